Background: an optimization exercise with open tools, aiming at small area. Do not read the settings as production practice. At most, simulation tests tie the RTL to the original design; equivalence was not proved. Order is by start time. A run may have started before the one above it ended, and the first run may already hold edits. The series may have gaps, and a smaller design here may also do less where the tests do not look. Function not checked in run 1: the RTL went through the layout flow alone.

[design/flow/design.v]
module fir_45
   #(parameter W = 20)
   (input clk,
    input reset_b,
    input  [W-1:0] data_input,
    output [W-1:0] data_output);
    wire signed [W:0] rom_coef [0:22];
    assign rom_coef [0  ] = 21'b111111110100110100000;
    assign rom_coef [1  ] = 21'b000000000100110100101;
    assign rom_coef [2  ] = 21'b000000000111101101101;
    assign rom_coef [3  ] = 21'b000000001011100101001;
    assign rom_coef [4  ] = 21'b000000001111000001011;
    assign rom_coef [5  ] = 21'b000000010000100001111;
    assign rom_coef [6  ] = 21'b000000001110110010011;
    assign rom_coef [7  ] = 21'b000000001000111101100;
    assign rom_coef [8  ] = 21'b111111111111000010110;
    assign rom_coef [9  ] = 21'b111111110010000010101;
    assign rom_coef [10 ] = 21'b111111100100000001101;
    assign rom_coef [11 ] = 21'b111111010111111011010;
    assign rom_coef [12 ] = 21'b111111010001001001101;
    assign rom_coef [13 ] = 21'b111111010010111111011;
    assign rom_coef [14 ] = 21'b111111100000000000011;
    assign rom_coef [15 ] = 21'b111111111001011001110;
    assign rom_coef [16 ] = 21'b000000011110101001001;
    assign rom_coef [17 ] = 21'b000001001101010000111;
    assign rom_coef [18 ] = 21'b000010000001000101111;
    assign rom_coef [19 ] = 21'b000010110100101100100;
    assign rom_coef [20 ] = 21'b000011100010001101010;
    assign rom_coef [21 ] = 21'b000100000100000111010;
    assign rom_coef [22 ] = 21'b000100010110001111101;
    reg signed [W-1:0] rg [0:45];
    always @ (posedge clk, negedge reset_b) begin : line_delay
    integer i;
        if(~reset_b) begin
            for(i=0; i < 46; i=i+1)
                rg[i] <= {(W){1'b0}};
        end else begin
            rg[0] <= data_input;
            for(i=0; i < 45; i=i+1)
                rg[i+1] <= rg[i];
        end
    end
    reg signed [W:0] add_0 [0:22];
    always @ (posedge clk, negedge reset_b) begin : adder_0
    integer i;
        if(~reset_b) begin
            for (i=0; i<23; i=i+1)
                add_0[i] <= {(W+1){1'b0}};
        end else begin
            add_0[0 ] <= rg[0 ] + rg[45];
            add_0[1 ] <= rg[1 ] + rg[44];
            add_0[2 ] <= rg[2 ] + rg[43];
            add_0[3 ] <= rg[3 ] + rg[42];
            add_0[4 ] <= rg[4 ] + rg[41];
            add_0[5 ] <= rg[5 ] + rg[40];
            add_0[6 ] <= rg[6 ] + rg[39];
            add_0[7 ] <= rg[7 ] + rg[38];
            add_0[8 ] <= rg[8 ] + rg[37];
            add_0[9 ] <= rg[9 ] + rg[36];
            add_0[10] <= rg[10] + rg[35];
            add_0[11] <= rg[11] + rg[34];
            add_0[12] <= rg[12] + rg[33];
            add_0[13] <= rg[13] + rg[32];
            add_0[14] <= rg[14] + rg[31];
            add_0[15] <= rg[15] + rg[30];
            add_0[16] <= rg[16] + rg[29];
            add_0[17] <= rg[17] + rg[28];
            add_0[18] <= rg[18] + rg[27];
            add_0[19] <= rg[19] + rg[26];
            add_0[20] <= rg[20] + rg[25];
            add_0[21] <= rg[21] + rg[24];
            add_0[22] <= rg[22] + rg[23];
        end
    end
    reg signed [W*2:0] mult [0:22];
    always @ (posedge clk, negedge reset_b) begin : multipliers
    integer i;
        if(~reset_b) begin
            for (i=0; i<23; i=i+1)
                mult[i] <= {(W*2+1){1'b0}};
        end else begin
            mult[0 ] <= add_0[0 ] * rom_coef[0 ];
            mult[1 ] <= add_0[1 ] * rom_coef[1 ];
            mult[2 ] <= add_0[2 ] * rom_coef[2 ];
            mult[3 ] <= add_0[3 ] * rom_coef[3 ];
            mult[4 ] <= add_0[4 ] * rom_coef[4 ];
            mult[5 ] <= add_0[5 ] * rom_coef[5 ];
            mult[6 ] <= add_0[6 ] * rom_coef[6 ];
            mult[7 ] <= add_0[7 ] * rom_coef[7 ];
            mult[8 ] <= add_0[8 ] * rom_coef[8 ];
            mult[9 ] <= add_0[9 ] * rom_coef[9 ];
            mult[10] <= add_0[10] * rom_coef[10];
            mult[11] <= add_0[11] * rom_coef[11];
            mult[12] <= add_0[12] * rom_coef[12];
            mult[13] <= add_0[13] * rom_coef[13];
            mult[14] <= add_0[14] * rom_coef[14];
            mult[15] <= add_0[15] * rom_coef[15];
            mult[16] <= add_0[16] * rom_coef[16];
            mult[17] <= add_0[17] * rom_coef[17];
            mult[18] <= add_0[18] * rom_coef[18];
            mult[19] <= add_0[19] * rom_coef[19];
            mult[20] <= add_0[20] * rom_coef[20];
            mult[21] <= add_0[21] * rom_coef[21];
            mult[22] <= add_0[22] * rom_coef[22];
        end
    end
    reg signed [W*2:0] add_1 [0:11];
    reg signed [W*2:0] add_2 [0:5];
    reg signed [W*2:0] add_3 [0:2];
    always @ (posedge clk, negedge reset_b) begin : adder_1
    integer i;
        if(~reset_b) begin
            for (i=0; i<12; i=i+1)
                add_1[i] <= {(W*2+1){1'b0}};
        end else begin
            add_1[0 ] <= mult[0 ];
            add_1[1 ] <= mult[1 ] + mult[22];
            add_1[2 ] <= mult[2 ] + mult[21];
            add_1[3 ] <= mult[3 ] + mult[20];
            add_1[4 ] <= mult[4 ] + mult[19];
            add_1[5 ] <= mult[5 ] + mult[18];
            add_1[6 ] <= mult[6 ] + mult[17];
            add_1[7 ] <= mult[7 ] + mult[16];
            add_1[8 ] <= mult[8 ] + mult[15];
            add_1[9 ] <= mult[9 ] + mult[14];
            add_1[10] <= mult[10] + mult[13];
            add_1[11] <= mult[11] + mult[12];
        end
    end
    always @ (posedge clk, negedge reset_b)
        if(~reset_b) begin
            add_2[0] <= {(W*2+1){1'b0}};
            add_2[1] <= {(W*2+1){1'b0}};
            add_2[2] <= {(W*2+1){1'b0}};
            add_2[3] <= {(W*2+1){1'b0}};
            add_2[4] <= {(W*2+1){1'b0}};
            add_2[5] <= {(W*2+1){1'b0}};
        end else begin
            add_2[0 ] <= add_1[0 ] + add_1[11];
            add_2[1 ] <= add_1[1 ] + add_1[10];
            add_2[2 ] <= add_1[2 ] + add_1[9 ];
            add_2[3 ] <= add_1[3 ] + add_1[8 ];
            add_2[4 ] <= add_1[4 ] + add_1[7 ];
            add_2[5 ] <= add_1[5 ] + add_1[6 ];
        end
    always @ (posedge clk, negedge reset_b)
        if(~reset_b) begin
            add_3[0] <= {(W*2+1){1'b0}};
            add_3[1] <= {(W*2+1){1'b0}};
            add_3[2] <= {(W*2+1){1'b0}};
        end else begin
            add_3[0] <= add_2[0 ] + add_2[5 ];
            add_3[1] <= add_2[1 ] + add_2[4 ];
            add_3[2] <= add_2[2 ] + add_2[3 ];
        end
    reg signed [W*2:0] add_4;
    always @ (posedge clk, negedge reset_b)
        if(~reset_b) begin
            add_4 <= {(W*2+1){1'b0}};
        end else begin
            add_4 <= add_3[0] + add_3[1] + add_3[2];
        end
    reg signed [W-1:0] add_5;
    always @ (posedge clk, negedge reset_b)
        if(~reset_b) begin
            add_5 <= {(W){1'b0}};
        end else  begin
            add_5 <= add_4[W*2:W+1]+$signed(add_4[W]);
        end
    assign data_output = add_5;
endmodule
[design/flow/run.sh]
#!/bin/bash
# synth_recipe.tcl (not shown) runs the flow's synth.tcl, then flattens the netlist and writes it again
# the make line also repeats each setting of config.mk as NAME=value (left out here)
make -C /OpenROAD-flow-scripts/flow DESIGN_CONFIG=/design/flow/config.mk WORK_HOME=/design/flow/orfs CLKGATE_MAP_FILE= SYNTH_SCRIPT=/design/flow/synth_recipe.tcl finish
[design/flow/constraint.sdc]
create_clock -name core_clock -period 12.0 [get_ports {clk}]
set_input_delay 2.4000 -clock core_clock [delete_from_list [all_inputs] [get_ports {clk}]]
set_output_delay 2.4000 -clock core_clock [all_outputs]
set_load 0.01 [all_outputs]
[design/flow/config.mk]
export PLATFORM = sky130hd
export DESIGN_NAME = fir_45
export DESIGN_NICKNAME = fir_45
export VERILOG_FILES = /design/flow/design.v
export SDC_FILE = /design/flow/constraint.sdc
export NUM_CORES = 4
export LEC_CHECK = 0
export CAP_MARGIN = 20
export CORE_MARGIN = 2
export CORE_UTILIZATION = 40
export SLEW_MARGIN = 20
==> results.py, run 1 <==
metrics = {
    "setup_path": {
        "critPathTopFamily": "adder cells",
        "r2r_slack_ns": 5.32,
        "reg2reg_to": "mult[22][39]",
        "crit_chain": "fa_1 > fa_1 > inv_1 > fa_1 > inv_1 > ha_1 > ha_1 > inv_1 > fa_1 > inv_1 > ha_1 > nor2b_1 > o21a_1 > o21ai_0 > a21oi_1 > o21ai_0 > a211oi_1 > a311oi_1 > a21oi_1 > and2_1 > o31a_1 > nor4b_1 > a311oi_1",
        "max_stage_delay_ns": 0.55,
        "cp-start-kind": "flop",
        "worstSetupPathType": "flop to flop",
        "worstReg2RegStart": "add_0[22][0]",
        "worst_setup_path_end_kind": "flop",
        "arrival_ns": 7.49,
        "cp_max_fo": 8,
        "critical_path.slowest_cell": "fa_1",
        "rr_worst_depth": 23,
        "worst_ep_required_time_ns": 12.81,
        "critPathBufInv": 4,
    },
    "timing": {
        "fin_crit_ns": 6.68,
        "finalSetupViolCount": 0,
        "max_slew.worst_pin.slew_ns": 1.33,
        "timing.fmax_mhz": 150,
        "period_share_pct": 55.6,
        "slew_headroom_pct": 10.8,
        "clock_skew_ns": 0.148,
        "maxSlewViolCount": 0,
        "fin_setup_tns_ns": 0,
        "rsz0062_at_grt": "no",
        "hold_violations": 0,
    },
    "clock_network": {
        "cts_sinks": 3102,
        "cts_buffer_depth": 4,
        "cts_setup_buffers": 0,
        "htree_levels": 5,
        "clock_latency_ns": 1.05,
        "hold_buffers": 0,
        "cts-root-buf": "clkbuf_16",
        "clk_pin_slew_worst_paths_ns": 0.07,
        "cts_made_buffers": 355,
        "cts-resized-gates": 0,
        "cts_tree": "built",
    },
    "logic_synthesis": {
        "yosys_warnings": 7,
        "synth-compound-area-share_pct": 11.3,
        "synth_xor_area_share_pct": 6.20,
        "synth_top_cells_by_count": "4816 x inv_1, 4512 x ha_1, 3102 x dfrtp_1",
        "syn_area_per_cell_um2": 10.6,
        "synth_fa_ha_area_share_pct": 39.4,
        "syn-num-nets": 31700,
        "yosysTopAreaCell": "dfrtp_1",
        "synthMuxAreaShare_pct": 0.238,
        "synth_top_family_by_area": "adder cells",
        "synth_seq_area_share_pct": 29.6,
        "synth-edff-count": 0,
        "synth_cell_types": 87,
        "postSynthCellCount": 24800,
        "syn_area_mm2": 0.262,
        "synth.most_common_cell": "inv_1",
        "async_reset_ff_share_pct": 100,
        "synth_area_leaders": "dfrtp_1 30%, ha_1 22%, fa_1 18%",
        "synth-simple-area-share_pct": 6.24,
        "synth-seq-cells": 3102,
        "synth_top_area_share_pct": 29.6,
        "synth_flop_cell": "dfrtp_1",
    },
    "global_route": {
        "grt_pass1_wl_mm": 1140,
        "grt_use_total_pct": 22.9,
        "antenna_found_initial": 127,
        "grt_max_degree": 188,
        "grt_pass1_vias": 179000,
        "grt_overflow": 0,
        "grt_busiest_layer": "met2",
        "use_met3_pct": 3.10,
        "grtUsageMet2_pct": 36.2,
        "grt_util_met1_pct": 31.9,
    },
    "layout": {
        "final_nets": 32100,
        "synthToLayoutAreaGrowth_pct": 9.43,
        "drive_above_1_share_pct": 3.41,
    },
    "placement": {
        "port_buffers": 41,
        "place_congestion": 0.978,
        "dpl.hpwl_mm": 645,
    },
    "drt": {
        "wl_per_cell_um": 22.2,
        "first_iter_violations": 11500,
        "wl_mm": 760,
        "firstDrtPassIters": 8,
        "drt-vias-per-instance": 5.10,
        "antenna_left": 0,
        "vias": 175000,
        "drc_errors": 0,
    },
    "die": {
        "ioPinCount": 42,
        "core_mm2": 0.654,
        "start_util_pct": 40.1,
        "die_h_um": 814,
        "dieArea_mm2": 0.662,
        "die_w_um": 814,
        "rows": 297,
    },
    "job": {
        "max_cap_violations": 0,
    },
    "min_path": {
        "hold_path_end": "rg[28][5]",
        "whs_path_depth": 0,
        "min_from": "rg[27][5]",
        "min_path_type": "flop to flop",
    },
    "status": {
        "status": "complete, no violations",
    },
}
==> final cells by class <==
| cell class | instances | area [um2] |
|---|---|---|
| fillers | 61600 | 367000 |
| diodes | 126 | 315 |
| clock buffers | 442 | 9700 |
| repair buffers | 142 | 1360 |
| inverters | 4819 | 18100 |
| well taps | 8671 | 10800 |
| multi-input cells | 16800 | 166000 |
| clock inverters | 206 | 2720 |
| flip-flops and latches | 3102 | 77600 |
==> per-stage QoR <==
stage / cells / util, % / instance area [um2] / hold WS [ns] / worst slack (ns)
final: 34300 / 43.9 / 287000 / 0.314 / 5.32
after global routing: 34200 / 43.9 / 287000 / 0.318 / 4.86
after CTS: 34200 / 43.8 / 287000 / 0.304 / 5.31
after detailed placement: 33500 / 41.9 / 274000 / 0.335 / 5.31
after global placement: 33500 / 41.9 / 274000 / 0.332 / 5.30
after floorplan: 24800 / - / 262000 / 0.331 / 5.96
==> how the worst max path moves through the flow <==
stage                   end  depth (start not counted)           from
6_report       mult[22][39]                         23   add_0[22][0]
5_1_grt        mult[22][39]                         23   add_0[22][7]
4_1_cts        mult[13][30]                         25   add_0[13][8]
3_5_place_dp   mult[13][33]                         21   add_0[13][7]
3_3_place_gp   mult[22][39]                         23   add_0[22][7]
2_1_floorplan  mult[22][39]                         22  add_0[22][20]
==> layout by cell type, fill, tap and decap left out, types with 44 or more instances in the layout <==
cell / count
a211o_1: 63
a31oi_1: 120
o211ai_1: 60
o21a_1: 269
and3_1: 135
o21ai_0: 805
nand2b_1: 263
a21oi_1: 1452
ha_1: 4512
and2_1: 83
dfrtp_1: 3100
or2_2: 59
diode_2: 126
fa_1: 2343
mux2i_1: 50
or3_1: 98
clkinv_2: 57
a211oi_1: 119
nor2b_1: 267
clkbuf_16: 357
nand2_1: 728
a221oi_1: 44
a21o_1: 872
nand4_1: 144
xnor2_1: 1338
o31ai_1: 74
o21bai_1: 198
nor3_1: 249
a21boi_0: 115
buf_4: 88
nand3_1: 291
inv_1: 4815
clkbuf_8: 45
nor2_1: 967
xor2_1: 499
==> layer usage <==
metal / vias to the layer above / part of all wire, %
li1: 82800 / -
met1: 87300 / 46
met2: 3780 / 45
met3: 965 / 4.8
met4: 32 / 4.7
met5: - / 0.027
==> cells by family (layout without fill, tap and decap cells) <==
family / after synthesis / after routing
flip-flops: 3102 / 3102
buffers and inverters: 4922 / 5609
AO/OA/AOI/OAI: 4626 / 4626
multiplexers: 61 / 61
AND/OR/NAND/NOR: 3377 / 3377
other: 0 / 126
adder cells (fa/ha/maj): 6855 / 6855
XOR/XNOR: 1856 / 1856
==> sequential cells by signal, summed over array words and instances (netlist names) <==
name and cells:
add_2 246, add_1 470, add_4 21, mult 819, add_5 20, add_3 123
add_0 483, rg 920
Power of run 1 is not shown: default switching activity piles up to over one toggle a cycle in this logic, so the estimate is an artifact.
## Run 2: large edit since run 1, in outline
design/flow/design.v: 171 -> 7079 lines; modules unchanged: 0
  fir_45: edited, 171 -> 7071 lines, shown in part
  fir45_fa: new, 4 lines
  fir45_ha: new, 4 lines
==> module fir_45, changes in run 2, first 41 of 7226 lines <==
@@ -4,168 +4,7068 @@
     input reset_b,
     input  [W-1:0] data_input,
     output [W-1:0] data_output);
-    wire signed [W:0] rom_coef [0:22];
-    assign rom_coef [0  ] = 21'b111111110100110100000;
-    assign rom_coef [1  ] = 21'b000000000100110100101;
-    assign rom_coef [2  ] = 21'b000000000111101101101;
-    assign rom_coef [3  ] = 21'b000000001011100101001;
-    assign rom_coef [4  ] = 21'b000000001111000001011;
-    assign rom_coef [5  ] = 21'b000000010000100001111;
-    assign rom_coef [6  ] = 21'b000000001110110010011;
-    assign rom_coef [7  ] = 21'b000000001000111101100;
-    assign rom_coef [8  ] = 21'b111111111111000010110;
-    assign rom_coef [9  ] = 21'b111111110010000010101;
-    assign rom_coef [10 ] = 21'b111111100100000001101;
-    assign rom_coef [11 ] = 21'b111111010111111011010;
-    assign rom_coef [12 ] = 21'b111111010001001001101;
-    assign rom_coef [13 ] = 21'b111111010010111111011;
-    assign rom_coef [14 ] = 21'b111111100000000000011;
-    assign rom_coef [15 ] = 21'b111111111001011001110;
-    assign rom_coef [16 ] = 21'b000000011110101001001;
-    assign rom_coef [17 ] = 21'b000001001101010000111;
-    assign rom_coef [18 ] = 21'b000010000001000101111;
-    assign rom_coef [19 ] = 21'b000010110100101100100;
-    assign rom_coef [20 ] = 21'b000011100010001101010;
-    assign rom_coef [21 ] = 21'b000100000100000111010;
-    assign rom_coef [22 ] = 21'b000100010110001111101;
-    reg signed [W-1:0] rg [0:45];
-    always @ (posedge clk, negedge reset_b) begin : line_delay
-    integer i;
-        if(~reset_b) begin
-            for(i=0; i < 46; i=i+1)
-                rg[i] <= {(W){1'b0}};
+    reg [19:0] d0;
+    reg [19:0] d1;
+    reg [19:0] d2;
+    reg [19:0] d3;
+    reg [19:0] d4;
+    reg [19:0] d5;
+    reg [19:0] d6;
==> module fir45_fa as of run 2 <==
module fir45_fa (input a, input b, input c, output s, output co);
    assign s = a ^ b ^ c;
    assign co = (a & b) | (a & c) | (b & c);
endmodule
==> module fir45_ha as of run 2 <==
module fir45_ha (input a, input b, output s, output co);
    assign s = a ^ b;
    assign co = a & b;
endmodule
--- a/design/flow/config.mk
+++ b/design/flow/config.mk
@@ -9,3 +9,4 @@
 export CORE_MARGIN = 2
 export CORE_UTILIZATION = 40
 export SLEW_MARGIN = 20
+export SYNTH_HIERARCHICAL = 1
==> results.py, run 2 <==
metrics = {
    "timing": {
        "max_slew.worst_pin.slew_ns": 1.06,
        "slew_headroom_pct": 29.5,
        "maxSlewViolCount": 0,
        "period_share_pct": 80.4,
        "hold_violations": 0,
        "fin_crit_ns": 9.65,
        "finalSetupViolCount": 0,
        "timing.fmax_mhz": 104,
        "fin_setup_tns_ns": 0,
        "setup_ws_ns": 2.35,
        "clock_skew_ns": 0.0574,
        "rsz0062_at_grt": "no",
    },
    "setup_path": {
        "max_stage_delay_ns": 1.00,
        "critPathTopFamily": "adder cells",
        "worstSetupPathType": "flop to flop",
        "cp_max_fo": 6,
        "worst_setup_path_end_kind": "flop",
        "critPathBufInv": 0,
        "crit_top_cell": "fa_1",
        "arrival_ns": 10.37,
        "crit_chain": "fa_1 > fa_1 > fa_1 > fa_1 > fa_1 > fa_1 > fa_1 > fa_1 > fa_1 > fa_1 > fa_1 > fa_1 > fa_1 > fa_1 > fa_1 > fa_1 > fa_1 > fa_1 > fa_1",
        "worst_ep_required_time_ns": 12.73,
        "critical_path.slowest_cell": "fa_1",
        "cp-start-kind": "flop",
    },
    "clock_network": {
        "cts_sinks": 1124,
        "cts_buffer_depth": 3,
        "clock_latency_ns": 0.83,
        "hold_buffers": 0,
        "clk_pin_slew_worst_paths_ns": 0.06,
        "htree_levels": 4,
        "cts_made_buffers": 130,
        "cts-resized-gates": 0,
        "cts_setup_buffers": 0,
        "cts-root-buf": "clkbuf_16",
        "cts_tree": "built",
    },
    "logic_synthesis": {
        "synth_flop_cell": "dfrtp_1",
        "synth-seq-cells": 1124,
        "synth_top_area_share_pct": 66.5,
        "synth_cell_types": 6,
        "syn_area_per_cell_um2": 19.4,
        "synth_top_cells_by_count": "3063 x fa_1, 1090 x dfrtp_1, 486 x inv_1",
        "async_reset_ff_share_pct": 100,
        "yosysTopAreaCell": "fa_1",
        "syn-num-nets": 7887,
        "synth_seq_area_share_pct": 30.6,
        "synth_area_leaders": "fa_1 67%, dfrtp_1 30%, inv_1 2.0%",
        "yosys_warnings": 7,
        "synth-edff-count": 0,
        "syn_area_mm2": 0.0921,
        "postSynthCellCount": 4739,
        "synth.most_common_cell": "fa_1",
    },
    "drt": {
        "drc_errors": 0,
        "drt-vias-per-instance": 5.24,
        "first_iter_violations": 4185,
        "wl_mm": 286,
        "firstDrtPassIters": 5,
        "antenna_left": 0,
        "vias": 42400,
        "wl_per_cell_um": 35.3,
    },
    "global_route": {
        "grt_max_degree": 173,
        "antenna_found_initial": 1,
        "grt_use_total_pct": 25.8,
        "grt_overflow": 0,
        "grt_pass1_wl_mm": 412,
        "grt_pass1_vias": 53100,
    },
    "layout": {
        "synthToLayoutAreaGrowth_pct": 9.87,
        "drive_above_1_share_pct": 5.89,
        "final_cell_mix": "3063 x fa_1, 1090 x dfrtp_1, 486 x inv_1",
        "fin_util_pct": 44.1,
        "design_area_mm2": 0.101,
        "layout_commonest_cell": "fa_1",
        "final_nets": 8110,
        "multi_input_area_mm2": 0.0621,
        "seq_area_mm2": 0.0282,
        "fillers": 19800,
    },
    "die": {
        "start_util_pct": 40.2,
        "core_mm2": 0.229,
        "dieArea_mm2": 0.234,
        "rows": 176,
        "die_w_um": 484,
        "die_h_um": 484,
        "ioPinCount": 42,
    },
    "placement": {
        "place_congestion": 0.988,
        "port_buffers": 41,
        "dpl.hpwl_mm": 257,
        "place_area_mm2": 0.0967,
        "pre_cts_ws_ns": 2.32,
    },
    "min_path": {
        "min_path_type": "flop to flop",
    },
    "job": {
        "max_cap_violations": 0,
    },
    "status": {
        "status": "complete, no violations",
    },
}
==> run 2: changes by cell type in the layout (fill, tap and decap cells not counted), moves of 967 or more <==
cell     before   now
inv_1      4815   486
xnor2_1    1338     0
nor2_1      967     0
ha_1       4512    63
a21oi_1    1452     0
dfrtp_1    3100  1090
==> run 2: modules after synthesis (local to each module, per instance) <==
module / cells inside / copies in the design / area, um2 / flops+latches
fir_45: 1634 / 1 / 30300 / 1124
fir45_fa: 1 / 3063 / 20.0 / 0
fir45_ha: 1 / 42 / 12.5 / 0
==> run 2: worst register-to-register path, cell delays in order (launching register included) <==
cell and delay, ns:
dfrtp_1 0.40, fa_1 1.00, fa_1 0.57, fa_1 0.41, fa_1 0.46, fa_1 0.47
fa_1 0.50, fa_1 0.50, fa_1 0.48, fa_1 0.44, fa_1 0.47, fa_1 0.43
fa_1 0.41, fa_1 0.47, fa_1 0.47, fa_1 0.40, fa_1 0.39, fa_1 0.40
fa_1 0.41, fa_1 0.50
==> run 2: stage by stage <==
| stage | cells | hold slack, ns |
|---|---|---|
| 2_1_floorplan | 4739 | 0.331 |
| 6_report | 8084 | 0.337 |
| 3_3_place_gp | 7855 | 0.333 |
| 5_1_grt | 8084 | 0.348 |
| 3_5_place_dp | 7855 | 0.335 |
| 4_1_cts | 8082 | 0.337 |
==> run 2: layer usage <==
layer / wire [um] / up-vias / share of wire, % / track usage, %
met2: 136000 / 1986 / 48 / 39.6
met3: 25500 / 383 / 8.9 / 7.26
met1: 116000 / 25600 / 41 / 36.7
met4: 8320 / 0 / 2.9 / 6.61
li1: - / 14400 / - / -
met5: 0 / - / 0 / 0
==> run 2: kinds of logic after synthesis <==
family | after synthesis | synth area share, %
buffers and inverters | 486 | 1.98
adders and majority gates | 3126 | 67.4
and+or+nand+nor | 3 | 0.0448
DFF | 1124 | 30.6
==> run 2: final timing paths <==
check / startpoint / to / slack, ns / depth (start not counted)
max: d25[10] / p8608 / 2.35 / 19
min: d0[6] / d1[6] / 0.34 / 0
max reg2reg: d25[10] / p8608 / 2.35 / 19
min reg2reg: d0[6] / d1[6] / 0.34 / 0
max in group asynchronous: reset_b / d40[2] / 7.98 / 4
min in group asynchronous: reset_b / d1[18] / 1.46 / 1
==> run 2: cell type report <==
cell class | instances | area share [%]
Clock buffer | 175 | 3.68
Inverter | 486 | 1.80
Tap cell | 3026 | 3.74
Sequential cell | 1124 | 27.8
Antenna cell | 1 | 0.00247
Multi-Input combinational cell | 3129 | 61.4
Clock inverter | 52 | 0.709
Timing Repair Buffer | 91 | 0.849
Power of run 2 is left out for the same reason.
==> inputs of run 3 (changes only) <==
--- a/design/flow/config.mk
+++ b/design/flow/config.mk
@@ -7,6 +7,6 @@
 export LEC_CHECK = 0
 export CAP_MARGIN = 20
 export CORE_MARGIN = 2
-export CORE_UTILIZATION = 40
+export CORE_UTILIZATION = 65
 export SLEW_MARGIN = 20
 export SYNTH_HIERARCHICAL = 1
==> results.py, run 3 <==
metrics = {
    "layout": {
        "final_cell_mix": "3063 x fa_1, 1090 x dfrtp_1, 486 x inv_1",
        "fin_cells": 6908,
        "synthToLayoutAreaGrowth_pct": 7.45,
        "multi_input_area_mm2": 0.0621,
        "final_nets": 8058,
        "design_area_mm2": 0.0990,
        "seq_area_mm2": 0.0282,
        "fillers": 8781,
        "drive_above_1_share_pct": 4.78,
        "layout_commonest_cell": "fa_1",
    },
    "die": {
        "ioPinCount": 42,
        "dieArea_mm2": 0.145,
        "rows": 138,
        "core_mm2": 0.141,
        "die_h_um": 381,
        "start_util_pct": 65.3,
        "die_w_um": 381,
    },
    "clock_network": {
        "cts_sinks": 1124,
        "clk_pin_slew_worst_paths_ns": 0.07,
        "cts_made_buffers": 109,
        "cts-root-buf": "clkbuf_16",
        "cts_buffer_depth": 3,
        "htree_levels": 3,
        "cts_tree": "built",
        "cts_setup_buffers": 0,
        "cts-resized-gates": 0,
        "clock_latency_ns": 0.78,
        "hold_buffers": 0,
    },
    "timing": {
        "finalSetupViolCount": 0,
        "fin_setup_tns_ns": 0,
        "fin_crit_ns": 10.17,
        "slew_headroom_pct": 32.8,
        "rsz0062_at_grt": "no",
        "clock_skew_ns": 0.0853,
        "max_slew.worst_pin.slew_ns": 1.01,
        "setup_ws_ns": 1.83,
        "period_share_pct": 84.8,
        "maxSlewViolCount": 0,
        "hold_violations": 0,
        "timing.fmax_mhz": 98.3,
    },
    "logic_synthesis": {
        "syn_area_per_cell_um2": 19.4,
        "synth_area_leaders": "fa_1 67%, dfrtp_1 30%, inv_1 2.0%",
        "synth_seq_area_share_pct": 30.6,
        "synth_top_area_share_pct": 66.5,
        "syn-num-nets": 7887,
        "synth.most_common_cell": "fa_1",
        "synth_top_cells_by_count": "3063 x fa_1, 1090 x dfrtp_1, 486 x inv_1",
        "synth-compound-area-share_pct": 0,
        "synth_flop_cell": "dfrtp_1",
        "async_reset_ff_share_pct": 100,
        "synth-edff-count": 0,
        "synth_fa_ha_area_share_pct": 67.4,
        "synth_cell_types": 6,
        "synth-seq-cells": 1124,
        "yosys_warnings": 7,
        "postSynthCellCount": 4739,
        "yosysTopAreaCell": "fa_1",
        "syn_area_mm2": 0.0921,
        "synth-simple-area-share_pct": 0.0448,
        "synth_top_family_by_area": "adder cells",
        "synthMuxAreaShare_pct": 0,
        "synth_xor_area_share_pct": 0,
    },
    "setup_path": {
        "cp-start-kind": "flop",
        "cp_max_fo": 8,
        "worst_setup_path_end_kind": "flop",
        "worst_ep_required_time_ns": 12.70,
        "worstSetupPathType": "flop to flop",
        "arrival_ns": 10.87,
    },
    "global_route": {
        "use_met3_pct": 23.5,
        "grt_max_degree": 173,
        "grt_pass1_vias": 54100,
        "antenna_found_initial": 11,
        "grt_busiest_layer": "met1",
        "grt_pass1_wl_mm": 440,
        "grt_overflow": 0,
        "grtUsageMet2_pct": 62.3,
        "grt_use_total_pct": 46.6,
        "grt_util_met1_pct": 66.1,
    },
    "placement": {
        "port_buffers": 41,
        "post-place-cells": 6689,
        "place_area_mm2": 0.0951,
        "place_congestion": 1.12,
        "pre_cts_ws_ns": 2.01,
        "dpl.hpwl_mm": 272,
    },
    "drt": {
        "wl_per_cell_um": 45.0,
        "antenna_left": 0,
        "first_iter_violations": 5602,
        "drc_errors": 0,
        "vias": 44900,
        "wl_mm": 311,
        "firstDrtPassIters": 5,
        "drt-vias-per-instance": 6.50,
    },
    "min_path": {
        "min_path_type": "flop to flop",
    },
    "status": {
        "status": "complete, no violations",
    },
    "job": {
        "max_cap_violations": 0,
    },
}
## run 3: cell types whose count changed in the layout (fill, tap and decap cells not counted), sizes merged
cell,previous run,this run
buf,51,20
clkinv,21,27
clkbuf,175,149
bufinv,9,11
inv,500,495
diode,1,15
## run 3: critical path, cell delays in order (launching register included)
cell,delay [ns]
dfrtp_1,0.42
fa_1,0.48
fa_1,0.41
fa_1,0.45
fa_1,0.48
fa_1,0.50
fa_1,0.50
fa_1,0.46
fa_1,0.47
fa_1,1.04
fa_1,0.57
fa_1,0.58
fa_1,0.44
fa_1,0.40
fa_1,0.45
fa_1,0.49
fa_1,0.45
fa_1,0.49
inv_1,0.06
fa_1,0.43
fa_1,0.51
## run 3: cell type report
class                   count  share of cell area [%]
diodes                     15                  0.0379
repair buffers             60                   0.627
inverters                 486                    1.84
multi-input cells        3129                    62.8
clock inverters            55                   0.792
well taps                1890                    2.39
clock buffers             149                    3.09
flip-flops and latches   1124                    28.5
## run 3: worst paths after layout
kind | endpoint | slack (ns) | depth (start not counted) | start
setup / recovery | p8608 | 1.83 | 20 | d24[10]
hold / removal | d3[3] | 0.30 | 0 | d2[3]
setup reg to reg | p8608 | 1.83 | 20 | d24[10]
hold reg to reg | d3[3] | 0.30 | 0 | d2[3]
max in group asynchronous | d30[8] | 8.15 | 3 | reset_b
min in group asynchronous | q[11] | 1.61 | 1 | reset_b
## run 3: metal layers
| layer | vias up | routed length (um) |
|---|---|---|
| met4 | 10 | 17100 |
| li1 | 14300 | - |
| met3 | 707 | 49300 |
| met5 | - | 221 |
| met2 | 3831 | 132000 |
| met1 | 26000 | 112000 |
## run 3: logic make-up (layout without fill, tap and decap cells)
| group | after synthesis | in the layout |
|---|---|---|
| fa+ha+maj | 3126 | 3126 |
| buf+inv | 486 | 750 |
| flops | 1124 | 1124 |
| other cells | 0 | 15 |
| simple gates | 3 | 3 |
## run 3: modules after synthesis, one instance, submodules excluded
module,flip-flops and latches,cell area (um2),times used,cells
fir_45,1124,30300,1,1634
fir45_fa,0,20.0,3063,1
fir45_ha,0,12.5,42,1
## run 3: stage by stage
| stage | hold slack [ns] | utilization, % |
|---|---|---|
| final | 0.300 | 70.2 |
| after global routing | 0.310 | 70.2 |
| after CTS | 0.291 | 70.2 |
| after detailed placement | 0.335 | 67.4 |
| after global placement | 0.332 | 67.4 |
| after floorplan | 0.331 | - |
Power of run 3 is left out for the same reason.
--- run 4: outline of the changes from run 3 ---
design/flow/design.v: 7079 -> 5420 lines; modules unchanged: 2
  fir_45: edited, 7071 -> 5412 lines, shown in part
==> module fir_45 as of run 4, first 81 of 5412 lines <==
module fir_45
   #(parameter W = 20)
   (input clk,
    input reset_b,
    input  [W-1:0] data_input,
    output [W-1:0] data_output);
    reg [19:0] d0;
    reg [19:0] d1;
    reg [19:0] d2;
    reg [19:0] d3;
    reg [19:0] d4;
    reg [19:0] d5;
    reg [19:0] d6;
    reg [19:0] d7;
    reg [19:0] d8;
    reg [19:0] d9;
    reg [19:0] d10;
    reg [19:0] d11;
    reg [19:0] d12;
    reg [19:0] d13;
    reg [19:0] d14;
    reg [19:0] d15;
    reg [19:0] d16;
    reg [19:0] d17;
    reg [19:0] d18;
    reg [19:0] d19;
    reg [19:0] d20;
    reg [19:0] d21;
    reg [19:0] d22;
    reg [19:0] d23;
    reg [19:0] d24;
    reg [19:0] d25;
    reg [19:0] d26;
    reg [19:0] d27;
    reg [19:0] d28;
    reg [19:0] d29;
    reg [19:0] d30;
    reg [19:0] d31;
    reg [19:0] d32;
    reg [19:0] d33;
    reg [19:0] d34;
    reg [19:0] d35;
    reg [19:0] d36;
    reg [19:0] d37;
    reg [19:0] d38;
    reg [19:0] d39;
    reg [19:0] d40;
    reg [19:0] d41;
    reg [19:0] d42;
    reg [19:0] d43;
    reg [19:0] d44;
    reg [19:0] d45;
    reg [19:0] d46;
    reg [19:0] d47;
    reg [19:0] d48;
    reg [19:0] d49;
    reg [19:0] d50;
    always @(posedge clk, negedge reset_b) begin
        if (~reset_b) begin
            d0 <= 20'd0;
            d1 <= 20'd0;
            d2 <= 20'd0;
            d3 <= 20'd0;
            d4 <= 20'd0;
            d5 <= 20'd0;
            d6 <= 20'd0;
            d7 <= 20'd0;
            d8 <= 20'd0;
            d9 <= 20'd0;
            d10 <= 20'd0;
            d11 <= 20'd0;
            d12 <= 20'd0;
            d13 <= 20'd0;
            d14 <= 20'd0;
            d15 <= 20'd0;
            d16 <= 20'd0;
            d17 <= 20'd0;
            d18 <= 20'd0;
            d19 <= 20'd0;
            d20 <= 20'd0;
            d21 <= 20'd0;
==> results.py, run 4 <==
metrics = {
    "timing": {
        "period_share_pct": 90.9,
        "rsz0062_at_grt": "no",
        "clock_skew_ns": 0.0653,
        "fin_setup_tns_ns": 0,
        "timing.fmax_mhz": 91.7,
        "slew_headroom_pct": 33.4,
        "setup_ws_ns": 1.09,
        "hold_violations": 0,
        "finalSetupViolCount": 0,
        "maxSlewViolCount": 0,
        "max_slew.worst_pin.slew_ns": 0.999,
        "fin_crit_ns": 10.91,
        "fin_hold_ws_ns": 0.347,
    },
    "clock_network": {
        "cts_tree": "built",
        "cts_buffer_depth": 3,
        "clock_latency_ns": 0.75,
        "cts_made_buffers": 110,
        "cts_setup_buffers": 0,
        "cts-resized-gates": 0,
        "cts_sinks": 1178,
        "htree_levels": 3,
        "hold_buffers": 0,
        "cts-root-buf": "clkbuf_16",
        "clk_pin_slew_worst_paths_ns": 0.07,
    },
    "logic_synthesis": {
        "synth_seq_area_share_pct": 38.9,
        "synth_area_leaders": "fa_1 56%, dfrtp_1 37%, ha_1 2.3%",
        "async_reset_ff_share_pct": 100,
        "syn-num-nets": 6227,
        "synth_top_area_share_pct": 56.4,
        "synth_flop_cell": "dfrtp_1",
        "syn_area_per_cell_um2": 19.4,
        "synth-seq-cells": 1178,
        "syn_area_mm2": 0.0760,
        "synth_cell_types": 7,
        "synth.most_common_cell": "fa_1",
        "yosysTopAreaCell": "fa_1",
        "synth_top_cells_by_count": "2141 x fa_1, 1136 x dfrtp_1, 455 x inv_1",
        "yosys_warnings": 7,
        "postSynthCellCount": 3923,
        "synth-edff-count": 0,
    },
    "placement": {
        "pre_cts_ws_ns": 1.35,
        "place_congestion": 1.11,
        "port_buffers": 41,
        "place_area_mm2": 0.0784,
        "dpl.hpwl_mm": 221,
    },
    "layout": {
        "final_nets": 6392,
        "synthToLayoutAreaGrowth_pct": 8.31,
        "layout_commonest_cell": "fa_1",
        "design_area_mm2": 0.0823,
        "fillers": 6726,
        "final_cell_mix": "2141 x fa_1, 1136 x dfrtp_1, 455 x inv_1",
        "drive_above_1_share_pct": 5.81,
        "n_antenna_cell": 0,
    },
    "die": {
        "dieArea_mm2": 0.120,
        "die_h_um": 346,
        "start_util_pct": 65.5,
        "core_mm2": 0.116,
        "rows": 125,
        "die_w_um": 346,
        "ioPinCount": 42,
    },
    "global_route": {
        "grt_pass1_wl_mm": 358,
        "grt_pass1_vias": 44000,
        "antenna_found_initial": 6,
        "grt_max_degree": 207,
        "grt_overflow": 0,
        "grt_use_total_pct": 45.7,
    },
    "setup_path": {
        "cp-start-kind": "flop",
        "arrival_ns": 11.52,
        "crit_chain": "fa_1 > fa_1 > fa_1 > fa_1 > fa_1 > fa_1 > fa_1 > fa_1 > fa_1 > fa_1 > inv_1 > fa_1 > fa_1 > fa_1 > fa_1 > fa_1 > fa_1 > fa_1 > fa_1 > fa_1 > fa_1",
        "worstReg2RegStart": "d16[12]",
        "critical_path.slowest_cell": "fa_1",
        "crit_top_cell": "fa_1",
        "worst_ep_required_time_ns": 12.62,
        "worstSetupPathType": "flop to flop",
        "worst_setup_path_end_kind": "flop",
        "crit_start": "d16[12]",
        "max_stage_delay_ns": 0.92,
        "cp_max_fo": 2,
    },
    "drt": {
        "first_iter_violations": 4773,
        "wl_per_cell_um": 44.5,
        "firstDrtPassIters": 5,
        "vias": 37000,
        "wl_mm": 254,
        "antenna_left": 0,
        "drt-vias-per-instance": 6.49,
        "drc_errors": 0,
    },
    "min_path": {
        "min_from": "d2[9]",
        "min_path_type": "flop to flop",
    },
    "status": {
        "status": "complete, no violations",
    },
    "job": {
        "max_cap_violations": 0,
    },
}
-- run 4: cell types whose count changed after synthesis --
cell	delta
inv_1	-31
nor2b_4	+4
fa_1	-922
dfrtp_1	+46
nand2b_1	+1
dfstp_2	+8
ha_1	+78
-- run 4: worst paths after layout --
check | end | slack, ns | cells past startpoint
hold / removal | d3[9] | 0.35 | 0
min in group asynchronous | q[18] | 1.69 | 1
max in group asynchronous | d3[10] | 7.64 | 4
hold reg to reg | d3[9] | 0.35 | 0
setup reg to reg | p6883 | 1.09 | 21
setup / recovery | p6883 | 1.09 | 21
-- run 4: kinds of logic (layout without fill, tap and decap cells) --
group | Yosys count | in the layout | synth area share [%]
buf+inv | 455 | 712 | 2.25
simple gates | 8 | 8 | 0.135
fa+ha+maj | 2282 | 2282 | 58.7
flops | 1178 | 1178 | 38.9
-- run 4: per-stage QoR --
step                      instances  utilization [%]
after floorplan                3923                -
after global placement         5498             67.6
after detailed placement       5498             67.6
after CTS                      5702             70.9
after global routing           5704             70.9
final                          5704             70.9
-- run 4: worst max-delay path: cells and delay by family, from the launching register on --
family | cells | cell delay, ns
fa+ha+maj | 20 | 10.27
flops | 1 | 0.41
buf+inv | 1 | 0.06
-- run 4: routing by layer --
metal  wire length, um  track usage [%]  up-vias
li1                  -                -    12000
met1             94400             65.5    21400
met2            109000             63.0     2947
met3             33500             17.8      714
met4             16900             22.3        8
met5                76            0.280        -
-- run 4: cell type report --
cell class	instances	area, um2	area share (%)
Clock buffer	155	3140	3.82
Clock inverter	49	674	0.820
Inverter	455	1710	2.08
Multi-Input combinational cell	2290	44700	54.4
Sequential cell	1178	29500	35.9
Tap cell	1524	1910	2.32
Timing Repair Buffer	53	588	0.715
-- run 4: modules after synthesis (local to each module, per instance) --
module,copies in the design,flip-flops and latches,cells,cell area [um2]
fir_45,1,1178,1718,32300
fir45_fa,2141,0,1,20.0
fir45_ha,64,0,1,12.5
Power of run 4 is left out for the same reason.
==> run 5: too many edits to list; what changed since run 4 <==
design/flow/design.v: 5420 -> 5389 lines; modules unchanged: 2
  fir_45: edited, 5412 -> 5381 lines, shown in part
==> module fir_45 as of run 5, first 81 of 5381 lines <==
module fir_45
   #(parameter W = 20)
   (input clk,
    input reset_b,
    input  [W-1:0] data_input,
    output [W-1:0] data_output);
    reg [19:0] d0;
    reg [19:0] d1;
    reg [19:0] d2;
    reg [19:0] d3;
    reg [19:0] d4;
    reg [19:0] d5;
    reg [19:0] d6;
    reg [19:0] d7;
    reg [19:0] d8;
    reg [19:0] d9;
    reg [19:0] d10;
    reg [19:0] d11;
    reg [19:0] d12;
    reg [19:0] d13;
    reg [19:0] d14;
    reg [19:0] d15;
    reg [19:0] d16;
    reg [19:0] d17;
    reg [19:0] d18;
    reg [19:0] d19;
    reg [19:0] d20;
    reg [19:0] d21;
    reg [19:0] d22;
    reg [19:0] d23;
    reg [19:0] d24;
    reg [19:0] d25;
    reg [19:0] d26;
    reg [19:0] d27;
    reg [19:0] d28;
    reg [19:0] d29;
    reg [19:0] d30;
    reg [19:0] d31;
    reg [19:0] d32;
    reg [19:0] d33;
    reg [19:0] d34;
    reg [19:0] d35;
    reg [19:0] d36;
    reg [19:0] d37;
    reg [19:0] d38;
    reg [19:0] d39;
    reg [19:0] d40;
    reg [19:0] d41;
    reg [19:0] d42;
    reg [19:0] d43;
    reg [19:0] d44;
    reg [19:0] d45;
    reg [19:0] d46;
    reg [19:0] d47;
    reg [19:0] d48;
    reg [19:0] d49;
    reg [19:0] d50;
    always @(posedge clk, negedge reset_b) begin
        if (~reset_b) begin
            d0 <= 20'd0;
            d1 <= 20'd0;
            d2 <= 20'd0;
            d3 <= 20'd0;
            d4 <= 20'd0;
            d5 <= 20'd0;
            d6 <= 20'd0;
            d7 <= 20'd0;
            d8 <= 20'd0;
            d9 <= 20'd0;
            d10 <= 20'd0;
            d11 <= 20'd0;
            d12 <= 20'd0;
            d13 <= 20'd0;
            d14 <= 20'd0;
            d15 <= 20'd0;
            d16 <= 20'd0;
            d17 <= 20'd0;
            d18 <= 20'd0;
            d19 <= 20'd0;
            d20 <= 20'd0;
            d21 <= 20'd0;
--- a/design/flow/config.mk
+++ b/design/flow/config.mk
@@ -8,5 +8,7 @@
 export CAP_MARGIN = 20
 export CORE_MARGIN = 2
 export CORE_UTILIZATION = 65
+export CTS_CLUSTER_DIAMETER = 90
+export CTS_CLUSTER_SIZE = 25
 export SLEW_MARGIN = 20
 export SYNTH_HIERARCHICAL = 1
==> results.py, run 5 <==
metrics = {
    "status": {
        "status": "complete, no violations",
    },
    "clock_network": {
        "hold_buffers": 0,
        "cts_tree": "built",
        "cts_setup_buffers": 0,
        "clk_pin_slew_worst_paths_ns": 0.10,
        "cts_buffer_depth": 3,
        "cts_sinks": 1165,
        "htree_levels": 2,
        "cts-resized-gates": 0,
        "cts_made_buffers": 54,
        "clock_latency_ns": 0.72,
        "cts-root-buf": "clkbuf_16",
    },
    "layout": {
        "layout_commonest_cell": "fa_1",
        "fillers": 7159,
        "n_antenna_cell": 0,
        "final_nets": 6328,
        "seq_area_mm2": 0.0292,
        "synthToLayoutAreaGrowth_pct": 5.40,
        "final_cell_mix": "2141 x fa_1, 1119 x dfrtp_1, 460 x inv_1",
        "multi_input_area_mm2": 0.0447,
        "drive_above_1_share_pct": 2.98,
    },
    "logic_synthesis": {
        "synth-seq-cells": 1165,
        "postSynthCellCount": 3915,
        "synth_area_leaders": "fa_1 57%, dfrtp_1 37%, ha_1 2.3%",
        "synth_seq_area_share_pct": 38.6,
        "syn_area_mm2": 0.0756,
        "synth-edff-count": 0,
        "async_reset_ff_share_pct": 100,
        "synth_top_area_share_pct": 56.7,
        "synth_top_cells_by_count": "2141 x fa_1, 1119 x dfrtp_1, 460 x inv_1",
        "synth_cell_types": 7,
        "yosys_warnings": 7,
        "syn-num-nets": 6219,
        "syn_area_per_cell_um2": 19.3,
        "synth.most_common_cell": "fa_1",
        "yosysTopAreaCell": "fa_1",
        "synth_flop_cell": "dfrtp_1",
    },
    "global_route": {
        "grt_overflow": 0,
        "grt_pass1_wl_mm": 347,
        "grt_max_degree": 208,
        "grt_pass1_vias": 42300,
        "antenna_found_initial": 3,
        "grt_use_total_pct": 44.5,
    },
    "timing": {
        "slew_headroom_pct": 29.6,
        "clock_skew_ns": 0.0607,
        "hold_violations": 0,
        "finalSetupViolCount": 0,
        "fin_setup_tns_ns": 0,
        "timing.fmax_mhz": 91.6,
        "setup_ws_ns": 1.08,
        "max_slew.worst_pin.slew_ns": 1.06,
        "fin_crit_ns": 10.92,
        "maxSlewViolCount": 0,
        "rsz0062_at_grt": "no",
        "period_share_pct": 91.0,
    },
    "placement": {
        "place_congestion": 1.10,
        "pre_cts_ws_ns": 1.30,
        "dpl.hpwl_mm": 220,
        "port_buffers": 41,
    },
    "setup_path": {
        "worst_setup_path_end_kind": "flop",
        "worstSetupPathType": "flop to flop",
        "arrival_ns": 11.55,
        "worst_ep_required_time_ns": 12.62,
        "cp_max_fo": 3,
        "cp-start-kind": "flop",
    },
    "die": {
        "core_mm2": 0.116,
        "start_util_pct": 65.3,
        "dieArea_mm2": 0.119,
        "die_w_um": 345,
        "rows": 125,
        "ioPinCount": 42,
        "die_h_um": 345,
    },
    "min_path": {
        "min_path_type": "flop to flop",
    },
    "drt": {
        "drt-vias-per-instance": 6.39,
        "vias": 35700,
        "firstDrtPassIters": 5,
        "drc_errors": 0,
        "first_iter_violations": 4775,
        "wl_per_cell_um": 44.0,
        "wl_mm": 246,
        "antenna_left": 0,
    },
    "job": {
        "max_cap_violations": 0,
    },
}
run 5: cells by family (layout without fill, tap and decap cells):
group	Yosys count	after routing	share of synthesized area, %
simple gates	8	8	0.0662
flops	1165	1165	38.6
fa+ha+maj	2282	2282	59.0
buf+inv	460	603	2.28
run 5: area by class of cell:
| cell class | count | share of cell area [%] |
|---|---|---|
| clock buffer | 82 | 1.83 |
| clock inverter | 8 | 0.171 |
| inverter | 460 | 2.17 |
| multi-input combinational | 2290 | 56.1 |
| sequential | 1165 | 36.7 |
| tap | 1524 | 2.39 |
| timing repair buffer | 53 | 0.736 |
run 5: worst paths after layout:
path,depth (start not counted),slack [ns],endpoint,start
worst max-delay path,23,1.08,p6904,d7[12]
worst min-delay path,0,0.34,d1[14],d0[14]
worst max register to register,23,1.08,p6904,d7[12]
worst min register to register,0,0.34,d1[14],d0[14]
max in group asynchronous,4,7.86,d14[10],reset_b
min in group asynchronous,1,1.69,p6871,reset_b
run 5: through the flow:
step	cell area [um2]	hold slack, ns	utilization (%)	instances
2_1_floorplan	75600	0.331	-	3915
3_3_place_gp	78100	0.331	67.5	5491
3_5_place_dp	78100	0.335	67.5	5491
4_1_cts	79700	0.341	68.8	5581
5_1_grt	79700	0.345	68.9	5582
6_report	79700	0.344	68.9	5582
run 5: modules after synthesis, one instance, submodules excluded:
module    flops+latches  cell area, um2  cells inside
fir_45             1165           32000          1710
fir45_fa              0            20.0             1
fir45_ha              0            12.5             1
run 5: per-layer routing:
| layer | track usage [%] | vias to the layer above | wire length, um |
|---|---|---|---|
| met5 | 0 | - | 12 |
| met4 | 19.2 | 2 | 14100 |
| met3 | 16.3 | 524 | 31900 |
| met2 | 61.9 | 2580 | 107000 |
| met1 | 65.1 | 20800 | 92200 |
| li1 | - | 11800 | - |
run 5: worst max-delay path, cell delays in order (launching register included):
cell and delay (ns):
dfrtp_1 0.47, fa_1 0.49, fa_1 0.48, fa_1 0.42
fa_1 0.44, fa_1 0.46, fa_1 0.44, fa_1 0.41
inv_1 0.15, fa_1 0.57, fa_1 0.78, fa_1 0.53
fa_1 0.42, fa_1 0.48, fa_1 0.44, fa_1 0.55
fa_1 0.45, fa_1 0.41, fa_1 0.50, inv_1 0.06
fa_1 0.45, fa_1 0.44, fa_1 0.45, fa_1 0.55
Power of run 5 is left out for the same reason.
## Run 6: large edit since run 5, in outline
design/flow/design.v: 5389 -> 5332 lines; modules unchanged: 2
  fir_45: edited, 5381 -> 5324 lines, shown in part
==> module fir_45 as of run 6, first 81 of 5324 lines <==
module fir_45
   #(parameter W = 20)
   (input clk,
    input reset_b,
    input  [W-1:0] data_input,
    output [W-1:0] data_output);
    reg [19:0] d0;
    reg [19:0] d1;
    reg [19:0] d2;
    reg [19:0] d3;
    reg [19:0] d4;
    reg [19:0] d5;
    reg [19:0] d6;
    reg [19:0] d7;
    reg [19:0] d8;
    reg [19:0] d9;
    reg [19:0] d10;
    reg [19:0] d11;
    reg [19:0] d12;
    reg [19:0] d13;
    reg [19:0] d14;
    reg [19:0] d15;
    reg [19:0] d16;
    reg [19:0] d17;
    reg [19:0] d18;
    reg [19:0] d19;
    reg [19:0] d20;
    reg [19:0] d21;
    reg [19:0] d22;
    reg [19:0] d23;
    reg [19:0] d24;
    reg [19:0] d25;
    reg [19:0] d26;
    reg [19:0] d27;
    reg [19:0] d28;
    reg [19:0] d29;
    reg [19:0] d30;
    reg [19:0] d31;
    reg [19:0] d32;
    reg [19:0] d33;
    reg [19:0] d34;
    reg [19:0] d35;
    reg [19:0] d36;
    reg [19:0] d37;
    reg [19:0] d38;
    reg [19:0] d39;
    reg [19:0] d40;
    reg [19:0] d41;
    reg [19:0] d42;
    reg [19:0] d43;
    reg [19:0] d44;
    reg [19:0] d45;
    reg [19:0] d46;
    reg [19:0] d47;
    reg [19:0] d48;
    reg [19:0] d49;
    reg [19:0] d50;
    always @(posedge clk, negedge reset_b) begin
        if (~reset_b) begin
            d0 <= 20'd0;
            d1 <= 20'd0;
            d2 <= 20'd0;
            d3 <= 20'd0;
            d4 <= 20'd0;
            d5 <= 20'd0;
            d6 <= 20'd0;
            d7 <= 20'd0;
            d8 <= 20'd0;
            d9 <= 20'd0;
            d10 <= 20'd0;
            d11 <= 20'd0;
            d12 <= 20'd0;
            d13 <= 20'd0;
            d14 <= 20'd0;
            d15 <= 20'd0;
            d16 <= 20'd0;
            d17 <= 20'd0;
            d18 <= 20'd0;
            d19 <= 20'd0;
            d20 <= 20'd0;
            d21 <= 20'd0;
==> results.py, run 6 <==
metrics = {
    "status": {
        "status": "complete, no violations",
    },
    "placement": {
        "port_buffers": 41,
        "place_congestion": 1.10,
        "dpl.hpwl_mm": 214,
        "post-place-cells": 5429,
    },
    "timing": {
        "slew_headroom_pct": 31.9,
        "max_slew.worst_pin.slew_ns": 1.02,
        "finalSetupViolCount": 0,
        "rsz0062_at_grt": "no",
        "clock_skew_ns": 0.0284,
        "fin_setup_tns_ns": 0,
        "fin_hold_ws_ns": 0.351,
        "maxSlewViolCount": 0,
        "timing.fmax_mhz": 93.4,
        "period_share_pct": 89.2,
        "fin_crit_ns": 10.71,
        "hold_violations": 0,
    },
    "global_route": {
        "grt_overflow": 0,
        "grt_pass1_vias": 42100,
        "grt_pass1_wl_mm": 337,
        "grt_use_total_pct": 43.7,
        "antenna_found_initial": 1,
        "grt_max_degree": 209,
    },
    "drt": {
        "antenna_left": 0,
        "drc_errors": 0,
        "wl_mm": 239,
        "first_iter_violations": 4288,
        "firstDrtPassIters": 5,
        "wl_per_cell_um": 43.4,
        "drt-vias-per-instance": 6.42,
        "vias": 35400,
    },
    "die": {
        "core_mm2": 0.115,
        "start_util_pct": 65.6,
        "die_w_um": 344,
        "dieArea_mm2": 0.118,
        "die_h_um": 344,
        "rows": 124,
        "ioPinCount": 42,
    },
    "logic_synthesis": {
        "postSynthCellCount": 3866,
        "synth_seq_area_share_pct": 38.7,
        "synth.most_common_cell": "fa_1",
        "syn_area_per_cell_um2": 19.4,
        "syn_area_mm2": 0.0751,
        "synth-compound-area-share_pct": 0,
        "synthMuxAreaShare_pct": 0,
        "synth-edff-count": 0,
        "yosysTopAreaCell": "fa_1",
        "synth_top_family_by_area": "adder cells",
        "synth_area_leaders": "fa_1 57%, dfrtp_1 38%, ha_1 2.3%",
        "synth-simple-area-share_pct": 0.0333,
        "synth-seq-cells": 1161,
        "async_reset_ff_share_pct": 100,
        "synth_fa_ha_area_share_pct": 59.0,
        "syn-num-nets": 6155,
        "synth_top_cells_by_count": "2127 x fa_1, 1129 x dfrtp_1, 433 x inv_1",
        "synth_cell_types": 7,
        "synth_flop_cell": "dfrtp_1",
        "synth_top_area_share_pct": 56.7,
        "yosys_warnings": 7,
        "synth_xor_area_share_pct": 0.0117,
    },
    "layout": {
        "seq_area_mm2": 0.0291,
        "n_antenna_cell": 0,
        "final_cell_mix": "2127 x fa_1, 1129 x dfrtp_1, 433 x inv_1",
        "synthToLayoutAreaGrowth_pct": 5.52,
        "layout_commonest_cell": "fa_1",
        "final_nets": 6266,
        "drive_above_1_share_pct": 2.82,
        "fin_cells": 5515,
        "multi_input_area_mm2": 0.0444,
        "fillers": 7084,
    },
    "clock_network": {
        "hold_buffers": 0,
        "cts_sinks": 1161,
        "htree_levels": 2,
        "cts_buffer_depth": 3,
        "cts_tree": "built",
        "cts-root-buf": "clkbuf_16",
        "cts_setup_buffers": 0,
        "cts_made_buffers": 55,
        "cts-resized-gates": 0,
        "clock_latency_ns": 0.72,
        "clk_pin_slew_worst_paths_ns": 0.10,
    },
    "setup_path": {
        "worstReg2RegStart": "d7[0]",
        "cp_max_fo": 3,
        "crit_start": "d7[0]",
        "worstSetupPathType": "flop to flop",
        "r2r_slack_ns": 1.29,
        "arrival_ns": 11.34,
        "rr_worst_depth": 22,
        "cp-start-kind": "flop",
        "worst_ep_required_time_ns": 12.63,
        "reg2reg_to": "p5697",
        "worst_setup_path_end_kind": "flop",
    },
    "min_path": {
        "hold_path_end": "d4[16]",
        "whs_path_depth": 0,
        "min_path_type": "flop to flop",
        "min_from": "d3[16]",
    },
    "job": {
        "max_cap_violations": 0,
    },
}
[run 6: cell count changes after synthesis]
cell | previous run | this run
inv_1 | 460 | 433
dfstp_2 | 46 | 32
fa_1 | 2141 | 2127
dfrtp_1 | 1119 | 1129
nor2b_1 | 7 | 4
ha_1 | 141 | 140
or2_1 | 1 | 0
xnor2_1 | 0 | 1
[run 6: per-layer routing]
| layer | track usage [%] | part of all wire, % |
|---|---|---|
| met1 | 63.5 | 38 |
| met2 | 60.1 | 43 |
| met3 | 17.6 | 13 |
| met4 | 18.6 | 5.6 |
| met5 | 0 | 0 |
[run 6: area by class of cell]
class | instances | area share, %
inverters | 433 | 2.05
well taps | 1512 | 2.39
multi-input cells | 2272 | 56.0
repair buffers | 54 | 0.791
clock buffers | 73 | 1.85
flip-flops and latches | 1161 | 36.7
clock inverters | 10 | 0.201
[run 6: cell families after synthesis]
group         Yosys count
xor+xnor                1
simple gates            4
fa+ha+maj            2267
buf+inv               433
flops                1161
[run 6: Yosys stat by module (local to each module, per instance)]
| module | flops+latches | copies in the design |
|---|---|---|
| fir_45 | 1161 | 1 |
| fir45_fa | 0 | 2126 |
| fir45_ha | 0 | 74 |
[run 6: metrics by stage]
step / setup slack [ns] / utilization (%) / cell area (um2)
3_3_place_gp: 1.30 / 67.7 / 77500
3_5_place_dp: 1.40 / 67.7 / 77500
4_1_cts: 1.35 / 69.1 / 79100
6_report: 1.29 / 69.2 / 79200
2_1_floorplan: 2.56 / - / 75100
5_1_grt: 1.16 / 69.2 / 79200
[run 6: worst max-delay path, stage by stage (launching register included)]
cell and delay (ns):
dfrtp_1 0.42, ha_1 0.23, fa_1 0.41, fa_1 0.61
fa_1 0.48, fa_1 0.40, fa_1 0.68, fa_1 0.56
fa_1 0.47, fa_1 0.40, fa_1 0.41, fa_1 0.51
fa_1 0.60, fa_1 0.70, fa_1 0.49, fa_1 0.49
fa_1 0.40, fa_1 0.43, fa_1 0.55, inv_1 0.08
fa_1 0.40, fa_1 0.40, fa_1 0.50
[run 6: how the worst max path moves through the flow]
stage	end	slack, ns	cells after the start
global placement	p5697	1.30	22
finish	p5697	1.29	22
detailed placement	p5697	1.40	22
floorplan	p5697	2.56	22
CTS	p5697	1.35	22
global route	p5697	1.16	22
Power of run 6 is left out for the same reason.
==> inputs of run 7 (changes only) <==
--- a/design/flow/config.mk
+++ b/design/flow/config.mk
@@ -7,7 +7,7 @@
 export LEC_CHECK = 0
 export CAP_MARGIN = 20
 export CORE_MARGIN = 2
-export CORE_UTILIZATION = 65
+export CORE_UTILIZATION = 80
 export CTS_CLUSTER_DIAMETER = 90
 export CTS_CLUSTER_SIZE = 25
 export SLEW_MARGIN = 20
==> results.py, run 7 <==
metrics = {
    "status": {
        "status": "complete, no violations",
    },
    "setup_path": {
        "worstSetupPathType": "flop to flop",
        "rr_worst_depth": 22,
        "worst_ep_required_time_ns": 12.70,
        "critical_path.slowest_cell": "fa_1",
        "worstReg2RegStart": "d7[0]",
        "max_stage_delay_ns": 0.89,
        "crit_top_cell": "fa_1",
        "cp-start-kind": "flop",
        "critPathCapture": "p5697",
        "crit_chain": "ha_1 > fa_1 > fa_1 > fa_1 > fa_1 > fa_1 > fa_1 > fa_1 > fa_1 > fa_1 > fa_1 > fa_1 > fa_1 > fa_1 > fa_1 > fa_1 > fa_1 > fa_1 > fa_1 > inv_1 > fa_1 > fa_1",
        "worst_setup_path_end_kind": "flop",
        "arrival_ns": 11.49,
        "r2r_slack_ns": 1.21,
        "reg2reg_to": "p5697",
        "crit_start": "d7[0]",
        "cp_max_fo": 3,
    },
    "job": {
        "max_cap_violations": 0,
    },
    "logic_synthesis": {
        "synth_seq_area_share_pct": 38.7,
        "syn_area_per_cell_um2": 19.4,
        "postSynthCellCount": 3866,
        "async_reset_ff_share_pct": 100,
        "yosysTopAreaCell": "fa_1",
        "synth-seq-cells": 1161,
        "synth_top_area_share_pct": 56.7,
        "synth.most_common_cell": "fa_1",
        "syn-num-nets": 6155,
        "syn_area_mm2": 0.0751,
        "synth_top_cells_by_count": "2127 x fa_1, 1129 x dfrtp_1, 433 x inv_1",
        "synth_cell_types": 7,
        "synth_flop_cell": "dfrtp_1",
        "synth-edff-count": 0,
        "synth_area_leaders": "fa_1 57%, dfrtp_1 38%, ha_1 2.3%",
        "yosys_warnings": 7,
    },
    "drt": {
        "first_iter_violations": 5496,
        "vias": 37100,
        "firstDrtPassIters": 9,
        "wl_per_cell_um": 42.2,
        "drc_errors": 0,
        "wl_mm": 222,
        "drt-vias-per-instance": 7.04,
        "antenna_left": 0,
    },
    "clock_network": {
        "cts-resized-gates": 0,
        "cts_setup_buffers": 0,
        "cts-root-buf": "clkbuf_16",
        "cts_tree": "built",
        "cts_made_buffers": 56,
        "cts_sinks": 1161,
        "hold_buffers": 0,
        "clk_pin_slew_worst_paths_ns": 0.10,
        "htree_levels": 2,
        "cts_buffer_depth": 3,
        "clock_latency_ns": 0.75,
    },
    "timing": {
        "max_slew.worst_pin.slew_ns": 1.05,
        "clock_skew_ns": 0.0695,
        "period_share_pct": 89.9,
        "fin_setup_tns_ns": 0,
        "finalSetupViolCount": 0,
        "timing.fmax_mhz": 92.7,
        "fin_crit_ns": 10.79,
        "hold_violations": 0,
        "maxSlewViolCount": 0,
        "rsz0062_at_grt": "no",
        "slew_headroom_pct": 30.3,
    },
    "min_path": {
        "whs_path_depth": 0,
        "min_path_type": "flop to flop",
        "min_from": "d4[16]",
    },
    "placement": {
        "port_buffers": 41,
        "place_area_mm2": 0.0772,
        "place_congestion": 1.28,
        "dpl.hpwl_mm": 192,
    },
    "layout": {
        "final_nets": 6266,
        "design_area_mm2": 0.0790,
        "layout_commonest_cell": "fa_1",
        "drive_above_1_share_pct": 2.87,
        "final_cell_mix": "2127 x fa_1, 1129 x dfrtp_1, 433 x inv_1",
        "fillers": 4000,
        "synthToLayoutAreaGrowth_pct": 5.24,
    },
    "die": {
        "die_w_um": 310,
        "core_mm2": 0.0932,
        "start_util_pct": 80.6,
        "rows": 112,
        "ioPinCount": 42,
        "die_h_um": 310,
        "dieArea_mm2": 0.0963,
    },
    "global_route": {
        "grt_use_total_pct": 50.8,
        "grt_pass1_wl_mm": 319,
        "grt_pass1_vias": 43700,
        "grt_max_degree": 216,
        "grt_overflow": 0,
        "antenna_found_initial": 4,
    },
}
run 7: cell counts after synthesis:
Identical to the previous run, type by type.
run 7: logic make-up (layout without fill, tap and decap cells):
| group | after synthesis | in the layout | synth area share, % |
|---|---|---|---|
| simple gates | 4 | 4 | 0.0333 |
| buf+inv | 433 | 573 | 2.16 |
| xor+xnor | 1 | 1 | 0.0117 |
| other cells | 0 | 4 | 0 |
| fa+ha+maj | 2267 | 2267 | 59.0 |
| flops | 1161 | 1161 | 38.7 |
run 7: stage by stage:
| stage | util (%) | instances | setup slack, ns | hold WS (ns) |
|---|---|---|---|---|
| after floorplan | - | 3866 | 2.56 | 0.331 |
| after detailed placement | 82.8 | 5170 | 1.52 | 0.335 |
| after global routing | 84.8 | 5260 | 1.09 | 0.351 |
| after CTS | 84.7 | 5257 | 1.53 | 0.346 |
| after global placement | 82.8 | 5170 | 1.58 | 0.331 |
| final | 84.8 | 5264 | 1.21 | 0.345 |
run 7: cell type report:
type                       instances  area (um2)  share of cell area, %
tap                             1254        1570                   1.99
clock inverter                    13         264                  0.334
sequential                      1161       29100                   36.8
clock buffer                      74        1480                   1.87
multi-input combinational       2272       44400                   56.1
timing repair buffer              53         616                  0.779
antenna                            4        10.0                 0.0127
inverter                         433        1630                   2.06
run 7: worst min-delay path by stage:
| stage | slack (ns) | end |
|---|---|---|
| after floorplan | 0.33 | d15[12] |
| after global placement | 0.33 | d3[3] |
| after detailed placement | 0.33 | d15[12] |
| after CTS | 0.35 | d5[16] |
| after global routing | 0.35 | d9[12] |
| final | 0.35 | d5[16] |
run 7: metal layers:
metal | global-route usage [%] | up-vias | routed length [um]
li1 | - | 11600 | -
met1 | 69.0 | 20500 | 72000
met2 | 67.6 | 3918 | 93800
met3 | 26.5 | 1028 | 38000
met4 | 29.1 | 16 | 18100
met5 | 1.62 | - | 301
run 7: per-module statistics from Yosys (local to each module, per instance):
| module | flops+latches | cell area [um2] | cells inside | copies in the design |
|---|---|---|---|---|
| fir45_fa | 0 | 20.0 | 1 | 2126 |
| fir_45 | 1161 | 31600 | 1666 | 1 |
| fir45_ha | 0 | 12.5 | 1 | 74 |
run 7: critical path: cells and delay by family, from the launching register on:
family     cells  cell delay [ns]
fa+ha+maj     21            10.27
flops          1             0.43
buf+inv        1             0.06
Power of run 7 is left out for the same reason.
==> run 8: too many edits to list; what changed since run 7 <==
design/flow/design.v: 5332 -> 5347 lines; modules unchanged: 2
  fir_45: edited, 5324 -> 5339 lines, shown in part
==> module fir_45 as of run 8, first 81 of 5339 lines <==
module fir_45
   #(parameter W = 20)
   (input clk,
    input reset_b,
    input  [W-1:0] data_input,
    output [W-1:0] data_output);
    reg [19:0] d0;
    reg [19:0] d1;
    reg [19:0] d2;
    reg [19:0] d3;
    reg [19:0] d4;
    reg [19:0] d5;
    reg [19:0] d6;
    reg [19:0] d7;
    reg [19:0] d8;
    reg [19:0] d9;
    reg [19:0] d10;
    reg [19:0] d11;
    reg [19:0] d12;
    reg [19:0] d13;
    reg [19:0] d14;
    reg [19:0] d15;
    reg [19:0] d16;
    reg [19:0] d17;
    reg [19:0] d18;
    reg [19:0] d19;
    reg [19:0] d20;
    reg [19:0] d21;
    reg [19:0] d22;
    reg [19:0] d23;
    reg [19:0] d24;
    reg [19:0] d25;
    reg [19:0] d26;
    reg [19:0] d27;
    reg [19:0] d28;
    reg [19:0] d29;
    reg [19:0] d30;
    reg [19:0] d31;
    reg [19:0] d32;
    reg [19:0] d33;
    reg [19:0] d34;
    reg [19:0] d35;
    reg [19:0] d36;
    reg [19:0] d37;
    reg [19:0] d38;
    reg [19:0] d39;
    reg [19:0] d40;
    reg [19:0] d41;
    reg [19:0] d42;
    reg [19:0] d43;
    reg [19:0] d44;
    reg [19:0] d45;
    reg [19:0] d46;
    reg [19:0] d47;
    reg [19:0] d48;
    reg [19:0] d49;
    reg [19:0] d50;
    always @(posedge clk, negedge reset_b) begin
        if (~reset_b) begin
            d0 <= 20'd0;
            d1 <= 20'd0;
            d2 <= 20'd0;
            d3 <= 20'd0;
            d4 <= 20'd0;
            d5 <= 20'd0;
            d6 <= 20'd0;
            d7 <= 20'd0;
            d8 <= 20'd0;
            d9 <= 20'd0;
            d10 <= 20'd0;
            d11 <= 20'd0;
            d12 <= 20'd0;
            d13 <= 20'd0;
            d14 <= 20'd0;
            d15 <= 20'd0;
            d16 <= 20'd0;
            d17 <= 20'd0;
            d18 <= 20'd0;
            d19 <= 20'd0;
            d20 <= 20'd0;
            d21 <= 20'd0;
--- a/design/flow/config.mk
+++ b/design/flow/config.mk
@@ -7,7 +7,7 @@
 export LEC_CHECK = 0
 export CAP_MARGIN = 20
 export CORE_MARGIN = 2
-export CORE_UTILIZATION = 80
+export CORE_UTILIZATION = 65
 export CTS_CLUSTER_DIAMETER = 90
 export CTS_CLUSTER_SIZE = 25
 export SLEW_MARGIN = 20
==> results.py, run 8 <==
metrics = {
    "logic_synthesis": {
        "syn-num-nets": 6099,
        "synth_seq_area_share_pct": 38.9,
        "synth-seq-cells": 1165,
        "synth.most_common_cell": "fa_1",
        "synth_top_cells_by_count": "2126 x fa_1, 1126 x dfrtp_1, 370 x inv_1",
        "async_reset_ff_share_pct": 100,
        "synth_area_leaders": "fa_1 57%, dfrtp_1 38%, ha_1 2.4%",
        "postSynthCellCount": 3807,
        "syn_area_per_cell_um2": 19.7,
        "synth_top_area_share_pct": 56.8,
        "synth_cell_types": 6,
        "synth-edff-count": 0,
        "yosys_warnings": 7,
        "yosysTopAreaCell": "fa_1",
        "syn_area_mm2": 0.0750,
        "synth_flop_cell": "dfrtp_1",
    },
    "clock_network": {
        "cts-root-buf": "clkbuf_16",
        "clock_latency_ns": 0.74,
        "cts_buffer_depth": 3,
        "cts_made_buffers": 55,
        "clk_pin_slew_worst_paths_ns": 0.10,
        "cts-resized-gates": 0,
        "cts_tree": "built",
        "hold_buffers": 0,
        "htree_levels": 2,
        "cts_setup_buffers": 0,
        "cts_sinks": 1165,
    },
    "layout": {
        "n_antenna_cell": 0,
        "final_nets": 6207,
        "final_cell_mix": "2126 x fa_1, 1126 x dfrtp_1, 370 x inv_1",
        "drive_above_1_share_pct": 3.01,
        "layout_commonest_cell": "fa_1",
        "synthToLayoutAreaGrowth_pct": 5.56,
    },
    "global_route": {
        "grt_overflow": 0,
        "antenna_found_initial": 0,
        "grt_use_total_pct": 43.2,
        "grt_max_degree": 210,
        "grt_pass1_wl_mm": 334,
        "grt_pass1_vias": 41600,
    },
    "setup_path": {
        "critPathBufInv": 0,
        "worstReg2RegStart": "d8[13]",
        "worst_setup_path_end_kind": "flop",
        "rr_worst_depth": 21,
        "cp_max_fo": 3,
        "max_stage_delay_ns": 0.79,
        "crit_top_cell": "fa_1",
        "cp-start-kind": "flop",
        "critPathTopFamily": "adder cells",
        "worstSetupPathType": "flop to flop",
        "path_depth": 21,
        "arrival_ns": 11.35,
        "reg2reg_to": "p6865",
        "r2r_slack_ns": 1.21,
        "worst_ep_required_time_ns": 12.56,
        "critical_path.slowest_cell": "fa_1",
        "crit_chain": "fa_1 > fa_1 > fa_1 > fa_1 > fa_1 > fa_1 > fa_1 > fa_1 > fa_1 > fa_1 > fa_1 > fa_1 > fa_1 > fa_1 > fa_1 > fa_1 > fa_1 > fa_1 > fa_1 > ha_1 > ha_1",
    },
    "status": {
        "status": "complete, no violations",
    },
    "placement": {
        "port_buffers": 41,
        "place_congestion": 1.12,
        "dpl.hpwl_mm": 212,
    },
    "die": {
        "rows": 124,
        "die_h_um": 344,
        "die_w_um": 344,
        "dieArea_mm2": 0.118,
        "ioPinCount": 42,
        "core_mm2": 0.114,
        "start_util_pct": 65.6,
    },
    "drt": {
        "antenna_left": 0,
        "wl_mm": 235,
        "first_iter_violations": 4443,
        "drt-vias-per-instance": 6.40,
        "firstDrtPassIters": 7,
        "drc_errors": 0,
        "wl_per_cell_um": 43.0,
        "vias": 35000,
    },
    "timing": {
        "period_share_pct": 89.9,
        "maxSlewViolCount": 0,
        "timing.fmax_mhz": 92.7,
        "fin_crit_ns": 10.79,
        "fin_setup_tns_ns": 0,
        "hold_violations": 0,
        "rsz0062_at_grt": "no",
        "clock_skew_ns": 0.0678,
        "finalSetupViolCount": 0,
        "max_slew.worst_pin.slew_ns": 0.966,
        "slew_headroom_pct": 35.6,
    },
    "min_path": {
        "min_path_type": "flop to flop",
        "whs_path_depth": 0,
        "hold_path_end": "d3[14]",
        "min_from": "d2[14]",
    },
    "job": {
        "max_cap_violations": 0,
    },
}
## run 8: changes by cell type in the layout (fill, tap and decap cells not counted), moves of 3 or more
cell | before | now
clkbuf_1 | 17 | 29
clkinvlp_4 | 0 | 3
dfrtp_1 | 1129 | 1126
dfstp_2 | 32 | 39
diode_2 | 4 | 0
ha_1 | 140 | 144
inv_1 | 433 | 370
nor2b_1 | 4 | 0
## run 8: how the worst max path moves through the flow
stage	to	start
2_1_floorplan	p5711	d7[0]
3_3_place_gp	p5711	d7[0]
3_5_place_dp	p5711	d46[0]
4_1_cts	p5711	d46[0]
5_1_grt	p6865	d8[13]
6_report	p6865	d8[13]
## run 8: area by class of cell
class	instances	area, um2
well taps	1512	1890
clock inverters	12	205
inverters	370	1390
clock buffers	84	1490
multi-input cells	2272	44400
repair buffers	51	589
fillers	6890	35200
flip-flops and latches	1165	29200
## run 8: worst reg2reg max path, stage by stage (launching register included)
cell and delay, ns:
dfrtp_1 0.46, fa_1 0.68, fa_1 0.58, fa_1 0.44, fa_1 0.47, fa_1 0.79, fa_1 0.58, fa_1 0.53
fa_1 0.45, fa_1 0.64, fa_1 0.49, fa_1 0.51, fa_1 0.43, fa_1 0.43, fa_1 0.52, fa_1 0.42
fa_1 0.45, fa_1 0.44, fa_1 0.43, fa_1 0.39, ha_1 0.21, ha_1 0.29
## run 8: kinds of logic after synthesis
kind of cell	after synthesis	share of synthesized area, %
adder cells (fa/ha/maj)	2270	59.2
flip-flops	1165	38.9
buffers and inverters	370	1.85
AND/OR/NAND/NOR	2	0.0367
## run 8: metrics by stage
stage | worst slack [ns] | cells | util, % | hold slack, ns | area, um2
finish | 1.21 | 5466 | 69.2 | 0.344 | 79200
CTS | 1.35 | 5464 | 69.2 | 0.343 | 79100
global placement | 1.30 | 5368 | 67.7 | 0.332 | 77400
global route | 1.06 | 5466 | 69.2 | 0.352 | 79200
floorplan | 2.52 | 3807 | - | 0.331 | 75000
detailed placement | 1.34 | 5368 | 67.7 | 0.335 | 77400
## run 8: routing by layer
layer  vias to the layer above  GRT usage (%)  part of all wire, %
li1                      11500              -                    -
met2                      2585           59.5                   43
met4                         0           17.6                  5.4
met1                     20300           64.0                   38
met3                       558           16.5                   13
met5                         -              0                    0
## run 8: Yosys stat by module, one instance, submodules excluded
module    cell area [um2]  flip-flops and latches  cells  copies in the design
fir45_fa             20.0                       0      1                  2126
fir45_ha             12.5                       0      1                   119
fir_45              30900                    1165   1562                     1
Power of run 8 is left out for the same reason.
## Run 9: large edit since run 8, in outline
design/flow/design.v: 5347 -> 5284 lines; modules unchanged: 2
  fir_45: edited, 5339 -> 5276 lines, shown in part
==> module fir_45 as of run 9, first 81 of 5276 lines <==
module fir_45
   #(parameter W = 20)
   (input clk,
    input reset_b,
    input  [W-1:0] data_input,
    output [W-1:0] data_output);
    reg [19:0] d0;
    reg [19:0] d1;
    reg [19:0] d2;
    reg [19:0] d3;
    reg [19:0] d4;
    reg [19:0] d5;
    reg [19:0] d6;
    reg [19:0] d7;
    reg [19:0] d8;
    reg [19:0] d9;
    reg [19:0] d10;
    reg [19:0] d11;
    reg [19:0] d12;
    reg [19:0] d13;
    reg [19:0] d14;
    reg [19:0] d15;
    reg [19:0] d16;
    reg [19:0] d17;
    reg [19:0] d18;
    reg [19:0] d19;
    reg [19:0] d20;
    reg [19:0] d21;
    reg [19:0] d22;
    reg [19:0] d23;
    reg [19:0] d24;
    reg [19:0] d25;
    reg [19:0] d26;
    reg [19:0] d27;
    reg [19:0] d28;
    reg [19:0] d29;
    reg [19:0] d30;
    reg [19:0] d31;
    reg [19:0] d32;
    reg [19:0] d33;
    reg [19:0] d34;
    reg [19:0] d35;
    reg [19:0] d36;
    reg [19:0] d37;
    reg [19:0] d38;
    reg [19:0] d39;
    reg [19:0] d40;
    reg [19:0] d41;
    reg [19:0] d42;
    reg [19:0] d43;
    reg [19:0] d44;
    reg [19:0] d45;
    reg [19:0] d46;
    reg [19:0] d47;
    reg [19:0] d48;
    reg [19:0] d49;
    reg [19:0] d50;
    always @(posedge clk, negedge reset_b) begin
        if (~reset_b) begin
            d0 <= 20'd0;
            d1 <= 20'd0;
            d2 <= 20'd0;
            d3 <= 20'd0;
            d4 <= 20'd0;
            d5 <= 20'd0;
            d6 <= 20'd0;
            d7 <= 20'd0;
            d8 <= 20'd0;
            d9 <= 20'd0;
            d10 <= 20'd0;
            d11 <= 20'd0;
            d12 <= 20'd0;
            d13 <= 20'd0;
            d14 <= 20'd0;
            d15 <= 20'd0;
            d16 <= 20'd0;
            d17 <= 20'd0;
            d18 <= 20'd0;
            d19 <= 20'd0;
            d20 <= 20'd0;
            d21 <= 20'd0;
==> results.py, run 9 <==
metrics = {
    "setup_path": {
        "critPathBufInv": 1,
        "worst_setup_path_end_kind": "flop",
        "cp-start-kind": "flop",
        "crit_top_cell": "fa_1",
        "worst_ep_required_time_ns": 12.63,
        "critPathTopFamily": "adder cells",
        "crit_chain": "fa_1 > fa_1 > fa_1 > fa_1 > fa_1 > fa_1 > inv_1 > fa_1 > fa_1 > fa_1 > fa_1 > fa_1 > fa_1 > fa_1 > fa_1 > fa_1 > fa_1 > fa_1 > fa_1 > fa_1 > fa_1 > fa_1",
        "critical_path.slowest_cell": "fa_1",
        "arrival_ns": 11.61,
        "cp_max_fo": 3,
        "worstSetupPathType": "flop to flop",
        "max_stage_delay_ns": 0.86,
    },
    "clock_network": {
        "clk_pin_slew_worst_paths_ns": 0.11,
        "cts_made_buffers": 54,
        "cts_sinks": 1168,
        "clock_latency_ns": 0.70,
        "cts_buffer_depth": 3,
        "cts-resized-gates": 0,
        "htree_levels": 2,
        "cts-root-buf": "clkbuf_16",
        "cts_tree": "built",
        "hold_buffers": 0,
        "cts_setup_buffers": 0,
    },
    "logic_synthesis": {
        "synth_flop_cell": "dfrtp_1",
        "synth_seq_area_share_pct": 39.3,
        "synth-seq-cells": 1168,
        "syn_area_mm2": 0.0745,
        "synth-edff-count": 0,
        "synth_area_leaders": "fa_1 56%, dfrtp_1 38%, ha_1 2.5%",
        "synth.most_common_cell": "fa_1",
        "synth_cell_types": 8,
        "async_reset_ff_share_pct": 100,
        "postSynthCellCount": 3786,
        "syn-num-nets": 6053,
        "syn_area_per_cell_um2": 19.7,
        "synth_top_area_share_pct": 56.3,
        "yosys_warnings": 7,
        "yosysTopAreaCell": "fa_1",
        "synth_top_cells_by_count": "2097 x fa_1, 1133 x dfrtp_1, 365 x inv_1",
    },
    "timing": {
        "fin_crit_ns": 10.98,
        "slew_headroom_pct": 34.3,
        "hold_violations": 0,
        "fin_setup_tns_ns": 0,
        "maxSlewViolCount": 0,
        "timing.fmax_mhz": 91.0,
        "rsz0062_at_grt": "no",
        "period_share_pct": 91.5,
        "max_slew.worst_pin.slew_ns": 0.985,
        "clock_skew_ns": 0.0368,
        "finalSetupViolCount": 0,
    },
    "die": {
        "die_w_um": 343,
        "core_mm2": 0.114,
        "die_h_um": 343,
        "rows": 124,
        "ioPinCount": 42,
        "start_util_pct": 65.4,
        "dieArea_mm2": 0.117,
    },
    "placement": {
        "port_buffers": 41,
        "place_congestion": 1.06,
        "dpl.hpwl_mm": 215,
    },
    "layout": {
        "synthToLayoutAreaGrowth_pct": 5.60,
        "layout_commonest_cell": "fa_1",
        "final_cell_mix": "2097 x fa_1, 1133 x dfrtp_1, 365 x inv_1",
        "drive_above_1_share_pct": 2.95,
        "final_nets": 6163,
        "fillers": 6917,
    },
    "global_route": {
        "grt_pass1_vias": 41700,
        "grt_pass1_wl_mm": 339,
        "grt_use_total_pct": 44.4,
        "grt_overflow": 0,
        "grt_max_degree": 198,
        "antenna_found_initial": 4,
    },
    "drt": {
        "first_iter_violations": 4303,
        "drc_errors": 0,
        "vias": 35100,
        "wl_per_cell_um": 44.3,
        "antenna_left": 0,
        "drt-vias-per-instance": 6.45,
        "firstDrtPassIters": 6,
        "wl_mm": 242,
    },
    "job": {
        "max_cap_violations": 0,
    },
    "status": {
        "status": "complete, no violations",
    },
    "min_path": {
        "min_path_type": "flop to flop",
    },
}
run 9: cell types whose count changed after synthesis, sizes merged:
cell | before | now
nor3b | 0 | 1
dfstp | 39 | 35
inv | 370 | 365
nor2b | 2 | 6
fa | 2126 | 2097
xor2 | 0 | 1
ha | 144 | 148
dfrtp | 1126 | 1133
run 9: path summary, 6_finish.rpt:
check                         from  endpoint  slack (ns)  cells past startpoint
max in group asynchronous  reset_b   d20[12]        7.81                      4
min in group asynchronous  reset_b     q[18]        1.65                      1
min reg2reg                d47[13]   d48[13]        0.34                      0
min                        d47[13]   d48[13]        0.34                      0
max                         d6[12]     p6615        1.02                     22
max reg2reg                 d6[12]     p6615        1.02                     22
run 9: logic make-up after synthesis:
| logic type | Yosys count | share of synthesized area (%) |
|---|---|---|
| adder cells (fa/ha/maj) | 2245 | 58.8 |
| flip-flops | 1168 | 39.3 |
| buffers and inverters | 365 | 1.84 |
| AND/OR/NAND/NOR | 7 | 0.0672 |
| XOR/XNOR | 1 | 0.0118 |
run 9: worst register-to-register path: cells and delay by family (launching register included):
family	cells	cell delay [ns]
buf+inv	1	0.14
flops	1	0.46
fa+ha+maj	21	10.31
run 9: cell type report:
cell class                      instances  area (um2)  share of cell area (%)
Multi-Input combinational cell       2253       43900                    55.8
Timing Repair Buffer                   54         612                   0.777
Clock inverter                         10         184                   0.234
Inverter                              365        1370                    1.74
Tap cell                             1512        1890                    2.40
Sequential cell                      1168       29300                    37.2
Clock buffer                           81        1470                    1.87
Antenna cell                            4        10.0                  0.0127
run 9: through the flow:
| step | hold WS [ns] | util (%) | worst slack [ns] | area (um2) | std cells |
|---|---|---|---|---|---|
| final | 0.343 | 69.0 | 1.02 | 78700 | 5447 |
| after global routing | 0.361 | 69.0 | 0.909 | 78700 | 5443 |
| after CTS | 0.349 | 69.0 | 1.08 | 78600 | 5441 |
| after detailed placement | 0.335 | 67.5 | 1.09 | 77000 | 5350 |
| after global placement | 0.332 | 67.5 | 1.17 | 77000 | 5350 |
| after floorplan | 0.331 | - | 2.30 | 74500 | 3786 |
run 9: modules after synthesis (local to each module, per instance):
module | flops+latches | copies in the design
fir45_ha | 0 | 111
fir_45 | 1168 | 1
fir45_fa | 0 | 2097
run 9: metal layers:
layer,share of wire [%],global-route usage [%]
met3,12,15.8
met1,38,64.6
met4,5.8,19.2
met2,44,62.7
met5,0.012,0
Power of run 9 is left out for the same reason.
==> run 10: too many edits to list; what changed since run 9 <==
design/flow/design.v: 5284 -> 5272 lines; modules unchanged: 2
  fir_45: edited, 5276 -> 5264 lines, shown in part
==> module fir_45 as of run 10, first 81 of 5264 lines <==
module fir_45
   #(parameter W = 20)
   (input clk,
    input reset_b,
    input  [W-1:0] data_input,
    output [W-1:0] data_output);
    reg [19:0] d0;
    reg [19:0] d1;
    reg [19:0] d2;
    reg [19:0] d3;
    reg [19:0] d4;
    reg [19:0] d5;
    reg [19:0] d6;
    reg [19:0] d7;
    reg [19:0] d8;
    reg [19:0] d9;
    reg [19:0] d10;
    reg [19:0] d11;
    reg [19:0] d12;
    reg [19:0] d13;
    reg [19:0] d14;
    reg [19:0] d15;
    reg [19:0] d16;
    reg [19:0] d17;
    reg [19:0] d18;
    reg [19:0] d19;
    reg [19:0] d20;
    reg [19:0] d21;
    reg [19:0] d22;
    reg [19:0] d23;
    reg [19:0] d24;
    reg [19:0] d25;
    reg [19:0] d26;
    reg [19:0] d27;
    reg [19:0] d28;
    reg [19:0] d29;
    reg [19:0] d30;
    reg [19:0] d31;
    reg [19:0] d32;
    reg [19:0] d33;
    reg [19:0] d34;
    reg [19:0] d35;
    reg [19:0] d36;
    reg [19:0] d37;
    reg [19:0] d38;
    reg [19:0] d39;
    reg [19:0] d40;
    reg [19:0] d41;
    reg [19:0] d42;
    reg [19:0] d43;
    reg [19:0] d44;
    reg [19:0] d45;
    reg [19:0] d46;
    reg [19:0] d47;
    reg [19:0] d48;
    reg [19:0] d49;
    reg [19:0] d50;
    always @(posedge clk, negedge reset_b) begin
        if (~reset_b) begin
            d0 <= 20'd0;
            d1 <= 20'd0;
            d2 <= 20'd0;
            d3 <= 20'd0;
            d4 <= 20'd0;
            d5 <= 20'd0;
            d6 <= 20'd0;
            d7 <= 20'd0;
            d8 <= 20'd0;
            d9 <= 20'd0;
            d10 <= 20'd0;
            d11 <= 20'd0;
            d12 <= 20'd0;
            d13 <= 20'd0;
            d14 <= 20'd0;
            d15 <= 20'd0;
            d16 <= 20'd0;
            d17 <= 20'd0;
            d18 <= 20'd0;
            d19 <= 20'd0;
            d20 <= 20'd0;
            d21 <= 20'd0;
==> results.py, run 10 <==
metrics = {
    "clock_network": {
        "htree_levels": 2,
        "cts-root-buf": "clkbuf_16",
        "cts_tree": "built",
        "cts-resized-gates": 0,
        "cts_made_buffers": 55,
        "cts_setup_buffers": 0,
        "cts_buffer_depth": 3,
        "clock_latency_ns": 0.74,
        "hold_buffers": 0,
        "clk_pin_slew_worst_paths_ns": 0.11,
        "cts_sinks": 1162,
    },
    "die": {
        "rows": 124,
        "die_h_um": 342,
        "start_util_pct": 65.3,
        "dieArea_mm2": 0.117,
        "core_mm2": 0.114,
        "ioPinCount": 42,
        "die_w_um": 342,
    },
    "placement": {
        "dpl.hpwl_mm": 214,
        "port_buffers": 41,
        "place_congestion": 1.10,
    },
    "timing": {
        "period_share_pct": 96.1,
        "max_slew.worst_pin.slew_ns": 1.04,
        "timing.fmax_mhz": 86.7,
        "fin_crit_ns": 11.53,
        "maxSlewViolCount": 0,
        "finalSetupViolCount": 0,
        "hold_violations": 0,
        "clock_skew_ns": 0.0653,
        "fin_hold_ws_ns": 0.349,
        "fin_setup_tns_ns": 0,
        "rsz0062_at_grt": "no",
        "slew_headroom_pct": 30.4,
    },
    "logic_synthesis": {
        "syn_area_mm2": 0.0744,
        "synth_cell_types": 8,
        "syn_area_per_cell_um2": 19.7,
        "synth_flop_cell": "dfrtp_1",
        "synth-edff-count": 0,
        "syn-num-nets": 6046,
        "yosysTopAreaCell": "fa_1",
        "postSynthCellCount": 3779,
        "synth.most_common_cell": "fa_1",
        "synth-seq-cells": 1162,
        "synth_top_area_share_pct": 56.4,
        "synth_area_leaders": "fa_1 56%, dfrtp_1 38%, ha_1 2.5%",
        "synth_top_cells_by_count": "2097 x fa_1, 1129 x dfrtp_1, 364 x inv_1",
        "synth_seq_area_share_pct": 39.2,
        "yosys_warnings": 7,
        "async_reset_ff_share_pct": 100,
    },
    "drt": {
        "firstDrtPassIters": 5,
        "drc_errors": 0,
        "vias": 35300,
        "wl_per_cell_um": 44.2,
        "antenna_left": 0,
        "drt-vias-per-instance": 6.48,
        "wl_mm": 240,
        "first_iter_violations": 4304,
    },
    "layout": {
        "synthToLayoutAreaGrowth_pct": 5.56,
        "layout_commonest_cell": "fa_1",
        "final_nets": 6153,
        "drive_above_1_share_pct": 2.83,
        "final_cell_mix": "2097 x fa_1, 1129 x dfrtp_1, 364 x inv_1",
        "fillers": 6990,
    },
    "min_path": {
        "whs_path_depth": 0,
        "min_path_type": "flop to flop",
    },
    "setup_path": {
        "worst_ep_required_time_ns": 12.58,
        "arrival_ns": 12.11,
        "cp_max_fo": 3,
        "r2r_slack_ns": 0.47,
        "cp-start-kind": "flop",
        "worstSetupPathType": "flop to flop",
        "worst_setup_path_end_kind": "flop",
        "rr_worst_depth": 25,
    },
    "global_route": {
        "grt_pass1_vias": 41500,
        "grt_pass1_wl_mm": 339,
        "grt_max_degree": 195,
        "grt_overflow": 0,
        "grt_use_total_pct": 44.4,
        "antenna_found_initial": 2,
    },
    "job": {
        "max_cap_violations": 0,
    },
    "status": {
        "status": "complete, no violations",
    },
}
## run 10: final timing paths
| path | endpoint | startpoint |
|---|---|---|
| max | p6801 | d27[12] |
| max in group asynchronous | d0[8] | reset_b |
| max reg2reg | p6801 | d27[12] |
| min reg2reg | d13[12] | d12[12] |
| min | d13[12] | d12[12] |
| min in group asynchronous | q[17] | reset_b |
## run 10: area by class of cell
type / count / area (um2) / area share (%)
Timing Repair Buffer: 50 / 573 / 0.730
Clock buffer: 83 / 1490 / 1.90
Sequential cell: 1162 / 29100 / 37.1
Inverter: 364 / 1370 / 1.74
Tap cell: 1512 / 1890 / 2.41
Clock inverter: 11 / 174 / 0.222
Multi-Input combinational cell: 2253 / 43900 / 55.9
Antenna cell: 2 / 5.00 / 0.00637
## run 10: metrics by stage
step | worst slack, ns | area (um2) | utilization, % | cells
after floorplan | 1.99 | 74400 | - | 3779
after global placement | 0.800 | 76800 | 67.4 | 5340
after detailed placement | 0.776 | 76800 | 67.4 | 5340
after CTS | 0.566 | 78500 | 68.9 | 5434
after global routing | 0.287 | 78500 | 68.9 | 5435
final | 0.468 | 78500 | 68.9 | 5437
## run 10: Yosys stat by module, one instance, submodules excluded
module / flops+latches / cells inside
fir_45: 1162 / 1573
fir45_fa: 0 / 1
fir45_ha: 0 / 1
## run 10: cell families after synthesis
family,count (synthesis),share of synthesized area (%)
buffers and inverters,364,1.84
adders and majority gates,2245,58.9
and+or+nand+nor,7,0.0673
xor gates and xnor gates,1,0.0118
DFF,1162,39.2
## run 10: metal layers
layer	global-route usage [%]	vias up	wire length, um	part of all wire [%]
met2	62.3	2556	106000	44
met5	0.654	-	117	0.049
met4	20.6	4	15100	6.3
met3	16.3	633	29500	12
li1	-	11500	-	-
met1	63.6	20600	89400	37
## run 10: worst max-delay path, cell delays in order (launching register included)
cell and delay, ns:
dfrtp_1 0.43, fa_1 0.54, fa_1 0.47, fa_1 0.56, fa_1 0.45, fa_1 0.50
fa_1 0.46, fa_1 0.92, fa_1 0.55, fa_1 0.43, inv_1 0.08, fa_1 0.44
fa_1 0.61, fa_1 0.47, fa_1 0.47, fa_1 0.43, fa_1 0.45, fa_1 0.43
fa_1 0.44, fa_1 0.52, inv_1 0.06, fa_1 0.50, inv_1 0.05, ha_1 0.21
fa_1 0.41, fa_1 0.45
Power of run 10 is left out for the same reason.

port drivers added, routing unchanged:
No port has a modelled driver above. Below, the same layouts with a new extraction and two added sets of constraints.
Step 1 sets driving cells, clkbuf_16 on the clock port and buf_2 on the other inputs (assumed; they add their load-dependent delay and slew).
Step 2 also shifts input and output timing later by t, the mid clock arrival at the registers, as if the neighbouring blocks saw the same clock.
a / b / c = ideal ports / drivers / drivers and shift; a / b = the first two.
run	t (ns)	setup slack, ns	worst setup path at the end	clock arrival spread, ns	worst data-port slew with drivers (ns)
run 1	1.123	5.324 / 5.324 / 5.324	register to register	0.149 / 0.149	0.10
run 2	0.894	2.354 / 2.354 / 2.354	register to register	0.068 / 0.068	0.07
run 3	0.820	1.826 / 1.826 / 1.826	register to register	0.089 / 0.089	0.16
run 4	0.802	1.095 / 1.095 / 1.095	register to register	0.069 / 0.068	0.08
run 5	0.760	1.078 / 1.078 / 1.078	register to register	0.062 / 0.062	0.05
run 6	0.771	1.292 / 1.292 / 1.292	register to register	0.049 / 0.050	0.07
run 7	0.785	1.211 / 1.211 / 1.211	register to register	0.070 / 0.070	0.06
run 8	0.782	1.210 / 1.210 / 1.210	register to register	0.078 / 0.078	0.06
run 9	0.760	1.016 / 1.016 / 1.016	register to register	0.037 / 0.037	0.07
run 10	0.784	0.468 / 0.468 / 0.468	register to register	0.070 / 0.070	0.06
After both steps every run listed still meets setup and hold.
